Background: an optimization exercise with open tools, aiming at small area. Do not read the settings as production practice.
At most, simulation tests tie the RTL to the original design; equivalence was not proved.
The runs stand in the order in which they began. Some may have run side by side, so a run need not build on the results above it, and the first need not be the original design.
Some runs may be left out. An edit can pass the tests and still lose a function that they never use.
Only the layout flow was run in runs 3 and 4; the RTL was not checked for function there.
In runs 8 to 10 the design's own scripts or RTL, not TritonCTS, make the clock network.
The clock input has no modelled driver; a real chip could not lean on it and would need a root buffer or a full tree.
Power and IR drop assume default switching activity.

### design.v
module counter #(
    parameter WIDTH=4
) (
    input  wire             clk, enab, rst_n, rst,
    output reg  [WIDTH-1:0] cnt_out
);
    always @(posedge clk , negedge rst_n) begin
        if(~rst_n)
            cnt_out<=0;
        else if (rst)
            cnt_out<=0;
        else if (enab)
            cnt_out<=cnt_out+1'b1;
        else
            cnt_out<=cnt_out;
    end
endmodule
module Edge_Detector_Mealy (
    input clk,level,rst_n,
    output p_edge,n_edge
);
    localparam s0=0,s1=1;
    reg [1:0]  present_state,next_state;
    always @(posedge clk,negedge rst_n)
    begin
        if(~rst_n)
        present_state<=0;
        else
        present_state<=next_state;
    end
    always @(*) begin
        case (present_state)
            s0:      next_state<= level ? s1 : s0;
            s1:      next_state<= level ? s1 : s0;
            default: next_state<= s0; 
        endcase
    end
    assign {p_edge,n_edge}={(present_state==s0)&level&rst_n,(present_state==s1)&(~level)&rst_n};
endmodule
module Shift_Reg #(
    parameter N=8
  ) (
    input serial_in , clk , rst_n , enable , load,
    input [N-1:0] parallel_in,
    output serial_out,
    output [N-1:0] parallel_out
  );
  reg [N-1:0] shift_reg;
  always @(posedge clk, negedge rst_n)
  begin
    if(~rst_n)
      shift_reg<='b0;
    else if(load)
      shift_reg<=parallel_in;
    else if(enable)
      shift_reg<={serial_in,shift_reg[N-1:1]};
    else
      shift_reg<=shift_reg;
  end
  assign serial_out=shift_reg[0];
  assign parallel_out=shift_reg;
endmodule
module FSM_Controller_Tx #(
  parameter N = 8
)(
  input  wire       clk, arst_n, rst, tx_en, serial,
  input  wire [3:0] count,
  output wire       count_en, count_rst, shift_en, load_en, done, busy,
  output reg        Tx
);
  localparam idle  =2'b00;
  localparam start =2'b01;
  localparam data  =2'b10;
  localparam stop  =2'b11;
  reg [1:0] present_state, next_state;
  wire bit_done, bit_done_n_edge, frame_done, frame_rst;
  wire [3:0] bits_count;
  assign bit_done   = (count==4'd15 );
  assign frame_done = (bits_count==N);
  Edge_Detector_Mealy  Edge_Detector_Mealy_inst (
    .clk(clk),
    .level(bit_done),
    .rst_n(arst_n),
    .p_edge(),
    .n_edge(bit_done_n_edge)
  );
  counter counter_inst (
    .clk(clk),
    .enab(bit_done_n_edge && (present_state==data)),
    .rst_n(arst_n),
    .rst(present_state==idle),
    .cnt_out(bits_count)
  );
  always @(posedge clk, negedge arst_n) begin
    if(~arst_n)
      present_state<=idle;
    else if(rst|~tx_en)
      present_state<=idle;
    else
      present_state<=next_state;
  end
  always @(*) begin
    case(present_state)
      idle  : begin 
                next_state<= tx_en            ? start : idle ;
                Tx <= 1'b1;
              end
      start : begin 
                next_state<= bit_done_n_edge  ? data  : start;
                Tx <= 1'b0;
              end
      data  : begin 
                next_state<= frame_done       ? stop  : data ;
                Tx <= serial;
              end
      stop  : begin
                next_state<= bit_done_n_edge  ? idle  : stop ;
                Tx <= 1'b1;
              end
    endcase
  end
  assign shift_en = (present_state==data) && bit_done_n_edge;
  assign load_en  = (present_state==idle) && tx_en;
  assign count_en = (present_state!=idle);
  assign count_rst= (present_state==idle);
  assign done     = (present_state==stop) && bit_done_n_edge;
  assign busy     =  count_en;
endmodule
module FSM_Controller_Rx #(
  parameter N = 8
)(
  input  wire       clk, arst_n, rst, rx_en, Rx,
  input  wire [3:0] count,
  output wire       count_en, count_rst, shift_en, done, busy, err
);
  localparam idle  =2'b00;
  localparam start =2'b01;
  localparam data  =2'b10;
  localparam stop  =2'b11;
  reg [1:0] present_state, next_state;
  wire half_done, bit_done, bit_done_n_edge, frame_done;
  wire [3:0] bits_count;
  assign half_done  = (count==4'd8  );
  assign bit_done   = (count==4'd15 );
  assign frame_done = (bits_count==N);
  Edge_Detector_Mealy  Edge_Detector_Mealy_inst (
    .clk(clk),
    .level(bit_done),
    .rst_n(arst_n),
    .p_edge(),
    .n_edge(bit_done_n_edge)
  );
  counter counter_inst (
    .clk(clk),
    .enab(bit_done_n_edge && (present_state==data)),
    .rst_n(arst_n),
    .rst(present_state==idle),
    .cnt_out(bits_count)
  );
  always @(posedge clk, negedge arst_n) begin
    if(~arst_n)
      present_state<=idle;
    else if (rst|~rx_en)
      present_state<=idle;
    else
      present_state<=next_state;
  end
  always @(*) begin
    case(present_state)
      idle  :  next_state<= ~Rx        ? start : idle ;
      start :  next_state<= half_done  ? data  : start;
      data  :  next_state<= frame_done ? stop  : data ;
      stop  :  next_state<= bit_done_n_edge   ? idle  : stop ;
    endcase
  end
  assign shift_en = (present_state==data) & bit_done_n_edge;
  assign count_en = (present_state!=idle);
  assign count_rst= ((present_state==start)&&half_done || (present_state==idle));
  assign done     = (present_state==stop) && bit_done_n_edge &&  Rx;
  assign err      = (present_state==stop) && bit_done_n_edge && ~Rx;
  assign busy     =  count_en;
endmodule
`default_nettype none
module timer #(
    parameter TIMER_BITS=10
  ) (
    input  wire                   clk, rst_n, rst, enable,
    input  wire  [TIMER_BITS-1:0] Load_Value,
    output wire                   done
  );
  reg [TIMER_BITS-1:0] Q;
  always @(posedge clk, negedge rst_n)
  begin
    if(~rst_n)
      Q <= {TIMER_BITS{1'b0}};
	 else if (rst|done)
		Q <= Load_Value;
	 else
		Q <= Q - enable;
  end
  assign done=~|Q;
endmodule
`default_nettype wire
module Baud_Counter #(
  parameter TIMER_BITS=10
)(
  input  wire       clk , arst_n , count_en, count_rst,
  input  wire [9:0] Load_Value,
  output wire [3:0] count 
);
  wire done;
  timer #(.TIMER_BITS(TIMER_BITS)) timer_inst (
    .clk(clk),
    .rst_n(arst_n),
    .rst(count_rst),
    .enable(count_en),
    .Load_Value(Load_Value),
    .done(done)
  );
  counter counter_inst (
    .clk(clk),
    .enab(done),
    .rst_n(arst_n),
    .rst(count_rst),
    .cnt_out(count)
  );
endmodule
module UART_Tx #(
  parameter N = 8
)(
  input  wire       clk, arst_n, rst, tx_en,
  input  wire [7:0] data,
  input  wire [9:0] Load_Value,
  output wire       Tx, done, busy
);
  wire       count_en, count_rst, shift_en, load_en, serial;
  wire [3:0] count;
  FSM_Controller_Tx #(.N(N)) FSM_Controller_Tx_inst (
    .clk(clk),
    .arst_n(arst_n),
    .rst(rst),
    .tx_en(tx_en),
    .serial(serial),
    .count(count),
    .count_en(count_en),
    .count_rst(count_rst),
    .shift_en(shift_en),
    .load_en(load_en),
    .done(done),
    .busy(busy),
    .Tx(Tx)
  );
  Baud_Counter  Baud_Counter_inst (
    .clk(clk),
    .arst_n(arst_n),
    .count_rst(count_rst),
    .count_en(count_en),
    .Load_Value(Load_Value),
    .count(count)
  );
  Shift_Reg #(.N(N)) Shift_Reg_inst (
    .serial_in(1'b0),
    .clk(clk),
    .rst_n(arst_n),
    .enable(shift_en),
    .load(load_en),
    .parallel_in(data),
    .serial_out(serial),
    .parallel_out()
  );
endmodule
module UART_Rx #(
  parameter N = 8
)(
  input  wire       clk , arst_n, rst, rx_en, Rx,
  input  wire [9:0] Load_Value,
  output wire       done, busy, err,
  output wire [7:0] data
);
  wire       count_en, count_rst, shift_en;
  wire [3:0] count;
  FSM_Controller_Rx #(.N(N)) FSM_Controller_Rx_inst (
    .clk(clk),
    .arst_n(arst_n),
    .rst(rst),
    .rx_en(rx_en),
    .Rx(Rx),
    .count(count),
    .count_en(count_en),
    .count_rst(count_rst),
    .shift_en(shift_en),
    .done(done),
    .busy(busy),
    .err(err)
  );
  Baud_Counter  Baud_Counter_inst (
    .clk(clk),
    .arst_n(arst_n),
    .count_rst(count_rst),
    .count_en(count_en),
    .Load_Value(Load_Value),
    .count(count)
  );
  Shift_Reg #(.N(N)) Shift_Reg_inst (
    .serial_in(Rx),
    .clk(clk),
    .rst_n(arst_n),
    .enable(shift_en),
    .load(1'b0),
    .parallel_in(8'b0),
    .serial_out(),
    .parallel_out(data)
  );
endmodule
module UART_APB_Interface #(
  parameter N = 8
)(
  input  wire        PCLK, PRESETn, PSEL, PENABLE, PWRITE,
  input  wire [31:0] PADDR, PWDATA,
  output reg  [31:0] PRDATA,
  output reg         PREADY,
  input  wire        rx,
  output wire        tx
);
  wire         tx_en, rx_en, tx_rst, rx_rst,
               rx_busy, tx_busy, rx_done, tx_done, rx_error;
  wire [N-1:0] Tx_data, Rx_data;
  wire [9:0]   Load_Value;
  reg [31:0] reg_space [0:4];
  localparam idle = 2'b00;
  localparam write= 2'b01;
  localparam read = 2'b10;
  reg [1:0] state;
  always @(posedge PCLK, negedge PRESETn) begin
    if (~PRESETn) begin
      state <=idle;
      PRDATA<=0;
      PREADY<=1'b0;
		reg_space[0]<=32'b0;
		reg_space[1]<=32'b0;
		reg_space[2]<=32'b0;
		reg_space[3]<=32'b0;
      reg_space[4]<=10'd650;   
    end
    else begin
      case(state)
        idle:
          begin
            PRDATA<=0;
            state <= PSEL ? ( PWRITE ? write : read ) : idle;
          end
        write:
          begin
            if (PWRITE && PENABLE && PSEL) begin
              if((PADDR==3'd0)||(PADDR==3'd2)||(PADDR==3'd4))
                reg_space[PADDR]<=PWDATA;
            end
            PREADY<=1;
            state <= idle;
          end
        read:
          begin
            if (~PWRITE && PENABLE && PSEL) begin
              case (PADDR)
                3'd0: PRDATA <= reg_space[0];
                3'd1: PRDATA <= {27'b0,rx_busy,tx_busy,rx_done,tx_done,rx_error};
                3'd2: PRDATA <= reg_space[2];
                3'd3: PRDATA <= {Rx_data};
                3'd4: PRDATA <= reg_space[4];
                default: PRDATA <= 32'b0;
              endcase
            end
            PREADY<=1;
            state <= idle;
          end
        default: state<=idle;
      endcase
    end
  end
  assign rx_rst    = reg_space[0][0];
  assign tx_rst    = reg_space[0][1];
  assign rx_en     = reg_space[0][2];
  assign tx_en     = reg_space[0][3];
  assign Tx_data   = reg_space[2][N-1:0];
  assign Load_Value= reg_space[4][9:0];
  UART_Tx #(.N(N)) UART_Tx_inst (
    .clk(PCLK),
    .arst_n(PRESETn),
    .rst(tx_rst),
    .tx_en(tx_en),
    .data(Tx_data),
    .Load_Value(Load_Value),
    .Tx(tx),
    .done(tx_done),
    .busy(tx_busy)
  );
  UART_Rx #(.N(N)) UART_Rx_inst (
    .clk(PCLK),
    .arst_n(PRESETn),
    .rst(rx_rst),
    .rx_en(rx_en),
    .Rx(rx),
    .Load_Value(Load_Value),
    .done(rx_done),
    .busy(rx_busy),
    .err(rx_error),
    .data(Rx_data)
  );
endmodule
### run.sh
#!/bin/bash
# synth_recipe.tcl (not shown) runs the flow's synth.tcl, then flattens the netlist and writes it again
# the make line also repeats each setting of config.mk as NAME=value (left out here)
make -C /OpenROAD-flow-scripts/flow DESIGN_CONFIG=/design/flow/config.mk WORK_HOME=/design/flow/orfs CLKGATE_MAP_FILE= SYNTH_SCRIPT=/design/flow/synth_recipe.tcl finish
### config.mk
export PLATFORM = sky130hd
export DESIGN_NAME = UART_APB_Interface
export DESIGN_NICKNAME = UART_APB_Interface
export VERILOG_FILES = /design/flow/design.v
export SDC_FILE = /design/flow/constraint.sdc
export NUM_CORES = 4
export LEC_CHECK = 0
export CAP_MARGIN = 20
export CORE_MARGIN = 2
export CORE_UTILIZATION = 40
export SLEW_MARGIN = 20
### constraint.sdc
create_clock -name core_clock -period 10.0 [get_ports {PCLK}]
set_input_delay 2.0000 -clock core_clock [delete_from_list [all_inputs] [get_ports {PCLK}]]
set_output_delay 2.0000 -clock core_clock [all_outputs]
set_load 0.01 [all_outputs]
==> results.toml, run 1 <==
[global_route]
grt-ovfl-total = 0
grt_pass1_vias = 6467
met1_usage_pct = 24.6
grt_pass1_wl_um = 33800
busiest_layer = "met2"
gr-usage-met3_pct = 3.98
grt.met2_usage_pct = 33.4
antenna_found_initial = 0
grt_max_degree = 85
grt_usage_pct = 19.1

[sta]
grt_setup_unrepaired = "false"
clock_skew_ns = 0.0170
period_share_pct = 47.6
fmax_ghz = 0.210
setup_viol = 0
finalMaxSlewViolations = 0
hold_viol_final = 0
fin_crit_ns = 4.76
maxSlewHeadroom_pct = 34.7
worst_pin_slew_ns = 0.979
fin_setup_tns_ns = 0

[die]
die-area_um2 = 22900
ios = 104
die_h_um = 151
num_rows = 53
initial_utilization_pct = 41.0
core_area_um2 = 21200
die_w_um = 151

[synthesis]
yosysWarnings = 8
yosys-top-cells-area = "dfrtp_1 (53%), mux2_2 (13%), mux2_1 (4.5%)"
async_flop_share_pct = 100
synth_seq_cells = 189
post_synth_num_cell_types = 55
synth_top_area_share_pct = 53.4
yosysMostFrequentCell = "dfrtp_1"
synthCells = 720
syn_area_per_cell_um2 = 12.0
synth_edf_count = 0
synth-seq-area-share_pct = 54.6
synth_area_um2 = 8670
ys.flop_type = "dfrtp_1"
ys_top_cells_by_count = "dfrtp_1 (185), mux2_2 (99), nand2_1 (69)"
yosysTopAreaCell = "dfrtp_1"
synth_nets = 808

[power_and_ir_drop]
switchingPower_mw = 0.370
powerDensity_nw_per_um2 = 144
pwr-share-clk_pct = 45.3
power_mw = 1.52
switching_share_pct = 24.3
pwr-share-comb_pct = 4.6
power_leakage_nw = 4.82
p_seq_share_pct = 50.2
intPower_mw = 1.15
peakVddDrop_mv = 0.115

[clock_tree]
cts_sinks = 189
clk_path_buf_depth = 2
h-tree-depth = 4
cts_root_buf = "clkbuf_16"
cts_buffers = 17
clkSlewWorstSetupHoldPaths_ns = 0.07
hold_buffers = 0
cts_setup_buffers = 0
ctsResizeCount = 0
clk_latency_ns = 0.44
tritoncts = "done"

[cells_and_area]
reg.largest.list = "reg_space x96, PRDATA x32"
largest_register_ffs = 96
final_nets = 904
final_area_um2 = 10600
regMostFlops = "reg_space"
drive_above_1_share_pct = 20.3
areaGrowthSynthToFinish_pct = 22.2
n_antenna_cell = 0

[critical_path]
path_max_fanout = 32
arrival_ns = 5.07
endpoint_kind = "flop"
startpoint_type = "primary input"
worst-setup-path-type = "primary input to flop"
cp.required_ns = 10.30

[placed_design]
placed_area_um2 = 9970
place_congestion = 0.817
dp_hpwl_um = 14000
port_buffers = 103

[route]
dr.pass1.iters = 4
viasPerCell = 5.36
drcViolationCount = 0
dr.first_iter.drc_count = 355
routed_wirelength_um = 20800
drtAntennaViolNets = 0
vias = 5915
wl_per_cell_um = 18.8

[min_path]
min_path_type = "flop to flop"

[flow_run]
cap_violations = 0

[run_status]
status = "finished clean"
-- placed cells by master, fill, tap and decap left out, types with 5 or more instances in the layout --
cell type	netlist	routed
dfrtp_1	185	185
clkdlybuf4s50_1	0	101
mux2_2	99	99
nand2_1	69	69
o21ai_0	56	56
mux2_1	35	35
nor2_1	34	34
a22oi_1	31	31
inv_1	21	21
ha_1	18	18
a21oi_1	17	17
clkbuf_16	0	17
xnor2_1	16	16
mux2i_1	10	10
nand3_1	9	9
xor2_1	8	8
nor4_2	7	8
buf_4	3	7
inv_8	0	6
nand4_1	5	5
nor3_1	5	5
-- cell families after synthesis --
kind of cell,count (synthesis),synth area share (%)
AOI/OAI and AO/OA,121,8.50
DFF,189,54.6
muxes,146,19.1
and+or+nand+nor,164,9.92
xor gates and xnor gates,24,2.42
buffers and inverters,58,2.86
adders and majority gates,18,2.60
-- routing by layer --
layer  vias to the layer above  part of all wire (%)
met3                        10                   3.0
met4                         0                  0.66
met1                      3061                    45
met5                         -                     0
li1                       2748                     -
met2                        96                    51
-- path summary, 6_finish.rpt --
| check | startpoint | end | slack [ns] | depth (start not counted) |
|---|---|---|---|---|
| max | PADDR[14] | reg_space[2][5]$_DFFE_PN0P_ | 5.24 | 6 |
| max reg2reg | state[1]$_DFF_PN0_ | reg_space[0][10]$_DFFE_PN0P_ | 7.52 | 6 |
| min in group asynchronous | PRESETn | asynchronous set/reset pin | 1.41 | 1 |
| min reg2reg | reg_space[2][9]$_DFFE_PN0P_ | reg_space[2][9]$_DFFE_PN0P_ | 0.49 | 1 |
| max in group asynchronous | PRESETn | PRDATA[16]$_DFFE_PN0P_ | 6.86 | 3 |
| min | reg_space[2][9]$_DFFE_PN0P_ | reg_space[2][9]$_DFFE_PN0P_ | 0.49 | 1 |
-- power groups by stage --
stage / clock (mW) / combinational, mW / sequential [mW]
floorplan: 0 / 0.0138 / 0.780
global placement: 0 / 0.0693 / 0.779
detailed placement: 0 / 0.0707 / 0.780
CTS: 0.703 / 0.0710 / 0.764
global route: 0.738 / 0.0763 / 0.764
finish: 0.689 / 0.0697 / 0.765
-- area by class of cell --
| cell class | instances | area, um^2 |
|---|---|---|
| fill | 1824 | 10600 |
| clock buffer | 17 | 425 |
| sequential | 189 | 4730 |
| multi-input combinational | 473 | 3700 |
| tap | 275 | 344 |
| inverter | 21 | 78.8 |
| timing repair buffer | 114 | 1130 |
| clock inverter | 15 | 173 |
-- worst max-delay path: stages --
cell,delay [ns]
clkdlybuf4s50_1,0.44
nor4_2,0.32
nand4_2,0.26
nor3_4,0.55
nand3_2,0.85
mux2_1,0.63
-- metrics by stage --
stage          cells  worst slack, ns  util, %  hold slack, ns
2_1_floorplan    720             6.32        -           0.454
3_3_place_gp    1070             4.17     47.1           0.463
3_5_place_dp    1071             4.70     47.1           0.475
4_1_cts         1103             5.14     50.0           0.494
5_1_grt         1104             5.00     50.1           0.506
6_report        1104             5.24     50.1           0.492
==> inputs of run 2 (changes only) <==
==> design.v (replaced) <==
module uart_baud (
  input  wire       clk, rst,
  input  wire [9:0] L,
  output wire [3:0] cnt,
  output wire       nedge
);
  reg [9:0] q;
  reg [3:0] c;
  reg       c15;
  wire      tick = ~|q;
  always @(posedge clk) begin
    if (rst | tick) q <= L;
    else            q <= q - 1'b1;
    if (rst)        c <= 4'd0;
    else if (tick)  c <= c + 1'b1;
    c15 <= &c;
  end
  assign cnt   = c;
  assign nedge = c15 & ~c[0];
endmodule
module UART_APB_Interface #(
  parameter N = 8
)(
  input  wire        PCLK, PRESETn, PSEL, PENABLE, PWRITE,
  input  wire [31:0] PADDR, PWDATA,
  output wire [31:0] PRDATA,
  output reg         PREADY,
  input  wire        rx,
  output wire        tx
);
  wire acc   = PSEL & PENABLE;                
  wire hi0   = ~|PADDR[31:3];
  wire a0    = hi0 & (PADDR[2:0] == 3'd0);
  wire a1    = hi0 & (PADDR[2:0] == 3'd1);
  wire a2    = hi0 & (PADDR[2:0] == 3'd2);
  wire a3    = hi0 & (PADDR[2:0] == 3'd3);
  wire a4    = hi0 & (PADDR[2:0] == 3'd4);
  wire wr    = acc & PWRITE;
  wire rd    = acc & ~PWRITE;
  reg  [31:0] r0, r2, r4;
  wire [31:0] wd = PWDATA & {32{PRESETn}};
  wire [31:0] wd4 = {PWDATA[31:10] & {22{PRESETn}},
                     PWDATA[9:0] & {10{PRESETn}} | ({10{~PRESETn}} & 10'd650)};
  always @(posedge PCLK) begin
    if (~PRESETn | (wr & a0)) r0 <= wd;
    if (~PRESETn | (wr & a2)) r2 <= wd;
    if (~PRESETn | (wr & a4)) r4 <= wd4;
  end
  reg        s0, s2, s4;
  reg  [7:0] cap;
  wire       rx_busy, tx_busy, rx_done, tx_done, rx_error;
  wire [7:0] rx_sr;
  always @(posedge PCLK, negedge PRESETn) begin
    if (~PRESETn) begin
      s0 <= 1'b0; s2 <= 1'b0; s4 <= 1'b0;
      cap <= 8'd0;
      PREADY <= 1'b0;
    end else begin
      s0 <= rd & a0;
      s2 <= rd & a2;
      s4 <= rd & a4;
      cap <= ({8{rd & a1}} & {3'b0, rx_busy, tx_busy, rx_done, tx_done, rx_error})
           | ({8{rd & a3}} & rx_sr);
      PREADY <= PREADY | acc;
    end
  end
  assign PRDATA = ({32{s0}} & r0) | ({32{s2}} & r2) | ({32{s4}} & r4) | {24'd0, cap};
  wire       rx_rst = r0[0], tx_rst = r0[1], rx_en = r0[2], tx_en = r0[3];
  wire [9:0] L = r4[9:0];
  reg        ti;
  reg  [9:0] ts;
  wire [3:0] tcnt;
  wire       tedge;
  wire       tz = ~|ts[9:1];
  wire       tstop = tz & ~ts[0];
  uart_baud tbaud (.clk(PCLK), .rst(ti), .L(L), .cnt(tcnt), .nedge(tedge));
  always @(posedge PCLK, negedge PRESETn) begin
    if (~PRESETn)               ti <= 1'b1;
    else if (tx_rst | ~tx_en)   ti <= 1'b1;
    else if (ti)                ti <= 1'b0;
    else if (tstop & tedge)     ti <= 1'b1;
  end
  always @(posedge PCLK) begin
    if (ti)                     ts <= {1'b1, r2[7:0], 1'b0};
    else if (tedge | (tz & ts[0])) ts <= {1'b0, ts[9:1]};
  end
  assign tx      = ti | (ts[0] ^ tz);
  assign tx_busy = ~ti;
  assign tx_done = ~ti & tstop & tedge;
  localparam IDLE = 2'b00, START = 2'b01, DATA = 2'b10, STOP = 2'b11;
  reg  [1:0] rs;
  reg  [3:0] rb;
  reg  [7:0] rsr;
  wire [3:0] rcnt;
  wire       redge;
  wire       ridle = (rs == IDLE);
  wire       rdata = (rs == DATA);
  wire       rstop = (rs == STOP);
  wire       rhalf = (rcnt == 4'd8);
  uart_baud rbaud (.clk(PCLK), .rst(ridle | ((rs == START) & rhalf)), .L(L),
                   .cnt(rcnt), .nedge(redge));
  always @(posedge PCLK) begin
    if (~PRESETn | rx_rst | ~rx_en) rs <= IDLE;
    else case (rs)
      IDLE:  if (~rx)          rs <= START;
      START: if (rhalf)        rs <= DATA;
      DATA:  if (rb == 4'd8)   rs <= STOP;
      STOP:  if (redge)        rs <= IDLE;
    endcase
    if (ridle)                 rb <= 4'd0;
    else if (rdata & redge)    rb <= rb + 1'b1;
  end
  always @(posedge PCLK, negedge PRESETn) begin
    if (~PRESETn)              rsr <= 8'd0;
    else if (rdata & redge)    rsr <= {rx, rsr[7:1]};
  end
  assign rx_sr    = rsr;
  assign rx_busy  = ~ridle;
  assign rx_done  = rstop & redge & rx;
  assign rx_error = rstop & redge & ~rx;
endmodule
==> run 2 against run 1 <==
Effect of this change: largest cell class unchanged; still clean; synthesized cell count shrank 24%; global-route usage shrank 1.8 points; synthesized area shrank 22%; sequential power grew 4.3%; critical endpoint is now tx; critical path type is now flop to output port; design area shrank 18%; clock-buffer cell count grew 1; sequential cell count shrank 26; first-iteration DRC count grew 22%; highest routed layer unchanged; register-to-register slack gained 0.22 ns; wire length shrank 29%.
==> results.toml, run 2 <==
[placed_design]
place_congestion = 0.754
port_buffers = 103
dp_hpwl_um = 10200

[clock_tree]
cts_setup_buffers = 0
cts_sinks = 163
tritoncts = "done"
clk_latency_ns = 0.42
h-tree-depth = 4
cts_buffers = 17
clkSlewWorstSetupHoldPaths_ns = 0.06
hold_buffers = 0
ctsResizeCount = 0
clk_path_buf_depth = 2
cts_root_buf = "clkbuf_16"

[flow_run]
cap_violations = 0

[die]
num_rows = 47
ios = 104
initial_utilization_pct = 40.8
die_w_um = 134
die_h_um = 134
core_area_um2 = 16600
die-area_um2 = 18000

[cells_and_area]
areaGrowthSynthToFinish_pct = 28.5
n_antenna_cell = 0
final_cell_mix = "edfxtp_1 (104), clkdlybuf4s50_1 (102), nand2_1 (52), nor2_1 (39), dfxtp_1 (38)"
reg.largest.list = "r0 x32, r2 x32, r4 x32"
final_nets = 738
final_common_cell = "edfxtp_1"
nFillCells = 1428
final_util_pct = 52.5
ff_latch_area_um2 = 4410
multi_input_area_um2 = 2170
drive_above_1_share_pct = 9.00

[global_route]
grt_pass1_vias = 4501
grt_usage_pct = 17.3
antenna_found_initial = 0
grt-ovfl-total = 0
grt_max_degree = 62
grt_pass1_wl_um = 23700

[synthesis]
synthCells = 545
synth_edf_count = 104
yosysWarnings = 2
synth_nets = 629
async_flop_share_pct = 12.9
ys_top_cells_by_count = "edfxtp_1 (104), nand2_1 (52), nor2_1 (39)"
yosysTopAreaCell = "edfxtp_1"
post_synth_num_cell_types = 49
synth_area_um2 = 6770
synth-seq-area-share_pct = 65.1
ys.flop_type = "edfxtp_1"
synth_seq_cells = 163
syn_area_per_cell_um2 = 12.4
yosysMostFrequentCell = "edfxtp_1"
yosys-top-cells-area = "edfxtp_1 (46%), dfxtp_1 (11%), dfrtp_1 (7.4%)"
synth_top_area_share_pct = 46.1

[route]
routed_wirelength_um = 14800
vias = 4601
dr.pass1.iters = 5
drcViolationCount = 0
dr.first_iter.drc_count = 432
drtAntennaViolNets = 0
viasPerCell = 5.19
wl_per_cell_um = 16.7

[power_and_ir_drop]
peakVddDrop_mv = 0.137
power_leakage_nw = 3.36
powerDensity_nw_per_um2 = 179

[sta]
maxSlewHeadroom_pct = 55.1
finalMaxSlewViolations = 0
setup_viol = 0
fmax_ghz = 0.226
grt_setup_unrepaired = "false"
worst_pin_slew_ns = 0.674
fin_crit_ns = 4.42
clock_skew_ns = 0.00736
fin_setup_tns_ns = 0
period_share_pct = 44.2
hold_viol_final = 0

[critical_path]
critPathMostFrequentCell = "nor4_1"
slowest_delay_ns = 0.52
path_max_fanout = 2
cp_slowest_cell = "clkdlybuf4s50_1"
arrival_ns = 2.42
endpoint_kind = "output port"
cp.required_ns = 8.00
startpoint_type = "flop"
worst-setup-path-type = "flop to output port"
crit_chain = "nor4_1, nand2_1, nor4_1, ha_1, nand2b_1, clkdlybuf4s50_1"

[min_path]
min_path_type = "flop to flop"

[run_status]
status = "finished clean"
==> run 2: changes by cell type in the layout (fill, tap and decap cells not counted), moves of 25 or more <==
cell      before  now
mux2_2        99    7
and2_1         1   35
mux2_1        35    0
dfrtp_1      185   20
edfxtp_1       0  104
o21ai_0       56    4
dfxtp_1        0   38
a222oi_1       0   25
==> run 2: area by class of cell <==
type | count | area share [%]
multi-input combinational | 323 | 24.9
timing repair buffer | 112 | 12.6
tap | 220 | 3.16
clock buffer | 18 | 5.05
inverter | 37 | 1.60
clock inverter | 14 | 2.06
sequential | 163 | 50.7
==> run 2: logic make-up after synthesis <==
logic type / count (synthesis) / share of synthesized area [%]
mux: 11 / 1.75
flops: 163 / 65.1
buf+inv: 59 / 3.31
xor+xnor: 19 / 2.46
simple gates: 195 / 15.4
compound gates: 84 / 9.36
fa+ha+maj: 14 / 2.59
==> run 2: final timing paths <==
path / slack (ns) / endpoint / startpoint / depth (start not counted)
min in group asynchronous: 1.69 / rsr[0]$_DFFE_PN0P_ / PRESETn / 2
worst max register to register: 7.74 / ts[4]$_DFFE_PP_ / ts[5]$_DFFE_PP_ / 7
worst max-delay path: 5.58 / tx / ts[5]$_DFFE_PP_ / 6
worst min register to register: 0.45 / ti$_DFF_PN1_ / r0[3]$_DFFE_PP_ / 1
worst min-delay path: 0.45 / ti$_DFF_PN1_ / r0[3]$_DFFE_PP_ / 1
max in group asynchronous: 7.86 / PREADY$_DFF_PN0_ / PRESETn / 2
==> run 2: per-layer routing <==
metal	routed length [um]	global-route usage, %
met1	6710	23.6
met2	7170	27.7
met3	748	3.74
met4	202	5.79
met5	0	0
==> run 2: power breakdown <==
| group | internal (mW) | leakage (nW) | total, mW | switching, mW |
|---|---|---|---|---|
| Clock | 0.402 | 0.293 | 0.664 | 0.262 |
| Sequential | 0.768 | 1.60 | 0.798 | 0.0293 |
| Combinational | 0.0514 | 1.46 | 0.0963 | 0.0450 |
==> run 2: per-stage QoR <==
step	setup slack, ns	total power [mW]	instances	instance area (um^2)	hold WS, ns
after floorplan	3.27	0.854	545	6770	0.406
after global placement	5.58	0.904	855	8090	0.431
after detailed placement	5.52	0.908	855	8090	0.436
after CTS	5.52	1.57	887	8700	0.446
after global routing	5.37	1.61	887	8700	0.470
final	5.58	1.56	887	8700	0.452
==> run 2: worst max-delay path, delay by kind of cell (launching register included) <==
kind          cells  cell delay, ns
buf+inv           1            0.52
fa+ha+maj         1            0.31
flops             1            0.41
simple gates      4            0.76
==> inputs of run 3 (changes only) <==
--- a/design.v
+++ b/design.v
@@ -89,5 +89,5 @@
   assign tx_done = ~ti & tstop & tedge;
-  localparam IDLE = 2'b00, START = 2'b01, DATA = 2'b10, STOP = 2'b11;
-  reg  [1:0] rs;
-  reg  [3:0] rb;
+  localparam [3:0] R_D8 = 4'b0000, R_STOP = 4'b0001, R_IDLE = 4'b0010, R_START = 4'b0011,
+                   R_D0 = 4'b1000;
+  reg  [3:0] rm;
   reg  [7:0] rsr;
@@ -95,18 +95,13 @@
   wire       redge;
-  wire       ridle = (rs == IDLE);
-  wire       rdata = (rs == DATA);
-  wire       rstop = (rs == STOP);
-  wire       rhalf = (rcnt == 4'd8);
-  uart_baud rbaud (.clk(PCLK), .rst(ridle | ((rs == START) & rhalf)), .L(L),
+  wire       ridle  = (rm == R_IDLE);
+  wire       rstart = (rm == R_START);
+  wire       rdata  = rm[3];
+  wire       rstop  = (rm == R_STOP);
+  wire       rhalf  = (rcnt == 4'd8);
+  uart_baud rbaud (.clk(PCLK), .rst(ridle | (rstart & rhalf)), .L(L),
                    .cnt(rcnt), .nedge(redge));
   always @(posedge PCLK) begin
-    if (~PRESETn | rx_rst | ~rx_en) rs <= IDLE;
-    else case (rs)
-      IDLE:  if (~rx)          rs <= START;
-      START: if (rhalf)        rs <= DATA;
-      DATA:  if (rb == 4'd8)   rs <= STOP;
-      STOP:  if (redge)        rs <= IDLE;
-    endcase
-    if (ridle)                 rb <= 4'd0;
-    else if (rdata & redge)    rb <= rb + 1'b1;
+    if (~PRESETn | rx_rst | ~rx_en)              rm <= R_IDLE;
+    else if (rstart)                             begin if (rhalf) rm <= R_D0; end
+    else if ((rdata | rstop) ? redge : (rm == R_D8) | ~rx) rm <= rm + 1'b1;
   end
==> flow/run.sh (new file) <==
#!/bin/bash
# Standard ORFS layout (standard.sh) with two changes:
#  - port buffers use the smallest buffer cell (buf_1) instead of the resizer's default pick
#  - CTS builds the tree from small clock buffers and inserts no dummy loads
set -euo pipefail
bash standard.sh \
  "BUFFER_PORTS_ARGS=-buffer_cell sky130_fd_sc_hd__buf_1" \
  "CTS_ARGS=-sink_clustering_enable -repair_clock_nets -buf_list sky130_fd_sc_hd__clkbuf_4 -sink_clustering_size 10 -dont_use_dummy_load" \
  finish > make_finish.log 2>&1
==> standard.sh (new file) <==
#!/bin/bash
# synth_recipe.tcl (not shown) runs the flow's synth.tcl, then flattens the netlist and writes it again
# the make line also repeats each setting of config.mk as NAME=value (left out here)
make -C /OpenROAD-flow-scripts/flow DESIGN_CONFIG=/design/flow/config.mk WORK_HOME=/design/flow/orfs CLKGATE_MAP_FILE= SYNTH_SCRIPT=/design/flow/synth_recipe.tcl "${@:-finish}"
--- a/config.mk
+++ b/config.mk
@@ -9,3 +9,3 @@
 export CORE_MARGIN = 2
-export CORE_UTILIZATION = 40
+export CORE_UTILIZATION = 65
 export SLEW_MARGIN = 20
removed: run.sh
==> run 3 against run 2 <==
Effect of this change: synthesized area down 0.22%; critical path type unchanged; clock-buffer cell count fell by 1; wire length decreased by 7.9%; via count decreased by 0.22%; largest power group unchanged.
==> results.toml, run 3 <==
[placed_design]
port_buffers = 103
placed_area_um2 = 7290
dp_hpwl_um = 8950
dp.cells = 747
place_congestion = 0.789

[sta]
clock_skew_ns = 0.0182
maxSlewHeadroom_pct = 39.6
worst_pin_slew_ns = 0.905
period_share_pct = 41.5
fin_setup_tns_ns = 0
grt_setup_unrepaired = "false"
fmax_ghz = 0.241
finalMaxSlewViolations = 0
hold_viol_final = 0
setup_viol = 0
fin_crit_ns = 4.15

[synthesis]
synth_nets = 602
yosysWarnings = 2
synthCells = 521
synth_area_um2 = 6760
synth_top_area_share_pct = 46.2
post_synth_num_cell_types = 61
ys.flop_type = "edfxtp_1"
syn_area_per_cell_um2 = 13.0
async_flop_share_pct = 13.0
synth-seq-area-share_pct = 64.7
ys_top_cells_by_count = "edfxtp_1 (104), nor2_1 (38), inv_1 (37)"
yosysMostFrequentCell = "edfxtp_1"
yosys-top-cells-area = "edfxtp_1 (46%), dfxtp_1 (11%), dfrtp_1 (7.4%)"
synth_edf_count = 104
yosysTopAreaCell = "edfxtp_1"
synth_seq_cells = 161

[route]
viasPerCell = 6.01
vias = 4591
dr.first_iter.drc_count = 364
top_layer = "met4"
wl_met3_um = 804
dr.pass1.iters = 6
wl_met2_um = 6930
wl_per_cell_um = 17.9
routed_wirelength_um = 13700
drcViolationCount = 0
wl_met1_um = 5760
drtAntennaViolNets = 0

[critical_path]
arrival_ns = 2.15
path_max_fanout = 2
endpoint_kind = "output port"
cp.required_ns = 8.00
worst-setup-path-type = "flop to output port"
startpoint_type = "flop"

[clock_tree]
h-tree-depth = 4
cts_setup_buffers = 0
cts_buffers = 17
clk_path_buf_depth = 2
ctsResizeCount = 0
hold_buffers = 0
tritoncts = "done"
cts_root_buf = "clkbuf_4"
clk_latency_ns = 0.52
cts_sinks = 161
clkSlewWorstSetupHoldPaths_ns = 0.10

[cells_and_area]
n_antenna_cell = 0
reg.largest.list = "r0 x32, r2 x32, r4 x32"
final_cell_mix = "edfxtp_1 (104), buf_1 (102), nor2_1 (38), inv_1 (37), dfxtp_1 (36)"
finalNonFillerCells = 764
final_area_um2 = 7420
final_nets = 711
final_common_cell = "edfxtp_1"
drive_above_1_share_pct = 7.64
areaGrowthSynthToFinish_pct = 9.76

[flow_run]
cap_violations = 0

[die]
die-area_um2 = 11200
ios = 104
num_rows = 37
core_area_um2 = 10200
die_h_um = 106
die_w_um = 106
initial_utilization_pct = 66.1

[global_route]
grt_max_degree = 60
grt_usage_pct = 25.4
grt-ovfl-total = 0
grt_pass1_vias = 4402
antenna_found_initial = 0
grt_pass1_wl_um = 21800

[run_status]
status = "finished clean"

[power_and_ir_drop]
peakVddDrop_mv = 0.119
power_mw = 1.13
power_leakage_nw = 2.91
powerDensity_nw_per_um2 = 152

[min_path]
min_path_type = "flop to flop"
-- run 3: cell types whose count changed in the layout (fill, tap and decap cells not counted), sizes merged, moves of 6 or more --
cell           previous run  this run
clkinv                    6         0
nand2                    53        19
mux2                      7        13
clkdlybuf4s50           102         0
buf                      10       108
nor4                     17         9
-- run 3: power breakdown --
group          internal, mW  leakage [nW]  switching [mW]
logic                0.0358          1.25          0.0459
clock network        0.0779        0.0782           0.179
registers             0.761          1.59          0.0315
total                 0.874          2.91           0.257
-- run 3: kinds of logic (layout without fill, tap and decap cells) --
logic type | Yosys count | after routing | share of synthesized area (%)
AOI/OAI and AO/OA | 92 | 92 | 10.5
adders and majority gates | 11 | 11 | 2.04
buffers and inverters | 56 | 163 | 3.11
xor gates and xnor gates | 16 | 16 | 2.07
DFF | 161 | 161 | 64.7
and+or+nand+nor | 165 | 165 | 14.4
muxes | 20 | 20 | 3.20
-- run 3: final timing paths --
check                                      from                  to  slack [ns]  cells after the start
worst min register to register  r0[3]$_DFFE_PP_        ti$_DFF_PN1_        0.48                      1
min in group asynchronous               PRESETn    cap[2]$_DFF_PN0_        1.57                      2
max in group asynchronous               PRESETn  rsr[5]$_DFFE_PN0P_        7.99                      2
worst min-delay path            r0[3]$_DFFE_PP_        ti$_DFF_PN1_        0.48                      1
worst max register to register  ts[5]$_DFFE_PP_     ts[2]$_DFFE_PP_        7.76                      7
worst max-delay path            ts[5]$_DFFE_PP_                  tx        5.85                      6
-- run 3: area by class of cell --
cell class                 count  area (um^2)
clock buffer                  17          128
inverter                      37          139
tap                          136          170
sequential                   161         4370
multi-input combinational    304         2180
fill                         721         2810
timing repair buffer         109          433
-- run 3: per-stage QoR --
stage | util (%) | worst slack, ns | hold WS [ns]
5_1_grt | 72.5 | 5.61 | 0.487
6_report | 72.5 | 5.85 | 0.475
3_5_place_dp | 71.3 | 5.67 | 0.449
3_3_place_gp | 71.3 | 5.77 | 0.418
4_1_cts | 72.5 | 5.80 | 0.468
2_1_floorplan | - | 6.00 | 0.406
-- run 3: per-layer routing --
layer / track usage [%] / up-vias
met2: 42.4 / 145
met4: 7.05 / 0
met5: 0 / -
met1: 33.2 / 2266
li1: - / 2168
met3: 7.05 / 12
-- run 3: worst max-delay path, cell delays in order, from the launching register on --
cell and delay (ns):
edfxtp_1 0.41, nor4_1 0.31, nand2_1 0.08, nor4_1 0.31, ha_1 0.32, nand2b_1 0.07
buf_1 0.14
==> inputs of run 4 (changes only) <==
--- a/flow/run.sh
+++ b/flow/run.sh
@@ -7,3 +7,3 @@
   "BUFFER_PORTS_ARGS=-buffer_cell sky130_fd_sc_hd__buf_1" \
-  "CTS_ARGS=-sink_clustering_enable -repair_clock_nets -buf_list sky130_fd_sc_hd__clkbuf_4 -sink_clustering_size 10 -dont_use_dummy_load" \
+  "CTS_ARGS=-sink_clustering_enable -repair_clock_nets -buf_list {sky130_fd_sc_hd__clkbuf_4 sky130_fd_sc_hd__clkbuf_8} -dont_use_dummy_load" \
   finish > make_finish.log 2>&1
==> run 4 against run 3 <==
Effect of this change: critical path depth did not move; critical endpoint unchanged; still clean; hold slack got worse by 0.015 ns; sequential power barely moved; clock-buffer cell count did not move.
==> results.toml, run 4 <==
[sta]
worst_pin_slew_ns = 0.914
fmax_ghz = 0.245
setup_slack_ns = 5.92
clock_skew_ns = 0.0135
setup_viol = 0
period_share_pct = 40.8
hold_viol_final = 0
maxSlewHeadroom_pct = 39.0
finalMaxSlewViolations = 0
fin_setup_tns_ns = 0
fin_crit_ns = 4.08
grt_setup_unrepaired = "false"

[critical_path]
cp_slowest_cell = "edfxtp_1"
r2r_slack_ns = 7.75
endpoint_kind = "output port"
arrival_ns = 2.08
cp.required_ns = 8.00
critPathMostFrequentCell = "nor4_1"
path_max_fanout = 2
slowest_delay_ns = 0.40
worst-setup-path-type = "flop to output port"
startpoint_type = "flop"
crit_chain = "nor4_1, nand2_1, nor4_1, ha_1, nand2b_1, buf_1"

[power_and_ir_drop]
peakVddDrop_mv = 0.129
power_leakage_nw = 2.96
powerDensity_nw_per_um2 = 162

[clock_tree]
clk_path_buf_depth = 2
tritoncts = "done"
clk_latency_ns = 0.44
ctsResizeCount = 0
cts_buffers = 17
clkSlewWorstSetupHoldPaths_ns = 0.07
cts_root_buf = "clkbuf_8"
cts_sinks = 161
h-tree-depth = 4
cts_setup_buffers = 0
hold_buffers = 0

[global_route]
grt_max_degree = 60
antenna_found_initial = 0
grt_usage_pct = 25.8
grt-ovfl-total = 0
grt_pass1_wl_um = 22000
grt_pass1_vias = 4460

[run_status]
status = "finished clean"

[synthesis]
yosys.area_share.xor_xnor_pct = 2.07
synth_seq_cells = 161
synth_fa_ha_area_share_pct = 2.04
yosys-top-cells-area = "edfxtp_1 (46%), dfxtp_1 (11%), dfrtp_1 (7.4%)"
yosysTopAreaCell = "edfxtp_1"
yosysWarnings = 2
post_synth_num_cell_types = 61
synth_area_um2 = 6760
synth_edf_count = 104
synthSimpleGateAreaFrac_pct = 14.4
synth_nets = 602
yosysMostFrequentCell = "edfxtp_1"
ys.flop_type = "edfxtp_1"
synth_top_family_by_area = "simple AND/OR/NAND/NOR gates"
synth_compound_area_share_pct = 10.5
syn_area_per_cell_um2 = 13.0
synth_top_area_share_pct = 46.2
async_flop_share_pct = 13.0
muxShareOfSynthArea_pct = 3.20
ys_top_cells_by_count = "edfxtp_1 (104), nor2_1 (38), inv_1 (37)"
synthCells = 521
synth-seq-area-share_pct = 64.7

[min_path]
min_path_type = "flop to flop"

[route]
drcViolationCount = 0
routed_wirelength_um = 13700
dr.pass1.iters = 6
drtAntennaViolNets = 0
wl_per_cell_um = 18.0
dr.first_iter.drc_count = 344
viasPerCell = 6.01
vias = 4595

[die]
initial_utilization_pct = 66.1
die-area_um2 = 11200
ios = 104
die_h_um = 106
die_w_um = 106
num_rows = 37
core_area_um2 = 10200

[cells_and_area]
ff_latch_area_um2 = 4370
reg.largest.list = "r0 x32, r2 x32, r4 x32"
n_antenna_cell = 0
areaGrowthSynthToFinish_pct = 11.3
final_util_pct = 73.5
final_nets = 711
final_common_cell = "edfxtp_1"
nFillCells = 709
multi_input_area_um2 = 2180
drive_above_1_share_pct = 7.64
final_cell_mix = "edfxtp_1 (104), buf_1 (102), nor2_1 (38), inv_1 (37), dfxtp_1 (36)"

[placed_design]
dp_hpwl_um = 8950
port_buffers = 103
dp_slack_ns = 5.67
place_congestion = 0.789

[flow_run]
cap_violations = 0
run 4: cell count changes in the layout (fill, tap and decap cells not counted):
| cell | change |
|---|---|
| clkbuf_4 | -17 |
| clkbuf_8 | +17 |
run 4: final cells by class:
cell class	instances	share of cell area, %
clock buffer	17	3.11
inverter	37	1.85
timing repair buffer	109	5.75
tap	136	2.26
sequential	161	58.1
multi-input combinational	304	28.9
run 4: per-stage QoR:
step	instance area (um^2)	total power, mW	hold WS (ns)	std cells
6_report	7520	1.22	0.460	764
5_1_grt	7520	1.26	0.484	764
4_1_cts	7520	1.22	0.460	764
3_5_place_dp	7290	0.888	0.449	747
3_3_place_gp	7290	0.883	0.418	747
2_1_floorplan	6760	0.851	0.406	521
run 4: logic make-up after synthesis:
| kind of cell | Yosys count |
|---|---|
| buf+inv | 56 |
| xor+xnor | 16 |
| fa+ha+maj | 11 |
| mux | 20 |
| simple gates | 165 |
| flops | 161 |
| compound gates | 92 |
run 4: layer usage:
| layer | share of wire [%] | global-route usage [%] | vias to the layer above |
|---|---|---|---|
| met3 | 5.9 | 7.97 | 14 |
| met4 | 1.1 | 7.61 | 0 |
| met1 | 42 | 33.2 | 2258 |
| met5 | 0 | 0 | - |
| met2 | 51 | 42.8 | 157 |
| li1 | - | - | 2166 |
run 4: power breakdown:
part / switching, mW / leakage (nW) / internal, mW
Sequential: 0.0318 / 1.59 / 0.761
Clock: 0.191 / 0.122 / 0.150
Combinational: 0.0460 / 1.25 / 0.0358
run 4: critical path, delay by kind of cell (launching register included):
family | cells | cell delay [ns]
buf+inv | 1 | 0.14
fa+ha+maj | 1 | 0.32
simple gates | 4 | 0.79
flops | 1 | 0.40
run 4: final timing paths:
check,cells after the start,to,from
worst max-delay path,6,tx,ts[5]$_DFFE_PP_
worst min-delay path,1,ti$_DFF_PN1_,r0[3]$_DFFE_PP_
worst max register to register,7,ts[2]$_DFFE_PP_,ts[5]$_DFFE_PP_
worst min register to register,1,ti$_DFF_PN1_,r0[3]$_DFFE_PP_
max in group asynchronous,2,rsr[6]$_DFFE_PN0P_,PRESETn
min in group asynchronous,2,cap[2]$_DFF_PN0_,PRESETn
==> inputs of run 5 (changes only) <==
--- a/design.v
+++ b/design.v
@@ -39,11 +39,12 @@
   wire rd    = acc & ~PWRITE;
-  reg  [31:0] r0, r2, r4;
-  wire [31:0] wd = PWDATA & {32{PRESETn}};
-  wire [31:0] wd4 = {PWDATA[31:10] & {22{PRESETn}},
-                     PWDATA[9:0] & {10{PRESETn}} | ({10{~PRESETn}} & 10'd650)};
+  reg  [31:0] n0, n2, n4;
+  wire [31:0] nwd = ~(PWDATA & {32{PRESETn}});
+  wire [31:0] nwd4 = ~{PWDATA[31:10] & {22{PRESETn}},
+                       PWDATA[9:0] & {10{PRESETn}} | ({10{~PRESETn}} & 10'd650)};
   always @(posedge PCLK) begin
-    if (~PRESETn | (wr & a0)) r0 <= wd;
-    if (~PRESETn | (wr & a2)) r2 <= wd;
-    if (~PRESETn | (wr & a4)) r4 <= wd4;
+    if (~PRESETn | (wr & a0)) n0 <= nwd;
+    if (~PRESETn | (wr & a2)) n2 <= nwd;
+    if (~PRESETn | (wr & a4)) n4 <= nwd4;
   end
+  wire [31:0] r0 = ~n0, r2 = ~n2, r4 = ~n4;
   reg        s0, s2, s4;
==> flow/run.sh (replaced) <==
#!/bin/bash
# Standard ORFS layout (standard.sh) with these changes:
#  - port buffers use the smallest buffer cell (buf_1) instead of the resizer's default pick
#  - CTS builds the tree from clkbuf_4 and inserts no dummy loads
#  - after CTS, leaf clock buffers whose flip-flops see a slow clock edge are upsized
#    (clkbuf_4 -> clkbuf_8), then the placement is legalised again
set -euo pipefail
VARS=("BUFFER_PORTS_ARGS=-buffer_cell sky130_fd_sc_hd__buf_1"
      "CTS_ARGS=-sink_clustering_enable -repair_clock_nets -buf_list sky130_fd_sc_hd__clkbuf_4 -dont_use_dummy_load")
bash standard.sh "${VARS[@]}" cts > make_cts.log 2>&1
RES=orfs/results/${FLOW_PLATFORM}/UART_APB_Interface/base
RES=$RES PLATFORM_DIR=$FLOW_HOME/platforms/${FLOW_PLATFORM} \
  openroad -no_init -exit flow/fix_cts.tcl > fix_cts.log 2>&1
bash standard.sh "${VARS[@]}" finish > make_finish.log 2>&1
==> flow/fix_cts.tcl (new file) <==
# Upsize the clock buffers that drive flip-flop clock pins with a slow edge.
set res $::env(RES)
foreach lib [glob $::env(PLATFORM_DIR)/lib/sky130_fd_sc_hd__tt_025C_1v80.lib] { read_liberty $lib }
read_db $res/4_cts.odb
read_sdc $res/4_cts.sdc
source $::env(PLATFORM_DIR)/setRC.tcl
set limit 0.110
for {set iter 0} {$iter < 4} {incr iter} {
  estimate_parasitics -placement
  set drivers {}
  foreach pin [get_pins -hierarchical */CLK] {
    if {[get_property $pin slew_max] > $limit} {
      set net [get_nets -of_objects $pin]
      foreach dp [get_pins -of_objects $net -filter "direction == output"] {
        set inst [get_cells -of_objects $dp]
        set name [get_full_name $inst]
        if {[lsearch $drivers $name] < 0} { lappend drivers $name }
      }
    }
  }
  if {[llength $drivers] == 0} { break }
  set changed 0
  foreach name $drivers {
    set inst [get_cells $name]
    set m [get_property $inst ref_name]
    set to ""
    if {$m == "sky130_fd_sc_hd__clkbuf_4"} { set to sky130_fd_sc_hd__clkbuf_8 }
    if {$m == "sky130_fd_sc_hd__clkbuf_8"} { set to sky130_fd_sc_hd__clkbuf_16 }
    if {$to != ""} { replace_cell $inst $to; incr changed; puts "upsized $name $m -> $to" }
  }
  if {$changed == 0} { break }
}
estimate_parasitics -placement
set worst 0
foreach pin [get_pins -hierarchical */CLK] {
  set s [get_property $pin slew_max]
  if {$s > $worst} { set worst $s }
}
puts "worst flip-flop clock slew (placement estimate): $worst"
set_placement_padding -global -left 0 -right 0
detailed_placement
check_placement
write_db $res/4_cts.odb
--- a/config.mk
+++ b/config.mk
@@ -7,5 +7,5 @@
 export LEC_CHECK = 0
-export CAP_MARGIN = 20
+export CAP_MARGIN = 0
 export CORE_MARGIN = 2
-export CORE_UTILIZATION = 65
-export SLEW_MARGIN = 20
+export CORE_UTILIZATION = 70
+export SLEW_MARGIN = 0
==> run 5 against run 4 <==
Effect of this change: register-to-register slack gained 0.07 ns; clock power is 17% lower; design area shrank 1.8%; critical path depth decreased by 2; power is 4.6% lower; combinational power is 2.4% higher; setup slack lost 0.30 ns; clock-buffer cell count did not move; still clean on timing, DRC and antenna; clock skew increased by 0.017 ns; final cell count shrank 1.2%.
==> results.toml, run 5 <==
[route]
drtAntennaViolNets = 0
vias = 4462
wl_per_cell_um = 17.8
dr.first_iter.drc_count = 244
drcViolationCount = 0
viasPerCell = 5.91
dr.pass1.iters = 5
routed_wirelength_um = 13400

[synthesis]
syn_area_per_cell_um2 = 12.8
synth_edf_count = 104
synth_seq_cells = 161
synthCells = 525
synth-seq-area-share_pct = 65.1
yosys-top-cells-area = "edfxtp_1 (47%), dfxtp_1 (11%), dfrtp_1 (7.5%)"
synth_nets = 606
yosysTopAreaCell = "edfxtp_1"
ys.flop_type = "edfxtp_1"
ys_top_cells_by_count = "edfxtp_1 (104), nand2_1 (45), dfxtp_1 (36)"
async_flop_share_pct = 13.0
post_synth_num_cell_types = 57
yosysMostFrequentCell = "edfxtp_1"
synth_area_um2 = 6710
synth_top_area_share_pct = 46.5
yosysWarnings = 2

[cells_and_area]
drive_above_1_share_pct = 6.71
reg.largest.list = "n0 x32, n2 x32, n4 x32"
final_util_pct = 79.6
final_nets = 709
nFillCells = 595
final_common_cell = "edfxtp_1"
n_antenna_cell = 0
finalNonFillerCells = 755
areaGrowthSynthToFinish_pct = 10.1
final_cell_mix = "edfxtp_1 (104), buf_1 (102), nand2_1 (45), dfxtp_1 (36), o22ai_1 (34)"
final_area_um2 = 7390

[sta]
clock_skew_ns = 0.0305
period_share_pct = 43.8
fmax_ghz = 0.228
grt_setup_unrepaired = "false"
setup_viol = 0
worst_pin_slew_ns = 1.21
finalMaxSlewViolations = 0
fin_setup_tns_ns = 0
hold_viol_final = 0
fin_crit_ns = 4.38
maxSlewHeadroom_pct = 19.2

[global_route]
grt-ovfl-total = 0
met1_usage_pct = 33.6
gr-usage-met3_pct = 7.59
grt_max_degree = 63
grt_pass1_wl_um = 21000
busiest_layer = "met2"
antenna_found_initial = 0
grt_pass1_vias = 4388
grt_usage_pct = 27.1
grt.met2_usage_pct = 46.2

[clock_tree]
clk_latency_ns = 0.55
h-tree-depth = 4
cts_sinks = 161
cts_setup_buffers = 0
hold_buffers = 0
cts_buffers = 17
clkSlewWorstSetupHoldPaths_ns = 0.10
ctsResizeCount = 0
tritoncts = "done"
cts_root_buf = "clkbuf_4"
clk_path_buf_depth = 2

[placed_design]
dp_hpwl_um = 9050
placed_area_um2 = 7230
port_buffers = 103
dp.cells = 738
place_congestion = 0.930

[critical_path]
r2r_slack_ns = 7.82
reg2reg_to = "ts[5]$_DFFE_PP_"
r2r_start = "ts[5]$_DFFE_PP_"
slowest_delay_ns = 0.87
crit_chain = "inv_1, o22ai_1, a211o_1, buf_1"
reg2regPathDepth = 7
worst-setup-path-type = "flop to output port"
cp_slowest_cell = "inv_1"
cp.required_ns = 8.00
endpoint_kind = "output port"
path_max_fanout = 32
arrival_ns = 2.38
startpoint_type = "flop"

[power_and_ir_drop]
switchingPower_mw = 0.265
powerDensity_nw_per_um2 = 157
pwr-share-comb_pct = 7.2
switching_share_pct = 22.8
power_leakage_nw = 2.75
intPower_mw = 0.895
pwr-share-clk_pct = 24.5
peakVddDrop_mv = 0.156
p_seq_share_pct = 68.3
power_mw = 1.16

[flow_run]
cap_violations = 0

[min_path]
hold-path-endpoint = "ti$_DFF_PN1_"
min_path_type = "flop to flop"
hold_path_depth = 1
hp-start = "n0[1]$_DFFE_PP_"

[die]
die_h_um = 102
ios = 104
num_rows = 35
die_w_um = 102
core_area_um2 = 9280
initial_utilization_pct = 72.3
die-area_um2 = 10400

[run_status]
status = "finished clean"
run 5: cell count changes in the layout (fill, tap and decap cells not counted), sizes merged, moves of 7 or more:
| cell | before | now |
|---|---|---|
| o22ai | 0 | 34 |
| and2 | 32 | 1 |
| nand2 | 19 | 45 |
| a222oi | 24 | 0 |
| o21bai | 0 | 24 |
| a21oi | 26 | 9 |
| mux2i | 7 | 19 |
| a211o | 1 | 10 |
| xnor2 | 6 | 14 |
| nor2 | 38 | 31 |
| nor4 | 9 | 16 |
run 5: metal layers:
metal	share of wire [%]	wire, um
met5	0	0
met4	1.4	182
met3	6.1	815
met2	53	7050
met1	40	5360
run 5: kinds of logic (layout without fill, tap and decap cells):
kind of cell	after synthesis	count (layout)	share of synthesized area [%]
flops	161	161	65.1
simple gates	146	146	11.9
compound gates	109	109	11.5
buf+inv	54	155	3.06
mux	26	26	4.01
xor+xnor	18	18	2.35
fa+ha+maj	11	11	2.05
run 5: critical path, delay by kind of cell (launching register included):
family	cells	cell delay (ns)
AOI/OAI and AO/OA	2	0.49
buffers and inverters	2	1.00
DFF	1	0.36
run 5: area by class of cell:
type                       count  area [um^2]  area share (%)
inverter                      32          120            1.63
timing repair buffer         106          410            5.56
tap                          129          161            2.18
sequential                   161         4370            59.2
multi-input combinational    310         2170            29.3
clock buffer                  17          159            2.15
run 5: worst max-delay path by stage:
stage / startpoint / to / slack [ns]
2_1_floorplan: PADDR[13] / n0[0]$_DFFE_PP_ / 3.28
3_3_place_gp: PENABLE / n4[28]$_DFFE_PP_ / 5.65
3_5_place_dp: PENABLE / n2[28]$_DFFE_PP_ / 5.52
4_1_cts: s4$_DFF_PN0_ / PRDATA[6] / 5.59
5_1_grt: s0$_DFF_PN0_ / PRDATA[18] / 5.46
6_report: s4$_DFF_PN0_ / PRDATA[6] / 5.62
run 5: through the flow:
| step | hold slack [ns] | worst slack, ns |
|---|---|---|
| 2_1_floorplan | 0.402 | 3.28 |
| 3_3_place_gp | 0.417 | 5.65 |
| 3_5_place_dp | 0.424 | 5.52 |
| 4_1_cts | 0.439 | 5.59 |
| 5_1_grt | 0.485 | 5.46 |
| 6_report | 0.449 | 5.62 |
run 5: power groups by stage:
stage | Clock, mW | Combinational [mW] | Sequential (mW)
floorplan | 0 | 0.0580 | 0.796
global placement | 0 | 0.0799 | 0.804
detailed placement | 0 | 0.0838 | 0.806
CTS | 0.263 | 0.0844 | 0.791
global route | 0.315 | 0.0934 | 0.798
finish | 0.284 | 0.0838 | 0.792
==> inputs of run 6 (changes only) <==
--- a/design.v
+++ b/design.v
@@ -2,3 +2,3 @@
   input  wire       clk, rst,
-  input  wire [9:0] L,
+  input  wire [9:0] nL,           
   output wire [3:0] cnt,
@@ -6,9 +6,9 @@
 );
-  reg [9:0] q;
+  reg [9:0] qn;
   reg [3:0] c;
   reg       c15;
-  wire      tick = ~|q;
+  wire      tick = &qn;
   always @(posedge clk) begin
-    if (rst | tick) q <= L;
-    else            q <= q - 1'b1;
+    if (rst | tick) qn <= nL;
+    else            qn <= qn + 1'b1;
     if (rst)        c <= 4'd0;
@@ -76,3 +76,3 @@
   wire       tstop = tz & ~ts[0];
-  uart_baud tbaud (.clk(PCLK), .rst(ti), .L(L), .cnt(tcnt), .nedge(tedge));
+  uart_baud tbaud (.clk(PCLK), .rst(ti), .nL(n4[9:0]), .cnt(tcnt), .nedge(tedge));
   always @(posedge PCLK, negedge PRESETn) begin
@@ -101,3 +101,3 @@
   wire       rhalf  = (rcnt == 4'd8);
-  uart_baud rbaud (.clk(PCLK), .rst(ridle | (rstart & rhalf)), .L(L),
+  uart_baud rbaud (.clk(PCLK), .rst(ridle | (rstart & rhalf)), .nL(n4[9:0]),
                    .cnt(rcnt), .nedge(redge));
--- a/flow/run.sh
+++ b/flow/run.sh
@@ -3,2 +3,3 @@
 #  - port buffers use the smallest buffer cell (buf_1) instead of the resizer's default pick
+#  - timing repair after global routing may downsize non-critical gates (RECOVER_POWER)
 #  - CTS builds the tree from clkbuf_4 and inserts no dummy loads
@@ -8,2 +9,3 @@
 VARS=("BUFFER_PORTS_ARGS=-buffer_cell sky130_fd_sc_hd__buf_1"
+      "RECOVER_POWER=100"
       "CTS_ARGS=-sink_clustering_enable -repair_clock_nets -buf_list sky130_fd_sc_hd__clkbuf_4 -dont_use_dummy_load")
--- a/config.mk
+++ b/config.mk
@@ -9,3 +9,3 @@
 export CORE_MARGIN = 2
-export CORE_UTILIZATION = 70
+export CORE_UTILIZATION = 80
 export SLEW_MARGIN = 0
==> run 6 against run 5 <==
Effect of this change: the layout now fails its checks (capacitance limit, slew limit); critical endpoint is now n4[30]$_DFFE_PP_; global-route usage is 7.4 points higher; critical path depth is 1 higher; fmax decreased by 23%; wire length increased by 12%; highest routed layer unchanged; first-iteration DRC count rose by 84%; setup slack got worse by 1.3 ns; sequential power about the same; die area decreased by 13%; power is 0.33% lower; largest power group unchanged; sequential share of layout area is 1.4 points higher; via count increased by 6.0%.
==> results.toml, run 6 <==
[critical_path]
worst-setup-path-type = "primary input to flop"
arrival_ns = 5.69
path_max_fanout = 55
r2r_slack_ns = 6.80
reg2reg_to = "tbaud.qn[5]$_DFF_P_"
reg2regPathDepth = 4
cp.required_ns = 9.98
r2r_start = "tbaud.qn[0]$_DFF_P_"
endpoint_kind = "flop"
startpoint_type = "primary input"

[synthesis]
synth_top_area_share_pct = 46.9
synthCells = 515
yosysMostFrequentCell = "edfxtp_1"
synth_edf_count = 104
syn_area_per_cell_um2 = 12.9
synth_seq_cells = 161
yosys-top-cells-area = "edfxtp_1 (47%), dfxtp_1 (11%), dfrtp_1 (7.5%)"
async_flop_share_pct = 13.0
ys.flop_type = "edfxtp_1"
synth-seq-area-share_pct = 65.6
yosysTopAreaCell = "edfxtp_1"
synth_nets = 596
yosysWarnings = 2
synth_area_um2 = 6660
post_synth_num_cell_types = 51
ys_top_cells_by_count = "edfxtp_1 (104), nand2_1 (55), dfxtp_1 (36)"

[route]
viasPerCell = 6.52
dr.first_iter.drc_count = 450
dr.pass1.iters = 7
vias = 4730
wl_per_cell_um = 20.6
routed_wirelength_um = 15000
drcViolationCount = 0
drtAntennaViolNets = 0

[die]
die_w_um = 95.3
ios = 104
num_rows = 33
initial_utilization_pct = 81.9
die_h_um = 95.3
die-area_um2 = 9070
core_area_um2 = 8130

[placed_design]
place_congestion = 0.880
dp_hpwl_um = 10300
port_buffers = 103
dp_slack_ns = 5.76
dp.cells = 708
placed_area_um2 = 7120

[clock_tree]
cts_setup_buffers = 0
tritoncts = "done"
cts_root_buf = "clkbuf_4"
h-tree-depth = 4
cts_sinks = 161
clk_path_buf_depth = 2
hold_buffers = 0
clkSlewWorstSetupHoldPaths_ns = 0.09
cts_buffers = 17
clk_latency_ns = 0.55
ctsResizeCount = 0

[global_route]
grt_pass1_vias = 4510
grt_max_degree = 56
grt-ovfl-total = 0
grt_usage_pct = 34.5
antenna_found_initial = 0
grt_pass1_wl_um = 22500

[sta]
grt_setup_unrepaired = "false"
setup_slack_ns = 4.29
worst_pin_slew_ns = 2.59
setup_viol = 0
period_share_pct = 57.1
fin_crit_ns = 5.71
worst_hold_slack_ns = 0.482
clock_skew_ns = 0.0339
hold_viol_final = 0
fmax_ghz = 0.175
maxSlewHeadroom_pct = -72.3
fin_setup_tns_ns = 0
finalMaxSlewViolations = 139

[cells_and_area]
final_cell_mix = "edfxtp_1 (104), buf_1 (102), nand2_1 (55), dfxtp_1 (36), o22ai_1 (32)"
final_common_cell = "edfxtp_1"
areaGrowthSynthToFinish_pct = 8.38
finalNonFillerCells = 725
n_antenna_cell = 0
drive_above_1_share_pct = 5.97
final_nets = 703
final_area_um2 = 7220
reg.largest.list = "n0 x32, n2 x32, n4 x32"
final_util_pct = 88.8

[flow_run]
cap_violations = 4

[min_path]
hp-start = "PREADY$_DFF_PN0_"
hold-path-endpoint = "PREADY$_DFF_PN0_"
min_path_type = "flop to flop"
hold_path_depth = 1

[run_status]
status = "finished with violations"
violations = "capacitance limit, slew limit"

[power_and_ir_drop]
peakVddDrop_mv = 0.135
power_leakage_nw = 2.75
power_mw = 1.16
powerDensity_nw_per_um2 = 160
==> run 6: changes by cell type after synthesis, sizes merged, moves of 6 or more <==
cell     change
nand4        +9
inv         -12
and4         +6
a22o         -9
nand2       +10
mux2         +8
o2bb2ai      +9
mux2i       -11
==> run 6: report_power, final <==
group          total [mW]  switching (mW)  internal, mW
Clock               0.279           0.185        0.0944
Combinational      0.0830          0.0517        0.0313
Sequential          0.794          0.0311         0.762
Total                1.16           0.268         0.888
==> run 6: cell families (layout without fill, tap and decap cells) <==
kind of cell               count (synthesis)  after routing  share of synthesized area (%)
AOI/OAI and AO/OA                        107            107                           11.6
muxes                                     23             23                           3.74
DFF                                      161            161                           65.6
xor gates and xnor gates                  20             20                           2.63
adders and majority gates                 11             11                           2.07
and+or+nand+nor                          154            154                           12.0
buffers and inverters                     39            144                           2.37
==> run 6: area by class of cell <==
class / count / area (um^2)
fillers: 348 / 915
repair buffers: 106 / 399
clock buffers: 17 / 153
multi-input cells: 315 / 2090
inverters: 21 / 78.8
well taps: 105 / 131
flip-flops and latches: 161 / 4370
==> run 6: worst max-delay path by stage <==
| stage | end | start | slack, ns |
|---|---|---|---|
| floorplan | n4[0]$_DFFE_PP_ | PADDR[4] | 6.00 |
| global placement | n2[21]$_DFFE_PP_ | PADDR[7] | 5.92 |
| detailed placement | n0[23]$_DFFE_PP_ | PADDR[4] | 5.76 |
| CTS | PRDATA[9] | s4$_DFF_PN0_ | 5.50 |
| global route | n4[30]$_DFFE_PP_ | PRESETn | 3.84 |
| finish | n4[30]$_DFFE_PP_ | PRESETn | 4.29 |
==> run 6: critical path, stage by stage <==
cell	delay [ns]
clkbuf_2	0.08
clkbuf_1	1.82
inv_1	0.59
a41o_1	0.41
clkbuf_1	0.76
==> run 6: routing by layer <==
metal  vias up  global-route usage [%]  share of wire (%)
met1      2255                    42.6                 37
met4         0                    12.7                2.8
met5         -                       0                  0
li1       2130                       -                  -
met3        41                    8.77                8.4
met2       304                    59.4                 52
==> inputs of run 7 (changes only) <==
--- a/flow/run.sh
+++ b/flow/run.sh
@@ -3,3 +3,2 @@
 #  - port buffers use the smallest buffer cell (buf_1) instead of the resizer's default pick
-#  - timing repair after global routing may downsize non-critical gates (RECOVER_POWER)
 #  - CTS builds the tree from clkbuf_4 and inserts no dummy loads
@@ -9,3 +8,2 @@
 VARS=("BUFFER_PORTS_ARGS=-buffer_cell sky130_fd_sc_hd__buf_1"
-      "RECOVER_POWER=100"
       "CTS_ARGS=-sink_clustering_enable -repair_clock_nets -buf_list sky130_fd_sc_hd__clkbuf_4 -dont_use_dummy_load")
==> run 7 against run 6 <==
Effect of this change: now clean on timing, DRC and antenna; register-to-register slack improved by 0.88 ns; clock power hardly changed; synthesized cell count stayed put; combinational power up 4.1%; critical path depth is 1 lower; fmax grew 27%; sequential power about the same; design area grew 0.80%; sequential cell count unchanged.
==> results.toml, run 7 <==
[die]
core_area_um2 = 8130
die_w_um = 95.3
ios = 104
die-area_um2 = 9070
num_rows = 33
die_h_um = 95.3
initial_utilization_pct = 81.9

[power_and_ir_drop]
peakVddDrop_mv = 0.134
power_leakage_nw = 2.78
powerDensity_nw_per_um2 = 159

[placed_design]
port_buffers = 103
place_congestion = 0.880
dp.cells = 708
dp_hpwl_um = 10300

[synthesis]
yosysWarnings = 2
yosysTopAreaCell = "edfxtp_1"
ys_top_cells_by_count = "edfxtp_1 (104), nand2_1 (55), dfxtp_1 (36)"
synth_area_um2 = 6660
synth-seq-area-share_pct = 65.6
syn_area_per_cell_um2 = 12.9
yosysMostFrequentCell = "edfxtp_1"
synth_nets = 596
ys.flop_type = "edfxtp_1"
synthCells = 515
synth_edf_count = 104
post_synth_num_cell_types = 51
synth_seq_cells = 161
synth_top_area_share_pct = 46.9
yosys-top-cells-area = "edfxtp_1 (47%), dfxtp_1 (11%), dfrtp_1 (7.5%)"
async_flop_share_pct = 13.0

[global_route]
antenna_found_initial = 0
grt_usage_pct = 34.5
grt_pass1_wl_um = 22500
grt-ovfl-total = 0
grt_max_degree = 56
grt_pass1_vias = 4510

[critical_path]
crit_chain = "clkinv_1, o22ai_1, o21bai_1, buf_1"
endpoint_kind = "output port"
startpoint_type = "flop"
critPathBufInv = 2
crit_family = "buffers and inverters"
path_max_fanout = 26
cp_slowest_cell = "clkinv_1"
cp.required_ns = 8.00
arrival_ns = 2.51
worst-setup-path-type = "flop to output port"
slowest_delay_ns = 0.68

[clock_tree]
clk_latency_ns = 0.55
hold_buffers = 0
cts_buffers = 17
cts_root_buf = "clkbuf_4"
clkSlewWorstSetupHoldPaths_ns = 0.09
cts_setup_buffers = 0
clk_path_buf_depth = 2
h-tree-depth = 4
tritoncts = "done"
ctsResizeCount = 0
cts_sinks = 161

[route]
drtAntennaViolNets = 0
drcViolationCount = 0
viasPerCell = 6.53
routed_wirelength_um = 14900
vias = 4736
dr.first_iter.drc_count = 426
wl_per_cell_um = 20.6
dr.pass1.iters = 5

[sta]
fin_crit_ns = 4.51
setup_viol = 0
fmax_ghz = 0.222
grt_setup_unrepaired = "false"
period_share_pct = 45.1
finalMaxSlewViolations = 0
hold_viol_final = 0
worst_pin_slew_ns = 1.01
maxSlewHeadroom_pct = 32.3
clock_skew_ns = 0.0358
fin_setup_tns_ns = 0

[cells_and_area]
final_common_cell = "edfxtp_1"
n_antenna_cell = 0
finalNonFillerCells = 725
drive_above_1_share_pct = 7.10
final_nets = 703
final_cell_mix = "edfxtp_1 (104), buf_1 (102), nand2_1 (55), dfxtp_1 (36), o22ai_1 (32)"
reg.largest.list = "n0 x32, n2 x32, n4 x32"
areaGrowthSynthToFinish_pct = 9.24

[run_status]
status = "finished clean"

[min_path]
min_path_type = "flop to flop"

[flow_run]
cap_violations = 0
==> run 7: cell counts after synthesis <==
No cell type changed its count.
==> run 7: per-stage QoR <==
stage | setup WS (ns) | total power [mW] | hold WS [ns] | utilization [%] | instance area (um^2)
global route | 5.34 | 1.19 | 0.501 | 89.5 | 7280
global placement | 5.92 | 0.880 | 0.454 | 87.6 | 7120
detailed placement | 5.76 | 0.891 | 0.451 | 87.6 | 7120
finish | 5.49 | 1.16 | 0.481 | 89.5 | 7280
CTS | 5.50 | 1.14 | 0.489 | 89.2 | 7250
floorplan | 6.00 | 0.851 | 0.436 | - | 6660
==> run 7: routing by layer <==
metal / track usage (%) / wire length, um
met3: 8.77 / 1400
met1: 42.6 / 5340
met2: 59.4 / 7750
met5: 0 / 0
met4: 12.7 / 405
==> run 7: cell type report <==
type | instances | area, um^2
inverters | 21 | 78.8
fillers | 338 | 857
well taps | 105 | 131
repair buffers | 106 | 410
flip-flops and latches | 161 | 4370
multi-input cells | 315 | 2130
clock buffers | 17 | 153
==> run 7: power by group <==
group          internal (mW)  switching (mW)  leakage, nW  total (mW)
Clock                 0.0943           0.183       0.0886       0.277
Sequential             0.762          0.0316         1.62       0.793
Combinational         0.0323          0.0541         1.08      0.0864
==> run 7: worst paths after layout <==
| path | from | endpoint | slack [ns] | cells after the start |
|---|---|---|---|---|
| worst min register to register | PREADY$_DFF_PN0_ | PREADY$_DFF_PN0_ | 0.48 | 1 |
| worst min-delay path | PREADY$_DFF_PN0_ | PREADY$_DFF_PN0_ | 0.48 | 1 |
| max in group asynchronous | PRESETn | PREADY$_DFF_PN0_ | 8.00 | 2 |
| worst max register to register | ts[4]$_DFFE_PP_ | ts[5]$_DFFE_PP_ | 7.68 | 7 |
| min in group asynchronous | PRESETn | cap[7]$_DFF_PN0_ | 1.55 | 2 |
| worst max-delay path | s4$_DFF_PN0_ | PRDATA[9] | 5.49 | 4 |
==> run 7: kinds of logic (layout without fill, tap and decap cells) <==
group           count (synthesis)  after routing  synth area share, %
compound gates                107            107                 11.6
mux                            23             23                 3.74
xor+xnor                       20             20                 2.63
buf+inv                        39            144                 2.37
simple gates                  154            154                 12.0
fa+ha+maj                      11             11                 2.07
flops                         161            161                 65.6
==> run 7: worst register-to-register path, cell delays in order (launching register included) <==
cell and delay (ns):
edfxtp_1 0.43, nor4_1 0.30, nand2_1 0.08, nor4_1 0.36, ha_1 0.25, nor2_1 0.09, nor2_1 0.46, o2bb2ai_1 0.18
==> inputs of run 8 (changes only) <==
==> flow/run.sh (replaced) <==
#!/bin/bash
# Standard ORFS layout (standard.sh) with these changes:
#  - port buffers use the smallest buffer cell (buf_1) instead of the resizer's default pick
#  - the clock tree that ORFS's CTS builds is replaced (flow/clock_tree.tcl) by a two-level
#    tree: the clock port drives one root clkbuf_4, which drives one clkbuf_8 per group of
#    about 20 flip-flops (groups from recursive bisection of the flip-flop positions); a leaf
#    whose flip-flops would see a slow clock edge is upsized to clkbuf_16
# Each tool's output goes to a log of its own here (make_cts.log, clock_tree.log,
# make_finish.log; ORFS's per-step logs are under orfs/logs/).
set -euo pipefail
VARS=("BUFFER_PORTS_ARGS=-buffer_cell sky130_fd_sc_hd__buf_1"
      "CTS_ARGS=-sink_clustering_enable -repair_clock_nets -buf_list sky130_fd_sc_hd__clkbuf_4 -dont_use_dummy_load")
bash standard.sh "${VARS[@]}" cts > make_cts.log 2>&1
RES=orfs/results/${FLOW_PLATFORM}/UART_APB_Interface/base \
PLATFORM_DIR=$FLOW_HOME/platforms/${FLOW_PLATFORM} \
CT_LEVELS=3 CT_LEAF=sky130_fd_sc_hd__clkbuf_8 CT_ROOT=sky130_fd_sc_hd__clkbuf_4 CT_LIMIT=0.120 \
  openroad -no_init -exit flow/clock_tree.tcl > clock_tree.log 2>&1
bash standard.sh "${VARS[@]}" finish > make_finish.log 2>&1
==> flow/clock_tree.tcl (new file) <==
# Replace the clock tree that CTS built with a two-level tree: one root buffer
# fed by the clock port, driving one leaf buffer per group of flip-flops. The
# groups come from recursive bisection of the flip-flops' positions.
# Environment: RES (results folder), PLATFORM_DIR, CT_LEVELS (2^levels groups),
# CT_LEAF (leaf buffer cell), CT_ROOT (root buffer cell), CT_LIMIT (slew target, ns).
set res $::env(RES)
read_liberty $::env(PLATFORM_DIR)/lib/sky130_fd_sc_hd__tt_025C_1v80.lib
read_db $res/4_cts.odb
read_sdc $res/4_cts.sdc
source $::env(PLATFORM_DIR)/setRC.tcl

set db [ord::get_db]
set block [ord::get_db_block]
set clk_port_net [[$block findBTerm PCLK] getNet]

# Walk the existing tree from the clock port: buffers to delete, flip-flop clock pins to keep.
set bufs {}
set sinks {}
set nets {}
set todo [list $clk_port_net]
while {[llength $todo]} {
  set net [lindex $todo 0]
  set todo [lrange $todo 1 end]
  foreach it [$net getITerms] {
    if {[$it isOutputSignal]} { continue }
    set inst [$it getInst]
    set m [[$inst getMaster] getName]
    if {[string match "sky130_fd_sc_hd__clkbuf_*" $m]} {
      lappend bufs $inst
      foreach o [$inst getITerms] {
        if {[$o isOutputSignal] && [$o getNet] ne "NULL"} { lappend todo [$o getNet]; lappend nets [$o getNet] }
      }
    } else {
      lappend sinks $it
    }
  }
}
puts "clock tree: [llength $bufs] buffers, [llength $sinks] sinks"
foreach it $sinks { $it disconnect }
foreach inst $bufs { odb::dbInst_destroy $inst }
foreach net $nets { odb::dbNet_destroy $net }

proc pin_xy {it} {
  set inst [$it getInst]
  set b [$inst getBBox]
  return [list [expr {([$b xMin] + [$b xMax]) / 2}] [expr {([$b yMin] + [$b yMax]) / 2}]]
}
proc bisect {items levels axis} {
  if {$levels == 0} { return [list $items] }
  set keyed {}
  foreach it $items { lappend keyed [list [lindex [pin_xy $it] $axis] $it] }
  set sorted {}
  foreach k [lsort -integer -index 0 $keyed] { lappend sorted [lindex $k 1] }
  set half [expr {[llength $sorted] / 2}]
  set a [lrange $sorted 0 [expr {$half - 1}]]
  set b [lrange $sorted $half end]
  return [concat [bisect $a [expr {$levels - 1}] [expr {1 - $axis}]] \
                 [bisect $b [expr {$levels - 1}] [expr {1 - $axis}]]]
}
set die [$block getDieArea]
set axis [expr {([$die dx] >= [$die dy]) ? 0 : 1}]
set groups [bisect $sinks $::env(CT_LEVELS) $axis]

set leaf_master [$db findMaster $::env(CT_LEAF)]
set root_master [$db findMaster $::env(CT_ROOT)]
set root [odb::dbInst_create $block $root_master clkroot_PCLK]
set root_net [odb::dbNet_create $block clkroot_net_PCLK]
$root_net setSigType CLOCK
[$root findITerm A] connect $clk_port_net
[$root findITerm X] connect $root_net
set leaves {}
set i 0
set rx 0; set ry 0
foreach g $groups {
  set sx 0; set sy 0
  foreach it $g { lassign [pin_xy $it] x y; incr sx $x; incr sy $y }
  set cx [expr {$sx / [llength $g]}]; set cy [expr {$sy / [llength $g]}]
  set leaf [odb::dbInst_create $block $leaf_master clkleaf_${i}_PCLK]
  set leaf_net [odb::dbNet_create $block clkleaf_net_${i}_PCLK]
  $leaf_net setSigType CLOCK
  [$leaf findITerm A] connect $root_net
  [$leaf findITerm X] connect $leaf_net
  foreach it $g { $it connect $leaf_net }
  $leaf setLocation $cx $cy
  $leaf setPlacementStatus PLACED
  lappend leaves $leaf
  incr rx $cx; incr ry $cy
  puts "leaf $i: [llength $g] sinks at ($cx, $cy)"
  incr i
}
$root setLocation [expr {$rx / [llength $leaves]}] [expr {$ry / [llength $leaves]}]
$root setPlacementStatus PLACED

set_placement_padding -global -left 0 -right 0
detailed_placement
estimate_parasitics -placement
set limit $::env(CT_LIMIT)
for {set iter 0} {$iter < 3} {incr iter} {
  set up 0
  foreach leaf $leaves {
    set worst 0
    set out [$leaf findITerm X]
    foreach it [[$out getNet] getITerms] {
      if {[$it isOutputSignal]} { continue }
      set s [get_property [get_pins [$it getName /]] slew_max]
      if {$s > $worst} { set worst $s }
    }
    puts "leaf [$leaf getName] [[$leaf getMaster] getName] worst sink slew $worst"
    if {$worst > $limit && [[$leaf getMaster] getName] ne "sky130_fd_sc_hd__clkbuf_16"} {
      set m [[$leaf getMaster] getName]
      set to [expr {$m eq "sky130_fd_sc_hd__clkbuf_4" ? "sky130_fd_sc_hd__clkbuf_8" : "sky130_fd_sc_hd__clkbuf_16"}]
      replace_cell [get_cells [$leaf getName]] $to
      incr up
    }
  }
  if {$up == 0} { break }
  detailed_placement
  estimate_parasitics -placement
}
set worst 0
foreach pin [get_pins -hierarchical */CLK] {
  set s [get_property $pin slew_max]
  if {$s > $worst} { set worst $s }
}
puts "worst flip-flop clock slew (placement estimate): $worst"
report_clock_skew
puts "hold [worst_slack -min] setup [worst_slack -max]"
check_placement
write_db $res/4_cts.odb
removed: flow/fix_cts.tcl
==> run 8 against run 7 <==
Effect of this change: clock skew decreased by 0.027 ns; design area decreased by 0.48%; utilization decreased by 0.43 points; final cell count decreased by 1.1%; via count decreased by 0.65%; sequential cell count unchanged; hold slack improved by 0.0047 ns; critical path type unchanged.
==> results.toml, run 8 <==
[run_status]
status = "finished clean"

[synthesis]
yosysWarnings = 2
synth_edf_count = 104
synth-seq-area-share_pct = 65.6
yosysMostFrequentCell = "edfxtp_1"
yosysTopAreaCell = "edfxtp_1"
async_flop_share_pct = 13.0
yosys-top-cells-area = "edfxtp_1 (47%), dfxtp_1 (11%), dfrtp_1 (7.5%)"
post_synth_num_cell_types = 51
ys.flop_type = "edfxtp_1"
syn_area_per_cell_um2 = 12.9
synth_top_area_share_pct = 46.9
synth_seq_cells = 161
synth_area_um2 = 6660
synthCells = 515
ys_top_cells_by_count = "edfxtp_1 (104), nand2_1 (55), dfxtp_1 (36)"
synth_nets = 596

[route]
drtAntennaViolNets = 0
drcViolationCount = 0
dr.pass1.iters = 5
dr.first_iter.drc_count = 438
wl_met2_um = 7610
viasPerCell = 6.56
wl_met3_um = 1430
wl_met1_um = 5260
vias = 4705
top_layer = "met4"
routed_wirelength_um = 14800
wl_per_cell_um = 20.6

[power_and_ir_drop]
pwr-share-clk_pct = 22.4
pwr-share-comb_pct = 7.6
power_mw = 1.13
peakVddDrop_mv = 0.116
power_leakage_nw = 2.75
switchingPower_mw = 0.263
intPower_mw = 0.871
switching_share_pct = 23.2
powerDensity_nw_per_um2 = 157
p_seq_share_pct = 70.0

[clock_tree]
clkSlewWorstSetupHoldPaths_ns = 0.11
hold_buffers = 0
ctsResizeCount = 0
cts_sinks = 161
cts_setup_buffers = 0
clk_latency_ns = 0.50

[critical_path]
critPathBufInv = 2
crit_chain = "clkinv_1, o22ai_1, o21bai_1, buf_1"
endpoint_kind = "output port"
cp.required_ns = 8.00
arrival_ns = 2.49
slowest_delay_ns = 0.69
cp_slowest_cell = "clkinv_1"
worst-setup-path-type = "flop to output port"
startpoint_type = "flop"
crit_family = "buffers and inverters"
path_max_fanout = 26

[placed_design]
port_buffers = 103
dp_hpwl_um = 10300
dp_slack_ns = 5.76
place_congestion = 0.880
dp.cells = 708

[min_path]
min_path_type = "flop to flop"

[sta]
worst_pin_slew_ns = 1.05
fmax_ghz = 0.223
period_share_pct = 44.9
setup_slack_ns = 5.51
fin_setup_tns_ns = 0
hold_viol_final = 0
finalMaxSlewViolations = 0
fin_crit_ns = 4.49
setup_viol = 0
maxSlewHeadroom_pct = 29.7
clock_skew_ns = 0.00836
grt_setup_unrepaired = "false"

[cells_and_area]
reg.largest.list = "n0 x32, n2 x32, n4 x32"
nFillCells = 341
drive_above_1_share_pct = 5.88
finalNonFillerCells = 717
final_nets = 695
ff_latch_area_um2 = 4370
final_cell_mix = "edfxtp_1 (104), buf_1 (102), nand2_1 (55), dfxtp_1 (36), o22ai_1 (32)"
multi_input_area_um2 = 2130
areaGrowthSynthToFinish_pct = 8.72
final_common_cell = "edfxtp_1"
final_util_pct = 89.0
n_antenna_cell = 0

[die]
num_rows = 33
die_w_um = 95.3
die_h_um = 95.3
core_area_um2 = 8130
die-area_um2 = 9070
ios = 104
initial_utilization_pct = 81.9

[global_route]
grt-ovfl-total = 0
grt_max_degree = 56
grt_pass1_wl_um = 22700
grt_pass1_vias = 4503
antenna_found_initial = 0
grt_usage_pct = 33.3

[flow_run]
cap_violations = 0
-- run 8: area by class of cell --
type	instances	area share, %
flip-flops and latches	161	60.3
multi-input cells	315	29.5
repair buffers	106	5.67
well taps	105	1.81
plain buffers	9	1.62
inverters	21	1.09
-- run 8: power by group through the flow --
stage / sequential [mW] / clock, mW / combinational [mW]
4_1_cts: 0.792 / 0.258 / 0.0854
6_report: 0.793 / 0.254 / 0.0860
5_1_grt: 0.798 / 0.275 / 0.0949
2_1_floorplan: 0.794 / 0 / 0.0566
3_5_place_dp: 0.806 / 0 / 0.0842
3_3_place_gp: 0.802 / 0 / 0.0783
-- run 8: metrics by stage --
step           hold slack, ns  area [um^2]
2_1_floorplan           0.436         6660
3_3_place_gp            0.454         7120
3_5_place_dp            0.451         7120
4_1_cts                 0.489         7250
5_1_grt                 0.530         7240
6_report                0.486         7240
-- run 8: per-layer routing --
layer | vias to the layer above | global-route usage (%)
met5 | - | 0
met4 | 0 | 12.1
met3 | 40 | 4.82
met2 | 318 | 58.4
met1 | 2228 | 42.7
li1 | 2119 | -
-- run 8: path summary, 6_finish.rpt --
check | endpoint | cells past startpoint | from | slack, ns
worst min-delay path | PREADY$_DFF_PN0_ | 1 | PREADY$_DFF_PN0_ | 0.49
worst max register to register | ts[6]$_DFFE_PP_ | 7 | ts[4]$_DFFE_PP_ | 7.68
worst max-delay path | PRDATA[9] | 4 | s4$_DFF_PN0_ | 5.51
worst min register to register | PREADY$_DFF_PN0_ | 1 | PREADY$_DFF_PN0_ | 0.49
min in group asynchronous | rsr[7]$_DFFE_PN0P_ | 2 | PRESETn | 1.59
max in group asynchronous | PREADY$_DFF_PN0_ | 2 | PRESETn | 7.99
-- run 8: cell families after synthesis --
family | after synthesis | share of synthesized area, %
AOI/OAI and AO/OA | 107 | 11.6
xor gates and xnor gates | 20 | 2.63
adders and majority gates | 11 | 2.07
buffers and inverters | 39 | 2.37
DFF | 161 | 65.6
muxes | 23 | 3.74
and+or+nand+nor | 154 | 12.0
==> inputs of run 9 (changes only) <==
--- a/flow/run.sh
+++ b/flow/run.sh
@@ -7,4 +7,6 @@
 #    whose flip-flops would see a slow clock edge is upsized to clkbuf_16
+#  - then gates that synthesis mapped to a stronger drive than they need are downsized
+#    (flow/downsize.tcl), each only if slew, capacitance, setup and hold stay met
 # Each tool's output goes to a log of its own here (make_cts.log, clock_tree.log,
-# make_finish.log; ORFS's per-step logs are under orfs/logs/).
+# downsize.log, make_finish.log; ORFS's per-step logs are under orfs/logs/).
 set -euo pipefail
@@ -17,2 +19,5 @@
   openroad -no_init -exit flow/clock_tree.tcl > clock_tree.log 2>&1
+RES=orfs/results/${FLOW_PLATFORM}/UART_APB_Interface/base \
+PLATFORM_DIR=$FLOW_HOME/platforms/${FLOW_PLATFORM} \
+  openroad -no_init -exit flow/downsize.tcl > downsize.log 2>&1
 bash standard.sh "${VARS[@]}" finish > make_finish.log 2>&1
==> flow/downsize.tcl (new file) <==
# Downsize gates that synthesis mapped to a stronger drive than they need: for
# each cell with a smaller variant of the same function, try the smallest one
# and keep it only if its output still meets slew and capacitance limits with
# margin and the design still meets setup and hold timing.
# Environment: RES (results folder), PLATFORM_DIR.
set res $::env(RES)
read_liberty $::env(PLATFORM_DIR)/lib/sky130_fd_sc_hd__tt_025C_1v80.lib
read_db $res/4_cts.odb
read_sdc $res/4_cts.sdc
source $::env(PLATFORM_DIR)/setRC.tcl
set_propagated_clock [all_clocks]
estimate_parasitics -placement

proc out_ok {inst} {
  foreach pin [get_pins -of_objects $inst -filter "direction == output"] {
    set s [get_property $pin slew_max]
    if {$s > 0.9} { return 0 }
    foreach vp [get_pins -of_objects [get_nets -of_objects $pin] -filter "direction == input"] {
      if {[get_property $vp slew_max] > 0.9} { return 0 }
    }
  }
  return 1
}
set saved 0
foreach inst [get_cells *] {
  set m [get_property $inst ref_name]
  if {![regexp {^(sky130_fd_sc_hd__[a-z0-9]+)_([0-9]+)$} $m -> base drive]} { continue }
  if {[string match "*clkbuf*" $base] || [string match "*df*" $base] || [string match "*buf*" $base] || $drive <= 1} { continue }
  set best ""
  foreach d {0 1 2} {
    if {$d >= $drive} { break }
    set lc [get_lib_cells -quiet */${base}_$d]
    if {[llength $lc]} { set best ${base}_$d; break }
  }
  if {$best eq ""} { continue }
  set a0 [get_property [get_lib_cells */$m] area]
  set a1 [get_property [get_lib_cells */$best] area]
  if {$a1 >= $a0} { continue }
  replace_cell $inst $best
  estimate_parasitics -placement
  if {[out_ok $inst] && [sta::max_slew_violation_count] == 0 && [sta::max_capacitance_violation_count] == 0 \
      && [worst_slack -max] > 1.0 && [worst_slack -min] > 0.1} {
    set saved [expr {$saved + $a0 - $a1}]
    puts "downsized [get_full_name $inst] $m -> $best"
  } else {
    replace_cell $inst $m
    estimate_parasitics -placement
  }
}
puts "area saved: $saved"
set_placement_padding -global -left 0 -right 0
detailed_placement
check_placement
write_db $res/4_cts.odb
==> run 9 against run 8 <==
Effect of this change: still clean on timing, DRC and antenna; critical path depth unchanged; sequential cell count unchanged; synthesized area unchanged; sequential power about the same; setup slack got worse by 0.0083 ns; final cell count unchanged; global-route usage about the same; register-to-register slack hardly changed; sequential share of layout area up 0.26 points.
==> results.toml, run 9 <==
[route]
dr.first_iter.drc_count = 439
dr.pass1.iters = 5
drtAntennaViolNets = 0
routed_wirelength_um = 14700
drcViolationCount = 0
viasPerCell = 6.52
wl_per_cell_um = 20.5
vias = 4676

[global_route]
grt_max_degree = 56
grt-ovfl-total = 0
grt_pass1_wl_um = 22700
grt_usage_pct = 33.3
grt_pass1_vias = 4498
antenna_found_initial = 0

[cells_and_area]
final_common_cell = "edfxtp_1"
final_cell_mix = "edfxtp_1 (104), buf_1 (102), nand2_1 (55), dfxtp_1 (36), o22ai_1 (32)"
n_antenna_cell = 0
areaGrowthSynthToFinish_pct = 8.25
drive_above_1_share_pct = 5.23
reg.largest.list = "n0 x32, n2 x32, n4 x32"
final_nets = 695

[run_status]
status = "finished clean"

[sta]
fmax_ghz = 0.222
setup_viol = 0
setup_slack_ns = 5.50
fin_setup_tns_ns = 0
worst_pin_slew_ns = 1.05
maxSlewHeadroom_pct = 29.8
finalMaxSlewViolations = 0
period_share_pct = 45.0
grt_setup_unrepaired = "false"
hold_viol_final = 0
clock_skew_ns = 0.0128
fin_crit_ns = 4.50

[synthesis]
yosys-top-cells-area = "edfxtp_1 (47%), dfxtp_1 (11%), dfrtp_1 (7.5%)"
ys_top_cells_by_count = "edfxtp_1 (104), nand2_1 (55), dfxtp_1 (36)"
syn_area_per_cell_um2 = 12.9
synthCells = 515
synth_top_area_share_pct = 46.9
yosysWarnings = 2
yosysTopAreaCell = "edfxtp_1"
synth-seq-area-share_pct = 65.6
synth_nets = 596
post_synth_num_cell_types = 51
synth_seq_cells = 161
ys.flop_type = "edfxtp_1"
async_flop_share_pct = 13.0
synth_area_um2 = 6660
synth_edf_count = 104
yosysMostFrequentCell = "edfxtp_1"

[clock_tree]
cts_setup_buffers = 0
cts_sinks = 161
ctsResizeCount = 0
hold_buffers = 0
clk_latency_ns = 0.50
clkSlewWorstSetupHoldPaths_ns = 0.11

[flow_run]
cap_violations = 0

[critical_path]
endpoint_kind = "output port"
cp.required_ns = 8.00
cp_slowest_cell = "clkinv_1"
startpoint_type = "flop"
reg2regPathDepth = 5
crit_start = "s4$_DFF_PN0_"
reg2reg_to = "tbaud.c[3]$_SDFFE_PP0P_"
arrival_ns = 2.50
crit_chain = "clkinv_1, o22ai_1, o21bai_1, buf_1"
worst-path-stages = 4
path_max_fanout = 26
critPathBufInv = 2
worst-setup-path-type = "flop to output port"
r2r_slack_ns = 7.67
slowest_delay_ns = 0.70
r2r_start = "tbaud.qn[0]$_DFF_P_"
crit_family = "buffers and inverters"

[power_and_ir_drop]
powerDensity_nw_per_um2 = 157
peakVddDrop_mv = 0.116
power_leakage_nw = 2.74
power_mw = 1.13

[die]
num_rows = 33
die_w_um = 95.3
die_h_um = 95.3
die-area_um2 = 9070
ios = 104
core_area_um2 = 8130
initial_utilization_pct = 81.9

[placed_design]
place_congestion = 0.880
dp_hpwl_um = 10300
port_buffers = 103
dp_slack_ns = 5.76

[min_path]
min_path_type = "flop to flop"
hp-start = "PREADY$_DFF_PN0_"
hold_path_depth = 1
hold-path-endpoint = "PREADY$_DFF_PN0_"
==> run 9: final cells by class <==
| cell class | instances | area (um^2) |
|---|---|---|
| Inverter | 21 | 78.8 |
| Timing Repair Buffer | 106 | 410 |
| Tap cell | 105 | 131 |
| Buffer | 9 | 118 |
| Multi-Input combinational cell | 315 | 2100 |
| Sequential cell | 161 | 4370 |
| Fill cell | 344 | 923 |
==> run 9: per-stage QoR <==
step	hold WS (ns)	area (um^2)	util (%)	std cells
3_5_place_dp	0.451	7120	87.6	708
3_3_place_gp	0.454	7120	87.6	708
4_1_cts	0.489	7250	89.2	725
6_report	0.486	7210	88.6	717
2_1_floorplan	0.436	6660	-	515
5_1_grt	0.530	7210	88.6	717
==> run 9: worst register-to-register path, cell delays in order (launching register included) <==
cell	delay [ns]
dfxtp_1	0.39
ha_1	0.20
nand3_1	0.24
nor4_1	0.85
nand4_1	0.19
mux2_1	0.35
==> run 9: logic make-up (layout without fill, tap and decap cells) <==
| kind of cell | Yosys count | after routing | synth area share, % |
|---|---|---|---|
| muxes | 23 | 23 | 3.74 |
| buffers and inverters | 39 | 136 | 2.37 |
| DFF | 161 | 161 | 65.6 |
| AOI/OAI and AO/OA | 107 | 107 | 11.6 |
| adders and majority gates | 11 | 11 | 2.07 |
| and+or+nand+nor | 154 | 154 | 12.0 |
| xor gates and xnor gates | 20 | 20 | 2.63 |
==> run 9: report_power, final <==
group	internal, mW	leakage (nW)	switching [mW]
registers	0.762	1.62	0.0309
clock network	0.0766	0.0621	0.177
logic	0.0317	1.07	0.0523
total	0.870	2.74	0.261
==> run 9: routing by layer <==
layer,GRT usage (%),part of all wire [%],vias to the layer above
met4,12.1,3.3,0
li1,-,-,2118
met1,42.7,36,2210
met5,0,0,-
met3,4.82,9.4,41
met2,58.3,51,307
==> run 9: worst max-delay path by stage <==
| stage | to | slack [ns] |
|---|---|---|
| finish | PRDATA[9] | 5.50 |
| global route | PRDATA[9] | 5.39 |
| CTS | PRDATA[9] | 5.50 |
| detailed placement | n0[23]$_DFFE_PP_ | 5.76 |
| global placement | n2[21]$_DFFE_PP_ | 5.92 |
| floorplan | n4[0]$_DFFE_PP_ | 6.00 |
==> inputs of run 10 (changes only) <==
--- a/flow/run.sh
+++ b/flow/run.sh
@@ -5,3 +5,3 @@
 #    tree: the clock port drives one root clkbuf_4, which drives one clkbuf_8 per group of
-#    about 20 flip-flops (groups from recursive bisection of the flip-flop positions); a leaf
+#    about 18 flip-flops (9 groups from recursive bisection of the flip-flop positions); a leaf
 #    whose flip-flops would see a slow clock edge is upsized to clkbuf_16
@@ -17,3 +17,3 @@
 PLATFORM_DIR=$FLOW_HOME/platforms/${FLOW_PLATFORM} \
-CT_LEVELS=3 CT_LEAF=sky130_fd_sc_hd__clkbuf_8 CT_ROOT=sky130_fd_sc_hd__clkbuf_4 CT_LIMIT=0.120 \
+CT_GROUPS=9 CT_LEAF=sky130_fd_sc_hd__clkbuf_8 CT_ROOT=sky130_fd_sc_hd__clkbuf_4 CT_LIMIT=0.120 \
   openroad -no_init -exit flow/clock_tree.tcl > clock_tree.log 2>&1
--- a/flow/clock_tree.tcl
+++ b/flow/clock_tree.tcl
@@ -3,3 +3,3 @@
 # groups come from recursive bisection of the flip-flops' positions.
-# Environment: RES (results folder), PLATFORM_DIR, CT_LEVELS (2^levels groups),
+# Environment: RES (results folder), PLATFORM_DIR, CT_GROUPS (number of groups),
 # CT_LEAF (leaf buffer cell), CT_ROOT (root buffer cell), CT_LIMIT (slew target, ns).
@@ -47,4 +47,4 @@
 }
-proc bisect {items levels axis} {
-  if {$levels == 0} { return [list $items] }
+proc bisect {items k axis} {
+  if {$k <= 1} { return [list $items] }
   set keyed {}
@@ -52,8 +52,9 @@
   set sorted {}
-  foreach k [lsort -integer -index 0 $keyed] { lappend sorted [lindex $k 1] }
-  set half [expr {[llength $sorted] / 2}]
-  set a [lrange $sorted 0 [expr {$half - 1}]]
-  set b [lrange $sorted $half end]
-  return [concat [bisect $a [expr {$levels - 1}] [expr {1 - $axis}]] \
-                 [bisect $b [expr {$levels - 1}] [expr {1 - $axis}]]]
+  foreach kv [lsort -integer -index 0 $keyed] { lappend sorted [lindex $kv 1] }
+  set k1 [expr {$k / 2}]
+  set k2 [expr {$k - $k1}]
+  set cut [expr {([llength $sorted] * $k1 + $k / 2) / $k}]
+  set a [lrange $sorted 0 [expr {$cut - 1}]]
+  set b [lrange $sorted $cut end]
+  return [concat [bisect $a $k1 [expr {1 - $axis}]] [bisect $b $k2 [expr {1 - $axis}]]]
 }
@@ -61,3 +62,3 @@
 set axis [expr {([$die dx] >= [$die dy]) ? 0 : 1}]
-set groups [bisect $sinks $::env(CT_LEVELS) $axis]
+set groups [bisect $sinks $::env(CT_GROUPS) $axis]
 
--- a/flow/downsize.tcl
+++ b/flow/downsize.tcl
@@ -27,20 +27,19 @@
   if {![regexp {^(sky130_fd_sc_hd__[a-z0-9]+)_([0-9]+)$} $m -> base drive]} { continue }
-  if {[string match "*clkbuf*" $base] || [string match "*df*" $base] || [string match "*buf*" $base] || $drive <= 1} { continue }
-  set best ""
-  foreach d {0 1 2} {
+  # leave the clock tree and the flip-flops alone
+  if {[string match "clk*" [get_full_name $inst]] || [string match "*__df*" $base] || [string match "*__edf*" $base] || $drive <= 1} { continue }
+  set a0 [get_property [get_lib_cells */$m] area]
+  foreach d {0 1 2 3 4 6 8} {
     if {$d >= $drive} { break }
-    set lc [get_lib_cells -quiet */${base}_$d]
-    if {[llength $lc]} { set best ${base}_$d; break }
-  }
-  if {$best eq ""} { continue }
-  set a0 [get_property [get_lib_cells */$m] area]
-  set a1 [get_property [get_lib_cells */$best] area]
-  if {$a1 >= $a0} { continue }
-  replace_cell $inst $best
-  estimate_parasitics -placement
-  if {[out_ok $inst] && [sta::max_slew_violation_count] == 0 && [sta::max_capacitance_violation_count] == 0 \
-      && [worst_slack -max] > 1.0 && [worst_slack -min] > 0.1} {
-    set saved [expr {$saved + $a0 - $a1}]
-    puts "downsized [get_full_name $inst] $m -> $best"
-  } else {
+    set cand ${base}_$d
+    if {![llength [get_lib_cells -quiet */$cand]]} { continue }
+    set a1 [get_property [get_lib_cells */$cand] area]
+    if {$a1 >= $a0} { continue }
+    replace_cell $inst $cand
+    estimate_parasitics -placement
+    if {[out_ok $inst] && [sta::max_slew_violation_count] == 0 && [sta::max_capacitance_violation_count] == 0 \
+        && [worst_slack -max] > 1.0 && [worst_slack -min] > 0.1} {
+      set saved [expr {$saved + $a0 - $a1}]
+      puts "downsized [get_full_name $inst] $m -> $cand"
+      break
+    }
     replace_cell $inst $m
==> run 10 against run 9 <==
Effect of this change: still clean on timing, DRC and antenna; design area grew 0.19%; final cell count grew 0.14%; combinational power grew 0.8%; sequential power is essentially flat; largest cell class unchanged.
==> results.toml, run 10 <==
[critical_path]
cp_slowest_cell = "clkinv_1"
cp.required_ns = 8.00
startpoint_type = "flop"
path_max_fanout = 26
crit_chain = "clkinv_1, o22ai_1, o21bai_1, buf_1"
endpoint_kind = "output port"
worst-setup-path-type = "flop to output port"
critPathBufInv = 2
r2r_slack_ns = 7.69
slowest_delay_ns = 0.69
crit_family = "buffers and inverters"
arrival_ns = 2.48

[global_route]
grt_usage_pct = 33.3
grt_pass1_vias = 4475
grt_max_degree = 56
antenna_found_initial = 0
grt-ovfl-total = 0
grt_pass1_wl_um = 22500

[synthesis]
ys_top_cells_by_count = "edfxtp_1 (104), nand2_1 (55), dfxtp_1 (36)"
synth_edf_count = 104
synth-seq-area-share_pct = 65.6
synth_seq_cells = 161
synth_area_um2 = 6660
ys.flop_type = "edfxtp_1"
synth_top_family_by_area = "simple AND/OR/NAND/NOR gates"
yosysMostFrequentCell = "edfxtp_1"
synth_compound_area_share_pct = 11.6
synth_top_area_share_pct = 46.9
post_synth_num_cell_types = 51
syn_area_per_cell_um2 = 12.9
yosys.area_share.xor_xnor_pct = 2.63
synth_nets = 596
synthSimpleGateAreaFrac_pct = 12.0
yosysTopAreaCell = "edfxtp_1"
synth_fa_ha_area_share_pct = 2.07
async_flop_share_pct = 13.0
yosysWarnings = 2
synthCells = 515
yosys-top-cells-area = "edfxtp_1 (47%), dfxtp_1 (11%), dfrtp_1 (7.5%)"
muxShareOfSynthArea_pct = 3.74

[power_and_ir_drop]
peakVddDrop_mv = 0.114
power_leakage_nw = 2.75
powerDensity_nw_per_um2 = 158

[clock_tree]
cts_sinks = 161
clkSlewWorstSetupHoldPaths_ns = 0.11
hold_buffers = 0
ctsResizeCount = 0
clk_latency_ns = 0.50
cts_setup_buffers = 0

[cells_and_area]
areaGrowthSynthToFinish_pct = 8.45
final_cell_mix = "edfxtp_1 (104), buf_1 (102), nand2_1 (55), dfxtp_1 (36), o22ai_1 (32)"
n_antenna_cell = 0
nFillCells = 340
reg.largest.list = "n0 x32, n2 x32, n4 x32"
final_nets = 696
final_area_um2 = 7220
drive_above_1_share_pct = 5.38
final_common_cell = "edfxtp_1"

[route]
routed_wirelength_um = 14900
dr.pass1.iters = 5
drtAntennaViolNets = 0
wl_per_cell_um = 20.7
dr.first_iter.drc_count = 402
viasPerCell = 6.53
vias = 4686
drcViolationCount = 0

[sta]
worst_pin_slew_ns = 1.01
fmax_ghz = 0.223
fin_crit_ns = 4.48
setup_viol = 0
fin_setup_tns_ns = 0
maxSlewHeadroom_pct = 32.8
period_share_pct = 44.8
grt_setup_unrepaired = "false"
finalMaxSlewViolations = 0
clock_skew_ns = 0.00765
hold_viol_final = 0

[die]
num_rows = 33
core_area_um2 = 8130
initial_utilization_pct = 81.9
die_h_um = 95.3
die_w_um = 95.3
ios = 104
die-area_um2 = 9070

[placed_design]
port_buffers = 103
dp_hpwl_um = 10300
place_congestion = 0.880
placed_area_um2 = 7120

[run_status]
status = "finished clean"

[flow_run]
cap_violations = 0

[min_path]
min_path_type = "flop to flop"
[run 10: worst register-to-register path: cells and delay by family (launching register included)]
kind	cells	cell delay [ns]
simple gates	5	1.29
flops	1	0.44
fa+ha+maj	1	0.25
compound gates	1	0.19
[run 10: final cells by class]
class	instances	area (um^2)	area share, %
Sequential cell	161	4370	60.5
Timing Repair Buffer	106	404	5.59
Buffer	10	131	1.82
Inverter	21	78.8	1.09
Tap cell	105	131	1.82
Multi-Input combinational cell	315	2110	29.2
[run 10: per-layer routing]
layer,up-vias,GRT usage [%],routed length [um]
met5,-,0,0
met4,0,8.94,401
met1,2242,42.5,5400
met3,35,4.43,1280
li1,2117,-,-
met2,292,60.2,7820
[run 10: logic make-up (layout without fill, tap and decap cells)]
logic type / count (synthesis) / in the layout
AO/OA/AOI/OAI: 107 / 107
flip-flops: 161 / 161
multiplexers: 23 / 23
XOR/XNOR: 20 / 20
adder cells (fa/ha/maj): 11 / 11
AND/OR/NAND/NOR: 154 / 154
buffers and inverters: 39 / 137
[run 10: where the power goes]
group | internal [mW] | switching [mW] | leakage (nW) | total, mW
clock network | 0.0850 | 0.180 | 0.0693 | 0.265
registers | 0.762 | 0.0311 | 1.62 | 0.793
logic | 0.0314 | 0.0533 | 1.06 | 0.0847
[run 10: path summary, 6_finish.rpt]
kind | startpoint | to | depth (start not counted)
setup / recovery | s4$_DFF_PN0_ | PRDATA[9] | 4
hold / removal | PREADY$_DFF_PN0_ | PREADY$_DFF_PN0_ | 1
setup reg to reg | ts[4]$_DFFE_PP_ | ts[6]$_DFFE_PP_ | 7
hold reg to reg | PREADY$_DFF_PN0_ | PREADY$_DFF_PN0_ | 1
max in group asynchronous | PRESETn | cap[3]$_DFF_PN0_ | 2
min in group asynchronous | PRESETn | rsr[7]$_DFFE_PN0P_ | 2
[run 10: per-stage QoR]
| step | hold slack [ns] | setup WS, ns | total power [mW] | cells | util [%] |
|---|---|---|---|---|---|
| 2_1_floorplan | 0.436 | 6.00 | 0.851 | 515 | - |
| 3_3_place_gp | 0.454 | 5.92 | 0.880 | 708 | 87.6 |
| 3_5_place_dp | 0.451 | 5.76 | 0.891 | 708 | 87.6 |
| 4_1_cts | 0.489 | 5.50 | 1.14 | 725 | 89.2 |
| 5_1_grt | 0.528 | 5.37 | 1.18 | 718 | 88.8 |
| 6_report | 0.483 | 5.52 | 1.14 | 718 | 88.8 |

==> what the ideal ports hide <==
Ports are ideal in the flow. The routed layouts listed here were re-timed in OpenROAD. Step 1 assumes that a clkbuf_16 drives the clock port and a buf_2 every other input. Step 2 times the ports against the registers' clock, not the clock port: input delays grow and output delays shrink by t, the midpoint of the rising clock arrivals with the driver on. Three values: ideal, step 1, step 2; two values: the first two.
run | t (ns) | setup WS [ns] | slew at the worst register clock pin (ns) | worst data-port slew with drivers (ns)
run 1 | 0.474 | 5.235 / 5.251 / 4.777 | 0.08 / 0.08 | 0.05
run 2 | 0.461 | 5.582 / 5.541 / 5.545 | 0.06 / 0.06 | 0.05
run 3 | 0.543 | 5.849 / 5.815 / 5.672 | 0.12 / 0.12 | 0.04
run 4 | 0.469 | 5.918 / 5.882 / 5.644 | 0.08 / 0.08 | 0.04
run 5 | 0.567 | 5.622 / 5.590 / 5.534 | 0.11 / 0.11 | 0.05
run 6 | 0.570 | 4.293 / 4.302 / 3.733 | 0.11 / 0.11 | 0.05
run 7 | 0.571 | 5.492 / 5.458 / 5.729 | 0.11 / 0.11 | 0.05
run 8 | 0.525 | 5.512 / 5.477 / 5.759 | 0.12 / 0.12 | 0.05
run 9 | 0.524 | 5.503 / 5.468 / 5.754 | 0.12 / 0.12 | 0.05
run 10 | 0.534 | 5.523 / 5.488 / 5.602 | 0.11 / 0.11 | 0.05
For run 6, which loses most, drivers alone change the setup slack by +0.009 ns; drivers and shift together by -0.560 ns.
